What follows belongs to an exercise in optimizing a design on an open flow for small area; a production flow would make more cautious choices. Only simulation tests tie the RTL to the original design; equivalence was not proved. Runs are listed by start time; runs that overlapped did not see each other's results, and the first one shown may already differ from the original design. The series may have gaps, and a smaller design here may also do less where the tests do not look. In runs 4 to 9 and 11 to 13 the design's own scripts or RTL, not TritonCTS, make the clock network. The clock port is modelled as an ideal driver, which makes a skipped or thinned clock tree look cheaper than it is; a real chip needs a root buffer or a tree. Power and IR drop assume default switching activity.

File: flow/run.sh
#!/bin/bash
# synth_recipe.tcl (not shown) runs the flow's synth.tcl, then flattens the netlist and writes it again
# the make line also repeats each setting of config.mk as NAME=value (left out here)
make -C /OpenROAD-flow-scripts/flow DESIGN_CONFIG=/design/flow/config.mk WORK_HOME=/design/flow/orfs CLKGATE_MAP_FILE= SYNTH_SCRIPT=/design/flow/synth_recipe.tcl finish
File: flow/config.mk
export PLATFORM = sky130hd
export DESIGN_NAME = lab6_top
export DESIGN_NICKNAME = lab6_top
export VERILOG_FILES = /design/flow/design.v
export SDC_FILE = /design/flow/constraint.sdc
export NUM_CORES = 4
export LEC_CHECK = 0
export ABC_AREA = 1
export CAP_MARGIN = 20
export CORE_MARGIN = 2
export CORE_UTILIZATION = 40
export SLEW_MARGIN = 20
File: flow/constraint.sdc
create_clock -name core_clock -period 125.0 [get_ports {clk}]
set_input_delay 25.0000 -clock core_clock [delete_from_list [all_inputs] [get_ports {clk}]]
set_output_delay 25.0000 -clock core_clock [all_outputs]
set_load 0.01 [all_outputs]
File: flow/design.v
module seven_seg_display(input clk, input rst,
 input [3:0] digit,    
 input uscore,         
 output reg [3:0] cnt,
 output a, b, c, d, e, f, g,
 output [3:0] an
 );
always @(posedge clk)
  if (rst) cnt <= 4'd0;
  else cnt <= cnt + 4'd1;
assign an = {~(cnt[3] & cnt[2]), ~(cnt[3] & ~cnt[2]), ~(~cnt[3] & cnt[2]), ~(~cnt[3] & ~cnt[2])};
wire x3 = digit[3], x2 = digit[2], x1 = digit[1], x0 = digit[0];
wire sa = ~x3 & ~x1 & (x2 ^ x0);            
wire sb = x2 & (x1 ^ x0);                   
wire sc = ~x2 & x1 & ~x0;                   
wire sd = (x2 & ~x1 & ~x0) | (~x3 & ~x2 & ~x1 & x0) | (x2 & x1 & x0);  
wire se = x0 | (x2 & ~x1);                  
wire sf = (~x3 & ~x2 & x0) | (~x2 & x1) | (x1 & x0);  
wire sg = (~x3 & ~x2 & ~x1) | (x2 & x1 & x0);         
assign a = sa | uscore;
assign b = sb | uscore;
assign c = sc | uscore;
assign d = sd & ~uscore;
assign e = se | uscore;
assign f = sf | uscore;
assign g = sg | uscore;
endmodule
module tracker(input clk, input rst, input pulse, input one_hz, input half_hz,
               input [1:0] sel,             
               output reg si,
               output reg [7:0] steps_per_sec,
               output reg [3:0] digit,
               output reg uscore);
reg p1, p2, p3, o1, o2, o3, h1, h2, h3;
always @(posedge clk) begin
  p1 <= pulse;   p2 <= p1; p3 <= p2;
  o1 <= one_hz;  o2 <= o1; o3 <= o2;
  h1 <= half_hz; h2 <= h1; h3 <= h2;
end
wire step = p2 & ~p3;
wire sec  = o2 & ~o3;
wire half = h2 & ~h3;
function [3:0] inc10(input [3:0] x);
  inc10 = {x[3] ? ~x[0] : (x[2] & x[1] & x[0]),
           x[2] ^ (x[1] & x[0]),
           (x[1] ^ x[0]) & ~x[3],
           ~x[0]};
endfunction
function nine(input [3:0] x);
  nine = x[3] & x[0];
endfunction
reg [3:0] s0, s1, s2, s3;
wire c0 = nine(s0);
wire c1 = c0 & nine(s1);
wire c2 = c1 & nine(s2);
wire all9 = c2 & nine(s3);
always @(posedge clk) begin
  if (rst) begin
    s0 <= 4'd0; s1 <= 4'd0; s2 <= 4'd0; s3 <= 4'd0; si <= 1'b0;
  end else if (step) begin
    if (all9) si <= 1'b1;
    else begin
      s0 <= inc10(s0);
      if (c0) s1 <= inc10(s1);
      if (c1) s2 <= inc10(s2);
      if (c2) s3 <= inc10(s3);
    end
  end
end
reg started;
reg [10:0] lcount;
reg [3:0] m0, m1;
always @(posedge clk) begin
  if (rst) begin
    started <= 1'b0; lcount <= 11'd0; m0 <= 4'd0; m1 <= 4'd0;
  end else if (step) begin
    started <= 1'b1;
    if (started) begin
      lcount <= lcount + 11'd1;
      if (&lcount) begin
        m0 <= inc10(m0);
        if (nine(m0)) m1 <= inc10(m1);
      end
    end
  end
end
reg [7:0] scount;
reg ge64;   
wire gt32 = ge64 | (scount[5] & (|scount[4:0]));
always @(posedge clk) begin
  if (rst) begin
    scount <= 8'd0; ge64 <= 1'b0; steps_per_sec <= 8'd0;
  end else if (sec) begin
    scount <= 8'd0; ge64 <= 1'b0; steps_per_sec <= scount;
  end else if (step) begin
    scount <= scount + 8'd1;
    if (&scount[5:0]) ge64 <= 1'b1;
  end
end
reg [3:0] nsec, nact;
always @(posedge clk) begin
  if (rst) begin
    nsec <= 4'd0; nact <= 4'd0;
  end else if (sec & ~nine(nsec)) begin
    nsec <= nsec + 4'd1;
    if (gt32) nact <= nact + 4'd1;
  end
end
reg [5:0] run;      
reg [3:0] t0, t1, t2, t3;
wire is59 = (run == 6'd59);
wire is60 = (run == 6'd60);
wire [3:0] t1p6 = t1 + 4'd6;
wire t1c6 = t1[3] | t1[2];    
wire [3:0] t1add6 = t1c6 ? t1 - 4'd4 : t1p6;
wire u0 = nine(t0);
wire u1 = nine(t1);
wire u2 = nine(t2);
always @(posedge clk) begin
  if (rst) begin
    run <= 6'd0; t0 <= 4'd0; t1 <= 4'd0; t2 <= 4'd0; t3 <= 4'd0;
  end else if (sec) begin
    if (!ge64) run <= 6'd0;
    else begin
      if (!is60) run <= run + 6'd1;
      if (is59) begin
        t1 <= t1add6;
        if (t1c6) begin
          t2 <= inc10(t2);
          if (u2) t3 <= inc10(t3);
        end
      end else if (is60) begin
        t0 <= inc10(t0);
        if (u0) begin
          t1 <= inc10(t1);
          if (u1) begin
            t2 <= inc10(t2);
            if (u2) t3 <= inc10(t3);
          end
        end
      end
    end
  end
end
reg [1:0] state;
always @(posedge clk)
  if (rst) state <= 2'd0;
  else if (half) state <= state + 2'd1;
always @(*) begin
  uscore = 1'b0;
  case (state)
    2'd0: case (sel)
            2'd0: digit = s0;
            2'd1: digit = s1;
            2'd2: digit = s2;
            default: digit = s3;
          endcase
    2'd1: case (sel)
            2'd0: digit = {1'b0, lcount[10], 1'b0, lcount[10]};
            2'd1: begin digit = 4'd0; uscore = 1'b1; end
            2'd2: digit = m0;
            default: digit = m1;
          endcase
    2'd2: digit = (sel == 2'd0) ? nact : 4'd0;
    default: case (sel)
            2'd0: digit = t0;
            2'd1: digit = t1;
            2'd2: digit = t2;
            default: digit = t3;
          endcase
  endcase
end
endmodule
module lab6_top(clk, rst, pulse, one_hz, half_hz, si, steps_per_sec, a, b, c, d, e, f, g, an);
input clk, rst;
input pulse, one_hz, half_hz;  
output si, a, b, c, d, e, f, g;
output [3:0] an;
output [7:0] steps_per_sec;
wire [1:0] state;
wire [3:0] digit;
wire uscore;
wire [3:0] cnt;
tracker tracker_inst(.clk(clk), .rst(rst), .pulse(pulse), .one_hz(one_hz), .half_hz(half_hz),
                     .sel(cnt[3:2]), .si(si), .steps_per_sec(steps_per_sec),
                     .digit(digit), .uscore(uscore));
seven_seg_display seven_seg_display_inst(.clk(clk), .rst(rst), .digit(digit), .uscore(uscore),
                     .cnt(cnt), .a(a), .b(b), .c(c), .d(d), .e(e), .f(f), .g(g), .an(an));
endmodule
==> qor.csv, run 1 <==
metric,value,unit
status,finished clean,
max frequency,36.0,MHz
Internal Dissipation,0.0520,mW
top cell family by delay on the critical path,simple AND/OR/NAND/NOR gates,
element type at the critical path start,flip-flop,
vias after detailed routing,4231,
final period utilization,22.2,%
kind of critical path,reg2out,
post-CTS setup-driven buffer insertion count,0,
HPWL Detailed,7660,µm
sequential element share of the synthesized area,40.9,%
count of buffering cells on the critical path with inverters included,3,
syn nets,706,
Clock Latency Late Sink,0.35,ns
"Arr. time, crit path",2.77,ns
area growth from synthesis to layout,14.4,%
vias in the first global route,3914,
number of levels in the clock H-tree,3,
number of endpoints with negative hold slack in the final report,0,
Die Span X,114,µm
antenna-violating nets left,0,
Switch Pwr,0.0151,mW
number of core rows,40,
synthesized netlist cell count,676,
routed length per instance,12.2,µm
sort of element at the end of the critical path,output pin,
stage delay of the slowest cell on the critical path,0.52,ns
post-cts resize count,0,
power density over the cells,12.1,mW/mm²
DIE HEIGHT,114,µm
count of pins on the block boundary,25,
total iterations of the first detailed-routing run,5,
"slowest stage cell, crit path",clkdlybuf4s50_1,
cts hold-fix bufs,0,
GPL Wtd Cong,0.846,
CTS tree,built,
maximum number of pins on one net before global-route repair,35,
Hold/Removal Path Class,reg2reg,
Total Negative Setup Slacks,0,ns
NumNets Final,729,
number of clock sinks seen by CTS,99,
number of diodes,0,
WHS,0.329,ns
clock slew seen by the registers of the worst setup and hold paths,0.07,ns
total leakage power,2.20,nW
fraction of layout cells with a size suffix above 1,6.96,%
area of the mapped netlist,0.00485,mm²
Yosys warning total,2,
most frequent cells in the layout,"129 x nand2_1, 99 x dfxtp_1, 90 x inv_1, 73 x a21oi_1, 58 x o21ai_0",
starting density of the core,40.7,%
RSZ-0062 raised after global routing,false,
global router's overall resource usage,17.0,%
number of antenna violations at the first check in global routing,0,
Maximum Capacitance Violations,0,
die area,0.0130,mm²
cell-by-cell trace of the critical path,nor2_2 > nand2_1 > o21ai_0 > nand3b_1 > nand2_2 > inv_2 > nand3_1 > nand3_1 > nand2_1 > inv_1 > clkdlybuf4s50_1,
"wirelength, routed",10400,µm
Flop pwr share,48.6,%
post-DR vias/cell,4.97,
Switching Fraction,22.5,%
peak ir drop on the vdd network,0.00000775,V
Final Total Pwr,0.0671,mW
Logic pwr share,6.4,%
Area after DPL,0.00522,mm²
global-route wire length before repair,18000,µm
number of failing setup endpoints in the final timing report,0,
number of slew-limit violations in the final report,0,
Worst EP required,100.00,ns
clk root buf,clkbuf_16,
mean instance size in the synthesized netlist,7.17,µm²
post-route DRC violation count,0,
count of different cell masters after synthesis,41,
Max clock buf depth,2,
Core Region,0.0119,mm²
"flops & latches, synth",99,
final critical-path required period,27.77,ns
normalized max-slew margin,61.1,%
final standard cell area without fillers,0.00555,mm²
number of DRC violations after detailed-routing iteration 0,198,
port buffer count,24,
global route overflow,0,
"most common cell after layout, fill and taps aside",nand2_1,
slew at the pin closest to its max-slew limit,0.582,ns
cts bufs inserted,9,
Clock Skew,0.00653,ns
share of power burned in the clock network,45.1,%
worst-path maximum fanout,17,
## logic make-up (layout without fill, tap and decap cells)
group | after synthesis | after routing | share of synthesized area (%)
DFF | 99 | 99 | 40.9
adders and majority gates | 25 | 25 | 6.45
xor gates and xnor gates | 4 | 4 | 0.723
buffers and inverters | 115 | 143 | 9.22
AOI/OAI and AO/OA | 154 | 154 | 17.1
and+or+nand+nor | 279 | 279 | 25.6
## power by group through the flow
stage	registers, mW	logic (mW)	clock network, mW
final	0.0326	0.00428	0.0302
after global routing	0.0326	0.00488	0.0325
after CTS	0.0326	0.00433	0.0312
after detailed placement	0.0333	0.00431	0
after global placement	0.0333	0.00422	0
after floorplan	0.0332	0.00282	0
## registers in the layout, indices dropped and copies added (netlist names), 2 cells and up
name,flops
tracker_inst.m0,4
tracker_inst.nact,4
tracker_inst.lcount,11
tracker_inst.t0,4
tracker_inst.run,6
tracker_inst.s2,4
tracker_inst.t3,4
tracker_inst.t2,4
tracker_inst.s0,4
tracker_inst.nsec,4
tracker_inst.state,2
tracker_inst.m1,4
tracker_inst.t1,4
tracker_inst.s1,4
tracker_inst.s3,4
tracker_inst.steps_per_sec,8
tracker_inst.scount,8
seven_seg_display_inst.cnt,4
## worst paths after layout
kind	from	end	slack [ns]	cells after the start
hold reg to reg	tracker_inst.h1$_DFF_P_	tracker_inst.h2$_DFF_P_	0.33	0
setup reg to reg	tracker_inst.o2$_DFF_P_	tracker_inst.run[5]$_SDFFE_PP0P_	123.16	9
hold / removal	tracker_inst.h1$_DFF_P_	tracker_inst.h2$_DFF_P_	0.33	0
setup / recovery	seven_seg_display_inst.cnt[2]$_SDFF_PP0_	d	97.23	11
## Yosys cell counts, drive strengths merged
master	count	area, µm²
clkinv	2	7.51
a21oi	75	383
nor4	2	12.5
nor3	13	65.1
or2	3	18.8
nor3b	1	7.51
and3	3	18.8
a32oi	1	8.76
o22ai	1	6.26
ha	25	313
nand2	133	509
a2bb2oi	1	8.76
a211oi	3	22.5
inv	99	372
xor2	3	26.3
nand3	43	220
nor2	65	284
a22oi	1	7.51
dfxtp	99	1980
buf	6	37.5
o21ai	62	314
nand4	14	87.6
nand3b	2	15.0
xnor2	1	8.76
a31oi	3	18.8
o211ai	2	20.0
a41oi	1	8.76
clkbuf	8	30.0
o21ba	1	10.0
o21a	3	22.5
## worst register-to-register path, cell delays in order, from the launching register on
cell and delay, ns:
dfxtp_1 0.32, inv_1 0.04, or2_1 0.31, inv_1 0.41
nand2_1 0.14, inv_1 0.13, nand2_1 0.08, nor2_1 0.13
a21oi_1 0.08, o21a_1 0.11
## metal layers
layer | track usage, % | share of wire, % | vias up
li1 | - | - | 2265
met1 | 22.2 | 50 | 1891
met2 | 27.3 | 45 | 62
met3 | 3.92 | 4.2 | 13
met4 | 6.26 | 1.7 | 0
met5 | 0 | 0 | -
## stage by stage
step,setup slack (ns),cells,utilization (%)
global placement,97.69,835,43.8
finish,97.23,851,46.6
floorplan,98.54,676,-
global route,97.02,851,46.6
detailed placement,97.61,835,43.8
CTS,97.25,851,46.6
## layout make-up
class / instances / area, µm²
well taps: 147 / 184
clock buffers: 10 / 239
multi-input cells: 462 / 2420
repair buffers: 26 / 255
flip-flops and latches: 99 / 1980
inverters: 101 / 379
clock inverters: 6 / 88.8
fillers: 1175 / 6370
==> run 2, diff against run 1 <==
==> flow/flow/run.sh (new file) <==
#!/bin/bash
# Own layout flow: the standard flow with an area-oriented ABC script, plain buf_1 port
# buffers and a smaller clock tree. Each tool's output is kept in its own log here.
set -euo pipefail
W=$PWD
export OWN_WORK=$W
export OWN_ABC_SCRIPT=$W/flow/abc.scr
bash standard.sh SYNTH_SCRIPT=$W/flow/synth.tcl \
  "BUFFER_PORTS_ARGS=-buffer_cell sky130_fd_sc_hd__buf_1" \
  "CTS_ARGS=$(cat $W/flow/cts_args)" \
  finish > $W/flow_make.log 2>&1
==> flow/flow/abc.scr (new file) <==
strash
&get -n
&deepsyn -T 60
&dch -f
&nf -R 1000
&put
==> flow/flow/cts_args (new file) <==
-sink_clustering_enable -repair_clock_nets -dont_use_dummy_load -buf_list sky130_fd_sc_hd__clkbuf_8
==> flow/flow/synth.tcl (new file) <==
# The standard flow's synthesis (synth_recipe.tcl, sourced unchanged) with ABC's technology mapping run on a
# stronger area-recovery script; registers are mapped before ABC and are left as they are.
proc abc {args} {
  set i [lsearch -exact $args -script]
  if { $i >= 0 } { lset args [expr { $i + 1 }] $::env(OWN_ABC_SCRIPT) }
  yosys abc {*}$args
}
source $::env(OWN_WORK)/synth_recipe.tcl
==> flow/standard.sh (new file) <==
#!/bin/bash
# synth_recipe.tcl (not shown) runs the flow's synth.tcl, then flattens the netlist and writes it again
# the make line also repeats each setting of config.mk as NAME=value (left out here)
make -C /OpenROAD-flow-scripts/flow DESIGN_CONFIG=/design/flow/config.mk WORK_HOME=/design/flow/orfs CLKGATE_MAP_FILE= SYNTH_SCRIPT=/design/flow/synth_recipe.tcl "${@:-finish}"
removed: flow/run.sh
==> run 2 against run 1 <==
Compared with the run above:
- maximum frequency down 1.7%
- flip-flop and latch count did not move
- die area down 12%
- area after synthesis down 12%
- critical path depth decreased by 2
- register-to-register slack worse by 1.2 ns
- global-route usage up 0.087 points
- synthesized cell count is 30% lower
- critical path type unchanged
==> qor.csv, run 2 <==
metric,value,unit,change
launch instance of the worst min-delay path,tracker_inst.o1$_DFF_P_,,
number of core rows,37,,-7.5%
cts bufs inserted,9,,unchanged
register ranked first by flip-flop count,tracker_inst.lcount,,
mean instance size in the synthesized netlist,9.03,µm²,+26%
cell types with the highest counts after synthesis,"99 x dfxtp_1, 51 x nor2_1, 48 x nor3_1, 38 x a21oi_1, 31 x and3_1",,
Maximum Capacitance Violations,0,,unchanged
"wirelength, routed",9020,µm,-13%
power density over the cells,11.5,mW/mm²,-5.2%
GPL Wtd Cong,0.827,,-2.4%
cts hold-fix bufs,0,,unchanged
area growth from synthesis to layout,9.22,%,
number of levels in the clock H-tree,3,,unchanged
worst-path maximum fanout,10,,-7
Inst Count DP,633,,-24%
vias in the first global route,3391,,-13%
Core Region,0.0103,mm²,-13%
antenna-violating nets left,0,,unchanged
Die Span X,107,µm,-6.0%
slew at the pin closest to its max-slew limit,0.744,ns,+0.162 ns
area share of the leading cell type in the synthesized netlist,46.5,%,+5.6 points
RSZ-0062 raised after global routing,false,,
max frequency,35.4,MHz,-1.7%
total leakage power,1.82,nW,-17%
Max clock buf depth,2,,unchanged
post-cts resize count,0,,unchanged
global-route wire length before repair,15400,µm,-15%
die area,0.0115,mm²,-12%
final period utilization,22.6,%,+0.39 points
Flop pwr share,60.7,%,+12 points
Hold/Removal Path Class,reg2reg,,
maximum number of pins on one net before global-route repair,72,,+110%
"most common cell after layout, fill and taps aside",dfxtp_1,,
number of failing setup endpoints in the final timing report,0,,unchanged
post-CTS setup-driven buffer insertion count,0,,unchanged
sort of element at the end of the critical path,output pin,,
Logic pwr share,8.7,%,+2.3 points
global router's overall resource usage,17.0,%,+0.087 points
Switching Fraction,24.9,%,+2.3 points
post-DR vias/cell,5.57,,+12%
Worst R2R End,tracker_inst.t3[3]$_SDFFE_PP0P_,,
Yosys warning total,2,,unchanged
Filler cells,1020,,-13%
vias after detailed routing,3576,,-15%
peak ir drop on the vdd network,0.00000645,V,-17%
worst r2r src,tracker_inst.o2$_DFF_P_,,
area of the mapped netlist,0.00426,mm²,-12%
number of antenna violations at the first check in global routing,0,,unchanged
number of slew-limit violations in the final report,0,,unchanged
Final Total Pwr,0.0534,mW,-20%
final standard cell area without fillers,0.00465,mm²,-16%
global route overflow,0,,unchanged
r2r setup slk,121.96,ns,-1.20 ns
number of DRC violations after detailed-routing iteration 0,212,,+7.1%
normalized max-slew margin,50.4,%,-11 points
DIE HEIGHT,107,µm,-6.0%
capture endpoint of the worst hold path,tracker_inst.o2$_DFF_P_,,
"flops & latches, synth",99,,unchanged
WHS,0.331,ns,+0.00172 ns
final critical-path required period,28.25,ns,+0.487 ns
fraction of layout cells with a size suffix above 1,2.17,%,-4.8 points
worst reg-to-reg path cell count,11,,+2
number of flip-flops under the largest register name,11,,unchanged
Post-synth EDFFs,0,,unchanged
element type at the critical path start,flip-flop,,
number of diodes,0,,unchanged
post-route DRC violation count,0,,unchanged
dominant register cell in the synthesized netlist,dfxtp_1,,
Worst EP required,100.00,ns,about the same
total iterations of the first detailed-routing run,5,,unchanged
count of different cell masters after synthesis,40,,-2.4%
kind of critical path,reg2out,,
Area after DPL,0.00453,mm²,-13%
Clock Skew,0.0179,ns,+0.0114 ns
clk root buf,clkbuf_8,,
status,finished clean,,
HPWL Detailed,6270,µm,-18%
CTS tree,built,,
"Arr. time, crit path",3.25,ns,+0.48 ns
share of power burned in the clock network,30.5,%,-15 points
NumNets Final,538,,-26%
Internal Dissipation,0.0401,mW,-23%
cell type with the highest aggregate area in the netlist,dfxtp_1,,
syn nets,502,,-29%
number of clock sinks seen by CTS,99,,unchanged
port buffer count,24,,unchanged
ys async rst share,0,%,unchanged
most frequently used cell type in the post-synthesis netlist,dfxtp_1,,
Clock Latency Late Sink,0.38,ns,+0.03 ns
number of endpoints with negative hold slack in the final report,0,,unchanged
sequential element share of the synthesized area,46.5,%,+5.6 points
count of pins on the block boundary,25,,unchanged
most frequent cells in the layout,"99 x dfxtp_1, 51 x nor2_1, 48 x nor3_1, 38 x a21oi_1, 31 x and3_1",,
"count of placed standard cells in the final layout, fillers left out",642,,-25%
synthesized netlist cell count,472,,-30%
starting density of the core,41.3,%,+0.60 points
leading cell types by total area after synthesis,"dfxtp_1 47%, ha_1 7.3%, nor3_1 5.6%",,
Regs by FF count,"tracker_inst.lcount (11), tracker_inst.scount (8), tracker_inst.steps_per_sec (8)",,
Switch Pwr,0.0133,mW,-12%
number of cells on the worst hold path,0,,unchanged
clock slew seen by the registers of the worst setup and hold paths,0.09,ns,+0.02 ns
Total Negative Setup Slacks,0,ns,unchanged
routed length per instance,14.0,µm,+15%
run 2: cell count changes in the layout (fill, tap and decap cells not counted), sizes merged, moves of 28 or more:
cell   change
nor3      +35
and3      +28
o21ai     -50
nand3     -28
a21oi     -37
nand2    -114
inv       -99
run 2: cell families after synthesis:
group | synth area share (%)
xor gates and xnor gates | 0.822
DFF | 46.5
and+or+nand+nor | 24.3
buffers and inverters | 1.59
AOI/OAI and AO/OA | 18.0
adders and majority gates | 7.34
muxes | 1.41
run 2: layout make-up:
class | count | area [µm²] | share of cell area (%)
multi-input cells | 355 | 2210 | 47.5
flip-flops and latches | 99 | 1980 | 42.6
well taps | 136 | 170 | 3.66
clock buffers | 9 | 124 | 2.66
repair buffers | 25 | 98.8 | 2.12
inverters | 18 | 67.6 | 1.45
run 2: routing by layer:
metal  track usage [%]  routed length (µm)
met1              20.9                4340
met2              27.8                4210
met3              5.47                 365
met4              6.59                 108
met5                 0                   0
run 2: worst max-delay path, cell delays in order (launching register included):
cell and delay (ns):
dfxtp_1 0.36, nor2_1 0.48, clkinv_1 0.32, o21ai_0 0.26, nor3_1 0.09, o21ai_0 0.54
nor2_1 0.13, xnor2_1 0.26, a31o_1 0.25, buf_1 0.17
run 2: worst max-delay path by stage:
stage / endpoint / start / cells after the start
after floorplan: d / seven_seg_display_inst.cnt[3]$_SDFF_PP0_ / 8
after detailed placement: c / seven_seg_display_inst.cnt[2]$_SDFF_PP0_ / 9
final: c / seven_seg_display_inst.cnt[2]$_SDFF_PP0_ / 9
after global placement: c / seven_seg_display_inst.cnt[3]$_SDFF_PP0_ / 9
after CTS: c / seven_seg_display_inst.cnt[2]$_SDFF_PP0_ / 9
after global routing: c / seven_seg_display_inst.cnt[3]$_SDFF_PP0_ / 9
run 2: stage by stage:
| stage | worst slack, ns | utilization [%] |
|---|---|---|
| after floorplan | 97.74 | - |
| after global placement | 97.35 | 43.9 |
| after detailed placement | 97.22 | 43.9 |
| after CTS | 96.77 | 45.1 |
| after global routing | 96.45 | 45.1 |
| final | 96.75 | 45.1 |
run 2: power groups by stage:
stage / Clock (mW) / Sequential (mW) / Combinational [mW]
after global placement: 0 / 0.0331 / 0.00453
after CTS: 0.0172 / 0.0324 / 0.00469
final: 0.0163 / 0.0324 / 0.00467
after floorplan: 0 / 0.0331 / 0.00310
after detailed placement: 0 / 0.0332 / 0.00466
after global routing: 0.0184 / 0.0325 / 0.00524
==> run 3, diff against run 2 <==
--- a/flow/design.v
+++ b/flow/design.v
@@ -68,18 +68,24 @@
   end
 end
 reg started;
-reg [10:0] lcount;
+reg [9:0] lq;
+reg half_mile;
 reg [3:0] m0, m1;
+wire lq_low0 = ~|lq[8:0];
+wire lq_last = lq[9] & lq_low0;    
 always @(posedge clk) begin
   if (rst) begin
-    started <= 1'b0; lcount <= 11'd0; m0 <= 4'd0; m1 <= 4'd0;
+    started <= 1'b0; lq <= 10'd0; half_mile <= 1'b0; m0 <= 4'd0; m1 <= 4'd0;
   end else if (step) begin
     started <= 1'b1;
     if (started) begin
-      lcount <= lcount + 11'd1;
-      if (&lcount) begin
-        m0 <= inc10(m0);
-        if (nine(m0)) m1 <= inc10(m1);
+      lq <= {lq[8:0], lq[9] ^ lq[6] ^ lq_low0};
+      if (lq_last) begin
+        half_mile <= ~half_mile;
+        if (half_mile) begin
+          m0 <= inc10(m0);
+          if (nine(m0)) m1 <= inc10(m1);
+        end
       end
     end
   end
@@ -106,10 +112,10 @@
     if (gt32) nact <= nact + 4'd1;
   end
 end
-reg [5:0] run;      
+reg [5:0] run;
 reg [3:0] t0, t1, t2, t3;
-wire is59 = (run == 6'd59);
-wire is60 = (run == 6'd60);
+wire is59 = ~run[5] & run[4] & ~run[3] & ~run[1] & ~run[0];
+wire is60 = run[5] & ~run[4] & ~run[2] & ~run[1] & ~run[0];
 wire [3:0] t1p6 = t1 + 4'd6;
 wire t1c6 = t1[3] | t1[2];    
 wire [3:0] t1add6 = t1c6 ? t1 - 4'd4 : t1p6;
@@ -122,7 +128,7 @@
   end else if (sec) begin
     if (!ge64) run <= 6'd0;
     else begin
-      if (!is60) run <= run + 6'd1;
+      if (!is60) run <= {run[4:0], ~(run[5] ^ run[4])};
       if (is59) begin
         t1 <= t1add6;
         if (t1c6) begin
@@ -156,7 +162,7 @@
             default: digit = s3;
           endcase
     2'd1: case (sel)
-            2'd0: digit = {1'b0, lcount[10], 1'b0, lcount[10]};
+            2'd0: digit = {1'b0, half_mile, 1'b0, half_mile};
             2'd1: begin digit = 4'd0; uscore = 1'b1; end
             2'd2: digit = m0;
             default: digit = m1;
==> flow/flow/run.sh (replaced) <==
#!/bin/bash
# Own layout flow: the standard flow with an area-oriented ABC script, no separate adder mapping, plain buf_1 port
# buffers and a smaller clock tree. Each tool's output is kept in its own log here.
set -euo pipefail
W=$PWD
export OWN_WORK=$W
export OWN_ABC_SCRIPT=$W/flow/abc.scr
bash standard.sh SYNTH_SCRIPT=$W/flow/synth.tcl \
  ADDER_MAP_FILE= "BUFFER_PORTS_ARGS=-buffer_cell sky130_fd_sc_hd__buf_1" \
  "CTS_ARGS=$(cat $W/flow/cts_args)" \
  finish > $W/flow_make.log 2>&1
==> run 3 against run 2 <==
Compared with the run above:
- critical endpoint is now a
- sequential share of layout area is 5.5 points higher
- cell count is 13% lower
- largest cell class is now sequential cells
- hold slack better by 0.0044 ns
- clock skew hardly changed
- count of clock-buffer cells in the layout stayed put
- flip-flop and latch count stayed put
==> qor.csv, run 3 <==
metric,value,unit,change
RSZ-0062 raised after global routing,false,,
launch instance of the worst min-delay path,tracker_inst.p1$_DFF_P_,,
total iterations of the first detailed-routing run,4,,-1
area of the mapped netlist,0.00376,mm²,-12%
top cell family by delay on the critical path,simple AND/OR/NAND/NOR gates,,
Regs by FF count,"tracker_inst.lq (10), tracker_inst.scount (8), tracker_inst.steps_per_sec (8)",,
post-cts resize count,0,,unchanged
post-CTS setup-driven buffer insertion count,0,,unchanged
clk root buf,clkbuf_8,,
number of levels in the clock H-tree,3,,unchanged
routed length per instance,13.9,µm,-0.87%
count of pins on the block boundary,25,,unchanged
"most common cell after layout, fill and taps aside",dfxtp_1,,
dominant register cell in the synthesized netlist,dfxtp_1,,
worst-path maximum fanout,9,,-1
NumNets Final,454,,-16%
normalized max-slew margin,32.9,%,-17 points
starting density of the core,40.9,%,-0.35 points
Inst Count DP,549,,-13%
Clock Skew,0.0183,ns,+0.000391 ns
final critical-path required period,28.04,ns,-0.216 ns
worst reg-to-reg path cell count,13,,+2
"wirelength, routed",7770,µm,-14%
vias after detailed routing,3093,,-14%
worst r2r src,tracker_inst.o3$_DFF_P_,,
number of clock sinks seen by CTS,99,,unchanged
DIE HEIGHT,101,µm,-5.8%
die area,0.0102,mm²,-11%
area growth from synthesis to layout,9.61,%,
capture endpoint of the worst hold path,tracker_inst.p2$_DFF_P_,,
leading cell types by total area after synthesis,"dfxtp_1 53%, nor2_1 6.1%, a22o_1 6.1%",,
Worst EP required,100.00,ns,about the same
r2r setup slk,121.29,ns,-0.67 ns
global route overflow,0,,unchanged
number of diodes,0,,unchanged
synthesized netlist cell count,413,,-13%
Clock Latency Late Sink,0.36,ns,-0.02 ns
"flops & latches, synth",99,,unchanged
Hold/Removal Path Class,reg2reg,,
cell type with the highest aggregate area in the netlist,dfxtp_1,,
mean instance size in the synthesized netlist,9.11,µm²,+0.93%
Post-synth EDFFs,0,,unchanged
Maximum Capacitance Violations,0,,unchanged
sort of element at the end of the critical path,output pin,,
syn nets,418,,-17%
clock slew seen by the registers of the worst setup and hold paths,0.08,ns,about the same
final period utilization,22.4,%,-0.17 points
slew at the pin closest to its max-slew limit,1.00,ns,+0.258 ns
stage delay of the slowest cell on the critical path,0.50,ns,-0.04 ns
HPWL Detailed,5420,µm,-14%
most frequent cells in the layout,"99 x dfxtp_1, 61 x nor2_1, 41 x a21oi_1, 39 x nor3_1, 26 x a22o_1",,
number of failing setup endpoints in the final timing report,0,,unchanged
fraction of layout cells with a size suffix above 1,2.46,%,+0.29 points
GPL Wtd Cong,0.876,,+6.0%
global-route wire length before repair,12900,µm,-16%
number of endpoints with negative hold slack in the final report,0,,unchanged
CTS tree,built,,
number of slew-limit violations in the final report,0,,unchanged
Total Negative Setup Slacks,0,ns,unchanged
peak ir drop on the vdd network,0.00000501,V,-22%
register ranked first by flip-flop count,tracker_inst.lq,,
cts bufs inserted,9,,unchanged
count of different cell masters after synthesis,34,,-15%
maximum number of pins on one net before global-route repair,66,,-8.3%
element type at the critical path start,flip-flop,,
cts hold-fix bufs,0,,unchanged
sequential element share of the synthesized area,52.7,%,+6.2 points
global router's overall resource usage,16.0,%,-1.0 points
count of buffering cells on the critical path with inverters included,2,,unchanged
Max clock buf depth,2,,unchanged
cell types with the highest counts after synthesis,"99 x dfxtp_1, 61 x nor2_1, 41 x a21oi_1, 39 x nor3_1, 26 x a22o_1",,
Worst R2R End,tracker_inst.t3[3]$_SDFFE_PP0P_,,
post-DR vias/cell,5.54,,-0.49%
ys async rst share,0,%,unchanged
cell-by-cell trace of the critical path,nor2b_1 > clkinv_1 > nor2_1 > nor3_1 > nor2_1 > o21ai_0 > a211oi_1 > nor2b_1 > nand2_1 > o21ai_0 > a21o_1 > buf_1,,
port buffer count,24,,unchanged
total leakage power,1.55,nW,-15%
power density over the cells,12.6,mW/mm²,+9.6%
Yosys warning total,2,,unchanged
number of core rows,35,,-5.4%
Die Span X,101,µm,-5.8%
"Arr. time, crit path",3.04,ns,-0.21 ns
"slowest stage cell, crit path",nor2b_1,,
max frequency,35.7,MHz,+0.77%
number of antenna violations at the first check in global routing,0,,unchanged
"count of placed standard cells in the final layout, fillers left out",558,,-13%
number of cells on the worst hold path,0,,unchanged
area share of the leading cell type in the synthesized netlist,52.7,%,+6.2 points
antenna-violating nets left,0,,unchanged
status,finished clean,,
number of DRC violations after detailed-routing iteration 0,144,,-32%
Core Region,0.00920,mm²,-11%
post-route DRC violation count,0,,unchanged
vias in the first global route,2782,,-18%
most frequently used cell type in the post-synthesis netlist,dfxtp_1,,
number of flip-flops under the largest register name,10,,-1
kind of critical path,reg2out,,
==> run 3: cell count changes after synthesis, moves of 9 or more <==
cell,delta
nor2_1,+10
a22o_1,+17
clkinv_1,-11
a31oi_1,-13
nor3_1,-9
ha_1,-25
nand3_1,-10
==> run 3: final cells by class <==
cell class / instances / area, µm²
inverters: 7 / 26.3
clock buffers: 9 / 124
multi-input cells: 307 / 1760
repair buffers: 25 / 98.8
fillers: 906 / 5070
well taps: 111 / 139
flip-flops and latches: 99 / 1980
==> run 3: how the worst max path moves through the flow <==
stage / start / endpoint / slack (ns) / cells past startpoint
3_3_place_gp: seven_seg_display_inst.cnt[3]$_SDFF_PP0_ / a / 97.53 / 12
3_5_place_dp: seven_seg_display_inst.cnt[3]$_SDFF_PP0_ / a / 97.36 / 12
2_1_floorplan: seven_seg_display_inst.cnt[3]$_SDFF_PP0_ / a / 97.65 / 11
5_1_grt: seven_seg_display_inst.cnt[3]$_SDFF_PP0_ / a / 96.47 / 12
4_1_cts: seven_seg_display_inst.cnt[3]$_SDFF_PP0_ / a / 96.96 / 12
6_report: seven_seg_display_inst.cnt[3]$_SDFF_PP0_ / a / 96.96 / 12
==> run 3: cells by family after synthesis <==
family / synth area share [%]
buffers and inverters: 0.698
AND/OR/NAND/NOR: 21.8
flip-flops: 52.7
XOR/XNOR: 0.233
AO/OA/AOI/OAI: 24.4
multiplexers: 0.266
==> run 3: routing by layer <==
metal  up-vias  part of all wire (%)  track usage (%)  routed length (µm)
met4         0                   2.4             7.38                 185
li1       1613                     -                -                   -
met2        53                    45             24.7                3510
met3        18                   4.9             5.06                 383
met5         -                     0                0                   0
met1      1409                    47             20.5                3680
==> run 3: stage by stage <==
stage | power, mW | hold slack (ns) | util (%) | area (µm²) | setup WS, ns
3_3_place_gp | 0.0364 | 0.310 | 43.5 | 4000 | 97.53
6_report | 0.0518 | 0.335 | 44.9 | 4130 | 96.96
3_5_place_dp | 0.0365 | 0.315 | 43.5 | 4000 | 97.36
5_1_grt | 0.0544 | 0.342 | 44.9 | 4130 | 96.47
2_1_floorplan | 0.0353 | 0.310 | - | 3760 | 97.65
4_1_cts | 0.0527 | 0.339 | 44.9 | 4130 | 96.96
==> run 3: power by group <==
group	leakage (nW)	internal (mW)	switching [mW]	total, mW
logic	0.688	0.00123	0.00228	0.00352
clock network	0.0647	0.00648	0.00957	0.0160
registers	0.803	0.0319	0.000353	0.0323
total	1.55	0.0396	0.0122	0.0518
==> run 4, diff against run 3 <==
--- a/flow/design.v
+++ b/flow/design.v
@@ -67,25 +67,21 @@
     end
   end
 end
-reg started;
 reg [9:0] lq;
 reg half_mile;
 reg [3:0] m0, m1;
-wire lq_low0 = ~|lq[8:0];
-wire lq_last = lq[9] & lq_low0;    
+wire lq_last = lq[9] & ~|lq[8:0];
+wire mile_step = lq_last & (s1[0] | s1[1] | s1[2]);
 always @(posedge clk) begin
   if (rst) begin
-    started <= 1'b0; lq <= 10'd0; half_mile <= 1'b0; m0 <= 4'd0; m1 <= 4'd0;
+    lq <= 10'b1000000000; half_mile <= 1'b0; m0 <= 4'd0; m1 <= 4'd0;
   end else if (step) begin
-    started <= 1'b1;
-    if (started) begin
-      lq <= {lq[8:0], lq[9] ^ lq[6] ^ lq_low0};
-      if (lq_last) begin
-        half_mile <= ~half_mile;
-        if (half_mile) begin
-          m0 <= inc10(m0);
-          if (nine(m0)) m1 <= inc10(m1);
-        end
+    lq <= {lq[8:0], lq[9] ^ lq[6] ^ ~|lq[8:0]};
+    if (mile_step) begin
+      half_mile <= ~half_mile;
+      if (half_mile) begin
+        m0 <= inc10(m0);
+        if (nine(m0)) m1 <= inc10(m1);
       end
     end
   end
==> flow/flow/run.sh (replaced) <==
#!/bin/bash
# Own layout flow: the standard flow with an area-oriented ABC script, no separate adder mapping, plain buf_1 port
# buffers and a two-level inverter clock tree in place of the one CTS builds. Each tool's output is kept in its own log here.
set -euo pipefail
W=$PWD
export OWN_WORK=$W
export OWN_ABC_SCRIPT=$W/flow/abc.scr
export POST_CTS_TCL=$W/flow/cts_post.tcl
bash standard.sh SYNTH_SCRIPT=$W/flow/synth.tcl \
  ADDER_MAP_FILE= "BUFFER_PORTS_ARGS=-buffer_cell sky130_fd_sc_hd__buf_1" \
  "CTS_ARGS=$(cat $W/flow/cts_args)" \
  finish > $W/flow_make.log 2>&1
==> flow/flow/cts_post.tcl (new file) <==
# POST_CTS hook: swap the clock tree CTS built for a smaller two-level inverter tree,
# then legalise the new cells.
source $::env(OWN_WORK)/flow/owntree.tcl
own_clock_tree sky130_fd_sc_hd__inv_4 sky130_fd_sc_hd__inv_12 4
detailed_placement
check_placement -verbose
estimate_parasitics -placement
report_clock_skew
==> flow/flow/owntree.tcl (new file) <==
# Replace the clock tree that CTS built with a two-level inverter tree:
# clk port -> one root inverter -> nleaf leaf inverters -> flip-flop clock pins.
# Leaves drive flip-flop groups found by k-means on the flip-flop positions.
proc own_clock_tree {root_master leaf_master nleaf} {
  set db [ord::get_db]
  set block [ord::get_db_block]
  set clknet [[$block findBTerm clk] getNet]
  set sinks {}
  foreach inst [$block getInsts] {
    if {[[$inst getMaster] isSequential]} {
      foreach it [$inst getITerms] {
        if {[[$it getMTerm] getName] == "CLK"} { lappend sinks $it }
      }
    }
  }
  # remove the cells CTS added and their nets
  foreach inst [$block getInsts] {
    set n [$inst getName]
    if {[string match clkbuf_* $n] || [string match clkload* $n]} { odb::dbInst_destroy $inst }
  }
  foreach net [$block getNets] {
    if {[string match clknet_* [$net getName]]} { odb::dbNet_destroy $net }
  }
  # sink positions
  set pts {}
  foreach it $sinks {
    set b [[$it getInst] getBBox]
    lappend pts [list [expr {([$b xMin]+[$b xMax])/2}] [expr {([$b yMin]+[$b yMax])/2}]]
  }
  set n [llength $pts]
  # k-means, seeded with points spread along the sorted order
  set order [lsort -integer -index 0 $pts]
  set cent {}
  for {set k 0} {$k < $nleaf} {incr k} { lappend cent [lindex $order [expr {int(($k+0.5)*$n/$nleaf)}]] }
  set cap [expr {int(ceil(double($n)/$nleaf)) + 2}]
  for {set iter 0} {$iter < 30} {incr iter} {
    # balanced assignment: greedy by distance with a size cap
    set pairs {}
    for {set i 0} {$i < $n} {incr i} {
      set p [lindex $pts $i]
      for {set k 0} {$k < $nleaf} {incr k} {
        set c [lindex $cent $k]
        lappend pairs [list [expr {abs([lindex $p 0]-[lindex $c 0]) + abs([lindex $p 1]-[lindex $c 1])}] $i $k]
      }
    }
    set pairs [lsort -integer -index 0 $pairs]
    set asg [lrepeat $n -1]
    set cnt [lrepeat $nleaf 0]
    foreach pr $pairs {
      lassign $pr d i k
      if {[lindex $asg $i] >= 0 || [lindex $cnt $k] >= $cap} continue
      lset asg $i $k
      lset cnt $k [expr {[lindex $cnt $k] + 1}]
    }
    set sx [lrepeat $nleaf 0]; set sy [lrepeat $nleaf 0]
    for {set i 0} {$i < $n} {incr i} {
      set k [lindex $asg $i]; set p [lindex $pts $i]
      lset sx $k [expr {[lindex $sx $k] + [lindex $p 0]}]
      lset sy $k [expr {[lindex $sy $k] + [lindex $p 1]}]
    }
    set cent {}
    for {set k 0} {$k < $nleaf} {incr k} {
      set c [expr {max(1,[lindex $cnt $k])}]
      lappend cent [list [expr {[lindex $sx $k]/$c}] [expr {[lindex $sy $k]/$c}]]
    }
  }
  # build the tree
  set rootm [$db findMaster $root_master]
  set leafm [$db findMaster $leaf_master]
  set rnet [odb::dbNet_create $block clknet_root]
  $rnet setSigType CLOCK
  set root [odb::dbInst_create $block $rootm clkbuf_root]
  [$root findITerm A] connect $clknet
  [$root findITerm Y] connect $rnet
  set rx 0; set ry 0
  for {set k 0} {$k < $nleaf} {incr k} {
    set net [odb::dbNet_create $block "clknet_leaf_$k"]
    $net setSigType CLOCK
    set inst [odb::dbInst_create $block $leafm "clkbuf_leaf_$k"]
    [$inst findITerm A] connect $rnet
    [$inst findITerm Y] connect $net
    set c [lindex $cent $k]
    $inst setLocation [lindex $c 0] [lindex $c 1]
    $inst setPlacementStatus PLACED
    incr rx [lindex $c 0]; incr ry [lindex $c 1]
  }
  for {set i 0} {$i < $n} {incr i} {
    set it [lindex $sinks $i]
    $it disconnect
    $it connect [$block findNet "clknet_leaf_[lindex $asg $i]"]
  }
  $root setLocation [expr {$rx/$nleaf}] [expr {$ry/$nleaf}]
  $root setPlacementStatus PLACED
}
==> run 4 against run 3 <==
Compared with the run above:
- critical path type unchanged
- clock skew is 0.0032 ns lower
- still clean on timing, DRC and antenna
- highest routed layer unchanged
- flip-flop and latch count is 1 lower
- combinational power hardly changed
==> qor.csv, run 4 <==
metric,value,unit,change
top cell family by delay on the critical path,simple AND/OR/NAND/NOR gates,,
"wirelength, routed",7840,µm,+0.98%
number of cells on the critical path,11,,-1
RSZ-0062 raised after global routing,false,,
die area,0.0102,mm²,-0.13%
post-route DRC violation count,0,,unchanged
"most common cell after layout, fill and taps aside",dfxtp_1,,
Die Span X,101,µm,about the same
starting density of the core,40.9,%,-0.054 points
most frequent cells in the layout,"98 x dfxtp_1, 52 x a21oi_1, 50 x nor2_1, 35 x nor3_1, 23 x buf_1",,
global router's overall resource usage,15.5,%,-0.53 points
final standard cell area without fillers,0.00407,mm²,-1.4%
vias after detailed routing,3104,,+0.36%
sequential element share of the synthesized area,52.2,%,-0.46 points
Hold/Removal Path Class,reg2reg,,
maximum number of pins on one net before global-route repair,65,,-1.5%
max frequency,35.8,MHz,+0.31%
GPL Wtd Cong,0.862,,-1.7%
post-DR vias/cell,5.61,,+1.3%
normalized max-slew margin,33.0,%,+0.10 points
register ranked first by flip-flop count,tracker_inst.lq,,
number of cells on the worst hold path,0,,unchanged
port buffer count,24,,unchanged
global route overflow,0,,unchanged
mean instance size in the synthesized netlist,9.12,µm²,+0.11%
Clock Latency Late Sink,0.26,ns,-0.10 ns
peak ir drop on the vdd network,0.00000585,V,+17%
Core Region,0.00920,mm²,unchanged
number of clock sinks seen by CTS,98,,-1.0%
syn nets,417,,-0.24%
most frequently used cell type in the post-synthesis netlist,dfxtp_1,,
dominant register cell in the synthesized netlist,dfxtp_1,,
power density over the cells,12.0,mW/mm²,-4.9%
Worst EP required,100.00,ns,about the same
Filler cells,929,,+2.5%
number of failing setup endpoints in the final timing report,0,,unchanged
stage delay of the slowest cell on the critical path,0.44,ns,-0.06 ns
number of antenna violations at the first check in global routing,0,,unchanged
leading cell types by total area after synthesis,"dfxtp_1 52%, a21oi_1 6.9%, nor2_1 5.0%",,
number of flip-flops under the largest register name,10,,unchanged
global-route wire length before repair,13200,µm,+2.3%
clock slew seen by the registers of the worst setup and hold paths,0.10,ns,+0.02 ns
"count of placed standard cells in the final layout, fillers left out",553,,-0.90%
total leakage power,1.49,nW,-4.0%
count of buffering cells on the critical path with inverters included,3,,+1
cell type with the highest aggregate area in the netlist,dfxtp_1,,
antenna-violating nets left,0,,unchanged
"flops & latches, synth",98,,-1.0%
final worst slack,97.05,ns,+0.0859 ns
routed length per instance,14.2,µm,+1.9%
Maximum Capacitance Violations,0,,unchanged
status,finished clean,,
NumNets Final,449,,-1.1%
ys async rst share,0,%,unchanged
"slowest stage cell, crit path",nor2b_1,,
HPWL Detailed,5480,µm,+1.1%
Flop pwr share,66.1,%,+3.8 points
worst setup slack before clock tree synthesis,97.37,ns,+0.00960 ns
slew at the pin closest to its max-slew limit,1.00,ns,-0.00157 ns
DIE HEIGHT,101,µm,about the same
number of DRC violations after detailed-routing iteration 0,155,,+7.6%
number of endpoints with negative hold slack in the final report,0,,unchanged
Internal Dissipation,0.0348,mW,-12%
element type at the critical path start,flip-flop,,
share of power burned in the clock network,26.7,%,-4.3 points
number of diodes,0,,unchanged
number of core rows,35,,unchanged
Area after DPL,0.00400,mm²,-0.13%
area of the mapped netlist,0.00376,mm²,-0.13%
final period utilization,22.4,%,-0.069 points
number of slew-limit violations in the final report,0,,unchanged
count of different cell masters after synthesis,41,,+21%
cell-by-cell trace of the critical path,nor2b_1 > clkinv_1 > o22ai_1 > o21bai_1 > a32o_1 > or3_1 > clkinv_1 > nand3_1 > nand2_1 > o2bb2ai_1 > buf_1,,
Regs by FF count,"tracker_inst.lq (10), tracker_inst.scount (8), tracker_inst.steps_per_sec (8)",,
Yosys warning total,2,,unchanged
kind of critical path,reg2out,,
count of pins on the block boundary,25,,unchanged
worst-path maximum fanout,7,,-2
Total Negative Setup Slacks,0,ns,unchanged
worst reg-to-reg path cell count,12,,-1
area growth from synthesis to layout,8.22,%,
area share of the leading cell type in the synthesized netlist,52.2,%,-0.46 points
synthesized netlist cell count,412,,-0.24%
final critical-path required period,27.95,ns,-0.0859 ns
cell repeated most along the worst path,clkinv_1,,
vias in the first global route,2780,,-0.072%
Switch Pwr,0.0139,mW,+14%
Post-synth EDFFs,0,,unchanged
Logic pwr share,7.2,%,+0.4 points
Inst Count DP,548,,-0.18%
cell types with the highest counts after synthesis,"98 x dfxtp_1, 52 x a21oi_1, 50 x nor2_1, 35 x nor3_1",,
"Arr. time, crit path",2.95,ns,-0.09 ns
Switching Fraction,28.5,%,+5.0 points
total iterations of the first detailed-routing run,6,,+2
Clock Skew,0.0151,ns,-0.00320 ns
fraction of layout cells with a size suffix above 1,1.58,%,-0.88 points
sort of element at the end of the critical path,output pin,,
run 4: cell count changes after synthesis, sizes merged, moves of 4 or more:
| cell | previous run | this run |
|---|---|---|
| or3 | 0 | 5 |
| a221oi | 7 | 2 |
| a21oi | 41 | 52 |
| nor3 | 39 | 35 |
| nor2 | 61 | 50 |
| a21o | 7 | 1 |
| a22o | 26 | 20 |
run 4: area by class of cell:
type / instances / area [µm²] / area share [%]
repair buffers: 25 / 98.8 / 2.43
well taps: 111 / 139 / 3.41
multi-input cells: 306 / 1770 / 43.4
inverters: 13 / 101 / 2.49
flip-flops and latches: 98 / 1960 / 48.2
run 4: final timing paths:
path / start / endpoint / slack, ns
setup / recovery: seven_seg_display_inst.cnt[3]$_SDFF_PP0_ / a / 97.05
setup reg to reg: tracker_inst.o2$_DFF_P_ / tracker_inst.t3[3]$_SDFFE_PP0P_ / 121.57
hold / removal: tracker_inst.o1$_DFF_P_ / tracker_inst.o2$_DFF_P_ / 0.34
hold reg to reg: tracker_inst.o1$_DFF_P_ / tracker_inst.o2$_DFF_P_ / 0.34
run 4: through the flow:
| stage | utilization, % | total power, mW | hold slack [ns] |
|---|---|---|---|
| finish | 44.2 | 0.0486 | 0.337 |
| global route | 44.2 | 0.0511 | 0.346 |
| detailed placement | 43.5 | 0.0364 | 0.312 |
| global placement | 43.5 | 0.0363 | 0.313 |
| floorplan | - | 0.0351 | 0.310 |
run 4: kinds of logic after synthesis:
kind of cell,count (synthesis),share of synthesized area [%]
buffers and inverters,8,0.799
flip-flops,98,52.2
XOR/XNOR,1,0.233
AND/OR/NAND/NOR,160,21.4
AO/OA/AOI/OAI,145,25.3
run 4: metal layers:
metal	wire length (µm)	share of wire, %	GRT usage, %	vias to the layer above
met3	208	2.7	2.08	8
met4	123	1.6	3.33	0
met5	0	0	0	-
met2	3430	44	25.0	37
met1	4080	52	22.2	1447
li1	-	-	-	1612
run 4: power by group through the flow:
| stage | registers, mW | clock network, mW | logic (mW) |
|---|---|---|---|
| finish | 0.0322 | 0.0130 | 0.00351 |
| global route | 0.0323 | 0.0148 | 0.00404 |
| detailed placement | 0.0328 | 0 | 0.00353 |
| global placement | 0.0328 | 0 | 0.00344 |
| floorplan | 0.0327 | 0 | 0.00241 |
==> run 5, diff against run 4 <==
==> flow/flow/run.sh (replaced) <==
#!/bin/bash
# Own layout flow: the standard flow with an area-oriented ABC script (best of several seeds), no separate adder mapping, plain buf_1 port
# buffers and a two-level inverter clock tree in place of the one CTS builds. Each tool's output is kept in its own log here.
set -euo pipefail
W=$PWD
export OWN_WORK=$W
export OWN_ABC_SCRIPT=$W/flow/abc.scr
export OWN_ABC_SEEDS="1 2 3 4 5 6"
export POST_CTS_TCL=$W/flow/cts_post.tcl
bash standard.sh SYNTH_SCRIPT=$W/flow/synth.tcl \
  ADDER_MAP_FILE= "BUFFER_PORTS_ARGS=-buffer_cell sky130_fd_sc_hd__buf_1" \
  "CTS_ARGS=$(cat $W/flow/cts_args)" \
  finish > $W/flow_make.log 2>&1
==> flow/flow/abc.scr (replaced) <==
strash
&get -n
&deepsyn -T 30 -S @SEED@
&dch -f
&nf -R 1000 -p
&put
==> flow/flow/synth.tcl (replaced) <==
# The standard flow's synthesis (synth_recipe.tcl, sourced unchanged) with ABC's technology mapping run on a
# stronger area-recovery script: deepsyn with a few random seeds, keeping the smallest result.
# Registers are mapped before ABC and are left as they are.
proc abc {args} {
  set i [lsearch -exact $args -script]
  set lib_args {}
  foreach lib $::env(LIB_FILES) { lappend lib_args -liberty $lib }
  yosys design -save own_pre
  set best_area -1
  foreach seed $::env(OWN_ABC_SEEDS) {
    yosys design -load own_pre
    set scr [file join $::env(OBJECTS_DIR) own_abc_$seed.script]
    set fh [open $::env(OWN_ABC_SCRIPT) r]
    set body [string map [list @SEED@ $seed] [read $fh]]
    close $fh
    set fh [open $scr w]; puts -nonewline $fh $body; close $fh
    if { $i >= 0 } { lset args [expr { $i + 1 }] $scr }
    yosys abc {*}$args
    set rpt [file join $::env(OBJECTS_DIR) own_abc_$seed.stat]
    yosys tee -q -o $rpt stat {*}$lib_args
    set fh [open $rpt r]; set txt [read $fh]; close $fh
    regexp {Chip area for module[^:]*:\s*([0-9.]+)} $txt -> area
    puts "own abc seed $seed: area $area"
    if { $best_area < 0 || $area < $best_area } {
      set best_area $area
      yosys design -save own_best
    }
  }
  yosys design -load own_best
  puts "own abc: kept area $best_area"
}
source $::env(OWN_WORK)/synth_recipe.tcl
--- a/flow/config.mk
+++ b/flow/config.mk
@@ -6,7 +6,7 @@
 export NUM_CORES = 4
 export LEC_CHECK = 0
 export ABC_AREA = 1
-export CAP_MARGIN = 20
+export CAP_MARGIN = 0
 export CORE_MARGIN = 2
 export CORE_UTILIZATION = 40
-export SLEW_MARGIN = 20
+export SLEW_MARGIN = 0
==> run 5 against run 4 <==
Compared with the run above:
- cell count is 1.6% lower
- register-to-register slack better by 0.07 ns
- final area is 0.65% lower
- critical path type unchanged
- sequential power hardly changed
- combinational power hardly changed
- utilization is 0.076 points lower
- largest power group unchanged
- hold slack worse by 0.0018 ns
- setup slack better by 0.016 ns
- area after synthesis is 0.70% lower
==> qor.csv, run 5 <==
metric,value,unit,change
RSZ-0062 raised after global routing,false,,
element type at the critical path start,flip-flop,,
HPWL Detailed,5500,µm,+0.47%
area of the mapped netlist,0.00373,mm²,-0.70%
normalized max-slew margin,34.0,%,+0.96 points
post-route DRC violation count,0,,unchanged
final critical-path required period,27.94,ns,-0.0155 ns
sequential element share of the synthesized area,52.6,%,+0.37 points
count of pins on the block boundary,25,,unchanged
routed length per instance,14.4,µm,+1.7%
"flops & latches, synth",98,,unchanged
launch instance of the worst min-delay path,tracker_inst.h1$_DFF_P_,,
antenna-violating nets left,0,,unchanged
global route overflow,0,,unchanged
GPL Wtd Cong,0.826,,-4.1%
combined flip-flop and latch cell area,0.00196,mm²,unchanged
sort of element at the end of the critical path,output pin,,
number of DRC violations after detailed-routing iteration 0,160,,+3.2%
Area after DPL,0.00397,mm²,-0.66%
DIE HEIGHT,101,µm,-0.34%
die area,0.0101,mm²,-0.67%
most frequent cells in the layout,"98 x dfxtp_1, 48 x a21oi_1, 42 x nor2_1, 33 x nor3_1",,
clock slew seen by the registers of the worst setup and hold paths,0.09,ns,about the same
post-DR vias/cell,5.73,,+2.1%
Regs by FF count,"tracker_inst.lq (10), tracker_inst.scount (8), tracker_inst.steps_per_sec (8)",,
leading cell types by total area after synthesis,"dfxtp_1 53%, a21oi_1 6.4%, a22o_1 4.7%",,
number of clock sinks seen by CTS,98,,unchanged
vias in the first global route,2642,,-5.0%
cell types with the highest counts after synthesis,"98 x dfxtp_1, 48 x a21oi_1, 42 x nor2_1, 33 x nor3_1, 23 x nand2_1",,
count of different cell masters after synthesis,43,,+4.9%
"most common cell after layout, fill and taps aside",dfxtp_1,,
Worst EP required,100.00,ns,about the same
multi-input logic area,0.00174,mm²,-1.3%
Filler cells,905,,-2.6%
synthesized netlist cell count,403,,-2.2%
area growth from synthesis to layout,8.28,%,about the same
"wirelength, routed",7850,µm,about the same
worst r2r src,tracker_inst.o2$_DFF_P_,,
Die Span X,101,µm,-0.34%
most frequently used cell type in the post-synthesis netlist,dfxtp_1,,
maximum number of pins on one net before global-route repair,62,,-4.6%
register ranked first by flip-flop count,tracker_inst.lq,,
number of core rows,35,,unchanged
total leakage power,1.45,nW,-2.5%
slew at the pin closest to its max-slew limit,0.986,ns,-0.0144 ns
mean instance size in the synthesized netlist,9.26,µm²,+1.5%
NumNets Final,440,,-2.0%
starting density of the core,40.8,%,-0.092 points
syn nets,408,,-2.2%
Core Region,0.00915,mm²,-0.48%
Total Negative Setup Slacks,0,ns,unchanged
"Arr. time, crit path",2.94,ns,about the same
area share of the leading cell type in the synthesized netlist,52.6,%,+0.37 points
power density over the cells,12.0,mW/mm²,about the same
kind of critical path,reg2out,,
number of diodes,0,,unchanged
number of flip-flops under the largest register name,10,,unchanged
status,finished clean,,
dominant register cell in the synthesized netlist,dfxtp_1,,
worst-path maximum fanout,8,,+1
cell type with the highest aggregate area in the netlist,dfxtp_1,,
total iterations of the first detailed-routing run,4,,-2
WHS,0.335,ns,-0.00184 ns
number of failing setup endpoints in the final timing report,0,,unchanged
Post-synth EDFFs,0,,unchanged
fraction of layout cells with a size suffix above 1,1.62,%,+0.033 points
final period utilization,22.3,%,about the same
max frequency,35.8,MHz,about the same
ys async rst share,0,%,unchanged
Clock Skew,0.0122,ns,-0.00291 ns
Yosys warning total,2,,unchanged
vias after detailed routing,3118,,+0.45%
global router's overall resource usage,15.3,%,-0.17 points
final standard cell area without fillers,0.00404,mm²,-0.65%
number of endpoints with negative hold slack in the final report,0,,unchanged
peak ir drop on the vdd network,0.00000583,V,-0.29%
Hold/Removal Path Class,reg2reg,,
Maximum Capacitance Violations,0,,unchanged
Clock Latency Late Sink,0.26,ns,about the same
port buffer count,24,,unchanged
number of slew-limit violations in the final report,0,,unchanged
origin of the worst setup path,seven_seg_display_inst.cnt[3]$_SDFF_PP0_,,
number of antenna violations at the first check in global routing,0,,unchanged
global-route wire length before repair,12900,µm,-2.7%
run 5: cell count changes after synthesis, moves of 3 or more:
cell,before,now
nand2_1,14,23
nor2_1,50,42
o21ai_0,20,15
a21oi_1,52,48
or3_1,5,1
and3_1,20,17
nand3_1,3,6
o221ai_1,0,3
run 5: kinds of logic (layout without fill, tap and decap cells):
kind of cell / after synthesis / count (layout) / share of synthesized area (%)
and+or+nand+nor: 156 / 156 / 20.9
AOI/OAI and AO/OA: 138 / 138 / 24.9
DFF: 98 / 98 / 52.6
buffers and inverters: 7 / 37 / 0.704
xor gates and xnor gates: 4 / 4 / 0.939
run 5: worst paths after layout:
kind / slack [ns] / depth (start not counted) / to
worst max register to register: 121.64 / 12 / tracker_inst.t3[3]$_SDFFE_PP0P_
worst max-delay path: 97.06 / 9 / f
worst min-delay path: 0.33 / 0 / tracker_inst.h2$_DFF_P_
worst min register to register: 0.33 / 0 / tracker_inst.h2$_DFF_P_
run 5: power breakdown:
group | internal, mW | switching, mW | leakage (nW)
sequential | 0.0316 | 0.000359 | 0.795
combinational | 0.00119 | 0.00229 | 0.626
clock | 0.00178 | 0.0111 | 0.0336
run 5: routing by layer:
| metal | up-vias | global-route usage (%) | wire length, µm |
|---|---|---|---|
| li1 | 1590 | - | - |
| met4 | 0 | 5.06 | 187 |
| met5 | - | 0 | 0 |
| met2 | 60 | 24.1 | 3490 |
| met1 | 1453 | 21.7 | 3900 |
| met3 | 15 | 2.15 | 263 |
run 5: area by class of cell:
class / count / share of cell area [%]
repair buffers: 25 / 2.45
inverters: 12 / 2.41
multi-input cells: 298 / 43.2
well taps: 111 / 3.44
flip-flops and latches: 98 / 48.5
run 5: per-stage QoR:
stage                     std cells  worst slack, ns  util [%]  power, mW
final                           544            97.06      44.2     0.0483
after global routing            544            96.67      44.2     0.0505
after detailed placement        539            97.41      43.4     0.0362
after global placement          539            97.59      43.4     0.0360
after floorplan                 403            97.69         -     0.0349
run 5: critical path, cell delays in order, from the launching register on:
cell      delay [ns]
dfxtp_1         0.39
nor2b_1         0.48
clkinv_1        0.31
o221ai_1        0.29
nor2_1          0.09
o31ai_1         0.46
nand2_1         0.08
o21ai_0         0.25
nand3b_1        0.17
buf_1           0.16
==> run 6, diff against run 5 <==
--- a/flow/design.v
+++ b/flow/design.v
@@ -112,9 +112,11 @@
 reg [3:0] t0, t1, t2, t3;
 wire is59 = ~run[5] & run[4] & ~run[3] & ~run[1] & ~run[0];
 wire is60 = run[5] & ~run[4] & ~run[2] & ~run[1] & ~run[0];
-wire [3:0] t1p6 = t1 + 4'd6;
 wire t1c6 = t1[3] | t1[2];    
-wire [3:0] t1add6 = t1c6 ? t1 - 4'd4 : t1p6;
+wire [3:0] t1add6 = {~t1[2] & t1[1],
+                     ~t1[2] & ~t1[1],
+                     (~t1[3] & ~t1[2] & ~t1[1]) | (t1[2] & t1[1]),
+                     t1[0]};    
 wire u0 = nine(t0);
 wire u1 = nine(t1);
 wire u2 = nine(t2);
--- a/flow/flow/run.sh
+++ b/flow/flow/run.sh
@@ -5,7 +5,7 @@
 W=$PWD
 export OWN_WORK=$W
 export OWN_ABC_SCRIPT=$W/flow/abc.scr
-export OWN_ABC_SEEDS="1 2 3 4 5 6"
+export OWN_ABC_SEEDS="1 2 3 4 5 6 7 8"
 export POST_CTS_TCL=$W/flow/cts_post.tcl
 bash standard.sh SYNTH_SCRIPT=$W/flow/synth.tcl \
   ADDER_MAP_FILE= "BUFFER_PORTS_ARGS=-buffer_cell sky130_fd_sc_hd__buf_1" \
==> flow/flow/abc.scr (replaced) <==
strash
&get -n
&deepsyn -T 30 -S @SEED@
&dch -f
&nf -R 1000 -p -F 8 -A 8
&put
strash
&get -n
&dch -f
&nf -R 1000 -p -F 8 -A 8
&put
strash
&get -n
&dch -f
&nf -R 1000 -p -F 8 -A 8
&put
==> flow/flow/cts_post.tcl (replaced) <==
# POST_CTS hook: swap the clock tree CTS built for a smaller two-level inverter tree,
# then legalise the new cells.
source $::env(OWN_WORK)/flow/owntree.tcl
own_clock_tree sky130_fd_sc_hd__inv_4 sky130_fd_sc_hd__inv_8 5
detailed_placement
check_placement -verbose
estimate_parasitics -placement
report_clock_skew
==> run 6 against run 5 <==
Compared with the run above:
- hold slack better by 0.0045 ns
- final area unchanged
- maximum frequency up 0.38%
- utilization unchanged
- setup slack better by 0.11 ns
- global-route usage up 0.71 points
- critical path depth up 5
- register-to-register slack better by 0.13 ns
==> qor.csv, run 6 <==
metric,value,unit,change
status,finished clean,,
Core Region,0.00915,mm²,unchanged
Post-synth EDFFs,0,,unchanged
post-DR vias/cell,5.59,,-2.4%
port buffer count,24,,unchanged
number of flip-flops under the largest register name,10,,unchanged
sequential element share of the synthesized area,52.4,%,-0.12 points
total leakage power,1.49,nW,+2.4%
Regs by FF count,"tracker_inst.lq (10), tracker_inst.scount (8), tracker_inst.steps_per_sec (8)",,
number of core rows,35,,unchanged
Flop pwr share,67.3,%,+1.1 points
mean instance size in the synthesized netlist,9.04,µm²,-2.4%
Hold/Removal Path Class,reg2reg,,
starting density of the core,40.9,%,+0.096 points
routing usage on met1,22.2,%,+0.46 points
power density over the cells,11.8,mW/mm²,-1.6%
area share of the leading cell type in the synthesized netlist,52.4,%,-0.12 points
r2r setup slk,121.77,ns,+0.13 ns
Logic pwr share,6.9,%,-0.3 points
met2 Usage GRT,26.1,%,+2.0 points
register ranked first by flip-flop count,tracker_inst.lq,,
syn nets,419,,+2.7%
number of failing setup endpoints in the final timing report,0,,unchanged
antenna-violating nets left,0,,unchanged
number of clock sinks seen by CTS,98,,unchanged
Internal Dissipation,0.0343,mW,-0.96%
Maximum Capacitance Violations,0,,unchanged
peak ir drop on the vdd network,0.00000519,V,-11%
DIE HEIGHT,101,µm,+0.11%
GR met3 Demand/Resource,2.64,%,+0.49 points
Filler cells,927,,+2.4%
share of power burned in the clock network,25.8,%,-0.8 points
worst r2r src,tracker_inst.o2$_DFF_P_,,
cell types with the highest counts after synthesis,"98 x dfxtp_1, 55 x a21oi_1, 41 x nor2_1, 29 x nand2_1, 28 x nor3_1",,
"flops & latches, synth",98,,unchanged
WHS,0.339,ns,+0.00450 ns
final critical-path required period,27.83,ns,-0.106 ns
launch instance of the worst min-delay path,tracker_inst.p1$_DFF_P_,,
routed length per instance,14.1,µm,-2.6%
number of slew-limit violations in the final report,0,,unchanged
clock slew seen by the registers of the worst setup and hold paths,0.11,ns,+0.02 ns
slew at the pin closest to its max-slew limit,1.21,ns,+0.227 ns
worst reg-to-reg path cell count,11,,-1
leading cell types by total area after synthesis,"dfxtp_1 52%, a21oi_1 7.4%, a22o_1 4.2%",,
Worst R2R End,tracker_inst.t3[2]$_SDFFE_PP0P_,,
cell type with the highest aggregate area in the netlist,dfxtp_1,,
Clock Skew,0.0208,ns,+0.00863 ns
number of diodes,0,,unchanged
final period utilization,22.3,%,-0.085 points
Worst EP required,100.00,ns,about the same
timing endpoint of the critical path,a,,
most frequent cells in the layout,"98 x dfxtp_1, 55 x a21oi_1, 41 x nor2_1, 29 x nand2_1, 28 x nor3_1",,
"wirelength, routed",7820,µm,-0.41%
Total Negative Setup Slacks,0,ns,unchanged
sort of element at the end of the critical path,output pin,,
number of endpoints with negative hold slack in the final report,0,,unchanged
count of pins on the block boundary,25,,unchanged
global router's overall resource usage,16.0,%,+0.71 points
origin of the worst setup path,seven_seg_display_inst.cnt[3]$_SDFF_PP0_,,
number of DRC violations after detailed-routing iteration 0,172,,+7.5%
global route overflow,0,,unchanged
post-route DRC violation count,0,,unchanged
vias after detailed routing,3110,,-0.26%
Yosys warning total,2,,unchanged
RSZ-0062 raised after global routing,false,,
ys async rst share,0,%,unchanged
count of different cell masters after synthesis,38,,-12%
fraction of layout cells with a size suffix above 1,1.80,%,+0.18 points
area growth from synthesis to layout,8.03,%,
Switching Fraction,27.9,%,-0.48 points
worst-path maximum fanout,9,,+1
HPWL Detailed,5480,µm,-0.44%
layer carrying the most global-route usage,met2,,
"Arr. time, crit path",2.83,ns,-0.11 ns
Clock Latency Late Sink,0.25,ns,about the same
GPL Wtd Cong,0.898,,+8.7%
NumNets Final,452,,+2.7%
element type at the critical path start,flip-flop,,
number of antenna violations at the first check in global routing,0,,unchanged
kind of critical path,reg2out,,
max frequency,35.9,MHz,+0.38%
most frequently used cell type in the post-synthesis netlist,dfxtp_1,,
maximum number of pins on one net before global-route repair,68,,+9.7%
total iterations of the first detailed-routing run,4,,unchanged
Die Span X,101,µm,+0.11%
Switch Pwr,0.0133,mW,-3.3%
global-route wire length before repair,13600,µm,+5.9%
vias in the first global route,2869,,+8.6%
dominant register cell in the synthesized netlist,dfxtp_1,,
normalized max-slew margin,18.8,%,-15 points
"most common cell after layout, fill and taps aside",dfxtp_1,,
die area,0.0101,mm²,+0.23%
synthesized netlist cell count,414,,+2.7%
area of the mapped netlist,0.00374,mm²,+0.23%
## run 6: cell types whose count changed after synthesis, moves of 3 or more
| cell | delta |
|---|---|
| nand2b_1 | -4 |
| and3_1 | +5 |
| o21ai_0 | +5 |
| nand2_1 | +6 |
| a21oi_1 | +7 |
| a22oi_1 | +3 |
| nor4_1 | +6 |
| nor3_1 | -5 |
## run 6: metrics by stage
step | utilization, % | power [mW] | cells | setup slack (ns) | area [µm²]
finish | 44.2 | 0.0476 | 556 | 97.17 | 4040
global route | 44.2 | 0.0501 | 556 | 96.77 | 4040
detailed placement | 43.5 | 0.0360 | 550 | 97.45 | 3980
global placement | 43.5 | 0.0359 | 550 | 97.61 | 3980
floorplan | - | 0.0348 | 414 | 97.86 | 3740
## run 6: cell families after synthesis
kind of cell | after synthesis | share of synthesized area [%]
and+or+nand+nor | 164 | 21.8
AOI/OAI and AO/OA | 141 | 24.2
xor gates and xnor gates | 3 | 0.702
DFF | 98 | 52.4
buffers and inverters | 8 | 0.803
## run 6: cell type report
class | instances | area [µm²] | area share (%)
Sequential cell | 98 | 1960 | 48.5
Multi-Input combinational cell | 308 | 1750 | 43.3
Tap cell | 111 | 139 | 3.44
Timing Repair Buffer | 25 | 98.8 | 2.45
Inverter | 14 | 92.6 | 2.29
## run 6: metal layers
metal | up-vias | routed length (µm)
met2 | 31 | 3590
met4 | 0 | 140
met1 | 1452 | 3840
li1 | 1618 | -
met5 | - | 0
met3 | 9 | 253
## run 6: worst min path at each step
stage / endpoint / slack (ns) / depth (start not counted)
2_1_floorplan: tracker_inst.h2$_DFF_P_ / 0.31 / 0
3_3_place_gp: tracker_inst.o2$_DFF_P_ / 0.31 / 0
3_5_place_dp: tracker_inst.p2$_DFF_P_ / 0.32 / 0
5_1_grt: tracker_inst.p2$_DFF_P_ / 0.35 / 0
6_report: tracker_inst.p2$_DFF_P_ / 0.34 / 0
## run 6: power by group through the flow
stage	sequential (mW)	clock [mW]	combinational, mW
finish	0.0320	0.0122	0.00330
global route	0.0321	0.0143	0.00375
detailed placement	0.0327	0	0.00330
global placement	0.0327	0	0.00323
floorplan	0.0326	0	0.00216
## run 6: worst max-delay path, cell delays in order (launching register included)
cell and delay, ns:
dfxtp_1 0.39, nor2b_1 0.51, clkinv_1 0.29, o22ai_1 0.23, nor4_1 0.06, nor2_1 0.12
a21oi_1 0.05, a31oi_1 0.15, a21oi_1 0.06, nor2_1 0.18, nand3_1 0.14, nand2_1 0.13
nand2_1 0.06, nand2_1 0.07, buf_1 0.15
==> run 7, diff against run 6 <==
--- a/flow/design.v
+++ b/flow/design.v
@@ -15,7 +15,7 @@
 wire sc = ~x2 & x1 & ~x0;                   
 wire sd = (x2 & ~x1 & ~x0) | (~x3 & ~x2 & ~x1 & x0) | (x2 & x1 & x0);  
 wire se = x0 | (x2 & ~x1);                  
-wire sf = (~x3 & ~x2 & x0) | (~x2 & x1) | (x1 & x0);  
+wire sf = ~x3 & ((~x2 & x0) | (~x2 & x1) | (x1 & x0));  
 wire sg = (~x3 & ~x2 & ~x1) | (x2 & x1 & x0);         
 assign a = sa | uscore;
 assign b = sb | uscore;
@@ -27,7 +27,7 @@
 endmodule
 module tracker(input clk, input rst, input pulse, input one_hz, input half_hz,
                input [1:0] sel,             
-               output reg si,
+               output si,
                output reg [7:0] steps_per_sec,
                output reg [3:0] digit,
                output reg uscore);
@@ -50,15 +50,16 @@
   nine = x[3] & x[0];
 endfunction
 reg [3:0] s0, s1, s2, s3;
+assign si = s0[3] & s0[1];
 wire c0 = nine(s0);
 wire c1 = c0 & nine(s1);
 wire c2 = c1 & nine(s2);
-wire all9 = c2 & nine(s3);
+wire all9 = c2 & nine(s3);    
 always @(posedge clk) begin
   if (rst) begin
-    s0 <= 4'd0; s1 <= 4'd0; s2 <= 4'd0; s3 <= 4'd0; si <= 1'b0;
+    s0 <= 4'd0; s1 <= 4'd0; s2 <= 4'd0; s3 <= 4'd0;
   end else if (step) begin
-    if (all9) si <= 1'b1;
+    if (all9) s0 <= 4'b1011;
     else begin
       s0 <= inc10(s0);
       if (c0) s1 <= inc10(s1);
--- a/flow/flow/run.sh
+++ b/flow/flow/run.sh
@@ -5,7 +5,7 @@
 W=$PWD
 export OWN_WORK=$W
 export OWN_ABC_SCRIPT=$W/flow/abc.scr
-export OWN_ABC_SEEDS="1 2 3 4 5 6 7 8"
+export OWN_ABC_SEEDS="1 2 3 4 5 6 7 8 9 10 11 12"
 export POST_CTS_TCL=$W/flow/cts_post.tcl
 bash standard.sh SYNTH_SCRIPT=$W/flow/synth.tcl \
   ADDER_MAP_FILE= "BUFFER_PORTS_ARGS=-buffer_cell sky130_fd_sc_hd__buf_1" \
--- a/flow/flow/abc.scr
+++ b/flow/flow/abc.scr
@@ -1,6 +1,6 @@
 strash
 &get -n
-&deepsyn -T 30 -S @SEED@
+&deepsyn -T 20 -S @SEED@
 &dch -f
 &nf -R 1000 -p -F 8 -A 8
 &put
==> run 7 against run 6 <==
Compared with the run above:
- synthesized cell count up 0.72%
- sequential power about the same
- clock skew down 0.0056 ns
- cell count up 0.54%
- largest cell class unchanged
- first-iteration DRC count down 40%
- combinational power down 4%
- clock power about the same
==> qor.csv, run 7 <==
metric,value,unit,change
"wirelength, routed",7910,µm,+1.1%
status,finished clean,,
normalized max-slew margin,38.6,%,+20 points
number of flip-flops under the largest register name,10,,unchanged
"count of placed standard cells in the final layout, fillers left out",559,,+0.54%
count of pins on the block boundary,25,,unchanged
Regs by FF count,"tracker_inst.lq (10), tracker_inst.scount (8), tracker_inst.steps_per_sec (8)",,
count of different cell masters after synthesis,33,,-13%
synthesized netlist cell count,417,,+0.72%
Worst R2R End,tracker_inst.t3[1]$_SDFFE_PP0P_,,
ys async rst share,0,%,unchanged
leading cell types by total area after synthesis,"dfxtp_1 52%, a21oi_1 7.3%, a22o_1 5.7%",,
clock slew seen by the registers of the worst setup and hold paths,0.11,ns,about the same
Yosys warning total,2,,unchanged
number of endpoints with negative hold slack in the final report,0,,unchanged
multi-input logic area,0.00174,mm²,-0.43%
r2r setup slk,121.40,ns,-0.37 ns
final critical-path required period,27.84,ns,+0.00600 ns
Inst Count DP,553,,+0.55%
fraction of layout cells with a size suffix above 1,1.56,%,-0.24 points
power density over the cells,11.8,mW/mm²,about the same
worst r2r src,tracker_inst.o2$_DFF_P_,,
dominant register cell in the synthesized netlist,dfxtp_1,,
global router's overall resource usage,15.5,%,-0.56 points
Final Total Pwr,0.0472,mW,-0.79%
register ranked first by flip-flop count,tracker_inst.lq,,
max frequency,35.9,MHz,about the same
Worst EP required,100.00,ns,about the same
Hold/Removal Path Class,reg2reg,,
post-route DRC violation count,0,,unchanged
GPL Wtd Cong,0.789,,-12%
Filler cells,910,,-1.8%
starting density of the core,40.8,%,-0.11 points
area of the mapped netlist,0.00371,mm²,-0.74%
maximum number of pins on one net before global-route repair,41,,-40%
number of diodes,0,,unchanged
number of failing setup endpoints in the final timing report,0,,unchanged
die area,0.0101,mm²,-0.70%
combined flip-flop and latch cell area,0.00194,mm²,-1.0%
number of core rows,35,,unchanged
"most common cell after layout, fill and taps aside",dfxtp_1,,
Clock Latency Late Sink,0.25,ns,about the same
vias in the first global route,2803,,-2.3%
vias after detailed routing,3144,,+1.1%
area share of the leading cell type in the synthesized netlist,52.3,%,-0.15 points
number of cells on the worst hold path,0,,unchanged
mean instance size in the synthesized netlist,8.91,µm²,-1.4%
sort of element at the end of the critical path,output pin,,
antenna-violating nets left,0,,unchanged
HPWL Detailed,5420,µm,-1.0%
area growth from synthesis to layout,8.05,%,about the same
port buffer count,24,,unchanged
peak ir drop on the vdd network,0.00000631,V,+21%
post-DR vias/cell,5.62,,+0.55%
most frequently used cell type in the post-synthesis netlist,dfxtp_1,,
syn nets,422,,+0.72%
number of antenna violations at the first check in global routing,0,,unchanged
number of DRC violations after detailed-routing iteration 0,104,,-40%
Post-synth EDFFs,0,,unchanged
Die Span X,100,µm,-0.35%
element type at the critical path start,flip-flop,,
worst-path maximum fanout,9,,unchanged
total leakage power,1.48,nW,-0.53%
routed length per instance,14.1,µm,+0.58%
sequential element share of the synthesized area,52.3,%,-0.15 points
cell type with the highest aggregate area in the netlist,dfxtp_1,,
number of slew-limit violations in the final report,0,,unchanged
kind of critical path,reg2out,,
number of clock sinks seen by CTS,97,,-1.0%
Core Region,0.00911,mm²,-0.48%
cell types with the highest counts after synthesis,"97 x dfxtp_1, 54 x a21oi_1, 44 x nor2_1, 41 x o21ai_0, 29 x nor3_1",,
capture endpoint of the worst hold path,tracker_inst.o2$_DFF_P_,,
DIE HEIGHT,100,µm,-0.35%
Clock Skew,0.0152,ns,-0.00561 ns
Total Negative Setup Slacks,0,ns,unchanged
global-route wire length before repair,13100,µm,-4.3%
slew at the pin closest to its max-slew limit,0.913,ns,-0.300 ns
most frequent cells in the layout,"97 x dfxtp_1, 54 x a21oi_1, 44 x nor2_1, 41 x o21ai_0, 29 x nor3_1",,
total iterations of the first detailed-routing run,4,,unchanged
RSZ-0062 raised after global routing,false,,
final period utilization,22.3,%,about the same
NumNets Final,455,,+0.66%
Maximum Capacitance Violations,0,,unchanged
"flops & latches, synth",97,,-1.0%
worst reg-to-reg path cell count,12,,+1
global route overflow,0,,unchanged
launch instance of the worst min-delay path,tracker_inst.o1$_DFF_P_,,
"Arr. time, crit path",2.84,ns,about the same
-- run 7: final cells by class --
class,count,area share [%]
sequential,97,48.4
inverter,14,2.31
tap,111,3.46
multi-input combinational,312,43.4
timing repair buffer,25,2.43
-- run 7: logic make-up after synthesis --
logic type	count (synthesis)	share of synthesized area (%)
AO/OA/AOI/OAI	157	26.3
buffers and inverters	8	0.809
flip-flops	97	52.3
AND/OR/NAND/NOR	155	20.6
-- run 7: metal layers --
layer	track usage [%]	part of all wire (%)
met1	22.1	51
met2	24.8	45
met3	2.65	2.9
met4	3.06	1.2
met5	0	0
-- run 7: power by group --
part | switching [mW] | internal (mW)
logic | 0.00214 | 0.00104
registers | 0.000355 | 0.0313
clock network | 0.0108 | 0.00154
-- run 7: how the worst max path moves through the flow --
| stage | from | to | slack, ns | depth (start not counted) |
|---|---|---|---|---|
| floorplan | seven_seg_display_inst.cnt[3]$_SDFF_PP0_ | a | 97.82 | 12 |
| global placement | seven_seg_display_inst.cnt[3]$_SDFF_PP0_ | a | 97.67 | 12 |
| detailed placement | seven_seg_display_inst.cnt[3]$_SDFF_PP0_ | a | 97.49 | 12 |
| global route | seven_seg_display_inst.cnt[3]$_SDFF_PP0_ | a | 96.82 | 12 |
| finish | seven_seg_display_inst.cnt[3]$_SDFF_PP0_ | a | 97.16 | 12 |
-- run 7: stage by stage --
stage | hold WS (ns) | util, % | setup slack (ns) | instance area [µm²]
floorplan | 0.310 | - | 97.82 | 3710
global placement | 0.311 | 43.4 | 97.67 | 3950
detailed placement | 0.315 | 43.4 | 97.49 | 3950
global route | 0.344 | 44.1 | 96.82 | 4010
finish | 0.335 | 44.1 | 97.16 | 4010
-- run 7: critical path, cell delays in order (launching register included) --
cell and delay (ns):
dfxtp_1 0.40, nor2b_1 0.55, clkinv_1 0.30, o22ai_1 0.22
nor2_1 0.06, o21ai_0 0.15, nand2_1 0.14, nor2_1 0.20
and2_0 0.19, a21o_1 0.11, nand2_1 0.06, nand2_1 0.06
buf_1 0.15
==> run 8, diff against run 7 <==
==> flow/flow/adapt.tcl (new file) <==
# Try clock trees from the smallest up; keep the first whose estimated worst flip-flop
# clock-pin slew is below the target.
proc own_max_clk_slew {} {
  set ms 0
  foreach p [get_pins -hierarchical */CLK] {
    set s [get_property $p slew_max]
    if { $s > $ms } { set ms $s }
  }
  return $ms
}
proc own_adaptive_tree {target candidates} {
  foreach c $candidates {
    lassign $c rm lm n
    own_clock_tree $rm $lm $n
    estimate_parasitics -placement
    set s [own_max_clk_slew]
    puts "own clock tree $rm + $n x $lm: estimated worst clock-pin slew [format %.4f $s] ns"
    if { $s < $target } { return $c }
  }
  error "no clock tree candidate met the slew target"
}
==> flow/flow/cts_post.tcl (replaced) <==
source $::env(OWN_WORK)/flow/owntree.tcl
source $::env(OWN_WORK)/flow/adapt.tcl
set_propagated_clock [all_clocks]
set own_tree [own_adaptive_tree 0.118 {
  {sky130_fd_sc_hd__inv_2 sky130_fd_sc_hd__inv_8 4}
  {sky130_fd_sc_hd__inv_4 sky130_fd_sc_hd__inv_8 4}
  {sky130_fd_sc_hd__inv_4 sky130_fd_sc_hd__inv_12 3}
  {sky130_fd_sc_hd__inv_4 sky130_fd_sc_hd__inv_8 5}
  {sky130_fd_sc_hd__inv_6 sky130_fd_sc_hd__inv_8 5}
  {sky130_fd_sc_hd__inv_4 sky130_fd_sc_hd__inv_12 4}
  {sky130_fd_sc_hd__inv_6 sky130_fd_sc_hd__inv_12 4}
  {sky130_fd_sc_hd__inv_6 sky130_fd_sc_hd__inv_16 4}
}]
puts "own clock tree chosen: $own_tree"
detailed_placement
check_placement -verbose
estimate_parasitics -placement
report_clock_skew
--- a/flow/config.mk
+++ b/flow/config.mk
@@ -8,5 +8,6 @@
 export ABC_AREA = 1
 export CAP_MARGIN = 0
 export CORE_MARGIN = 2
-export CORE_UTILIZATION = 40
+export CORE_UTILIZATION = 60
+export PLACE_DENSITY = 0.8
 export SLEW_MARGIN = 0
==> run 8 against run 7 <==
Compared with the run above:
- routed wire length decreased by 2.7%
- critical endpoint unchanged
- synthesized cell count did not move
- flip-flop and latch count unchanged
- die area shrank 32%
- largest power group unchanged
- combinational power barely moved
- utilization grew 23 points
- hold slack worse by 0.0089 ns
==> qor.csv, run 8 <==
metric,value,unit,change
Worst EP required,100.00,ns,about the same
"wirelength, routed",7690,µm,-2.7%
Hold/Removal Path Class,reg2reg,,
clock slew seen by the registers of the worst setup and hold paths,0.10,ns,about the same
post-route DRC violation count,0,,unchanged
slew at the pin closest to its max-slew limit,0.902,ns,-0.0117 ns
mean instance size in the synthesized netlist,8.91,µm²,unchanged
Regs by FF count,"tracker_inst.lq (10), tracker_inst.scount (8), tracker_inst.steps_per_sec (8)",,
number of endpoints with negative hold slack in the final report,0,,unchanged
Maximum Capacitance Violations,0,,unchanged
status,finished clean,,
Clock Latency Late Sink,0.24,ns,about the same
vias in the first global route,2831,,+1.0%
routed length per instance,14.7,µm,+4.0%
total iterations of the first detailed-routing run,4,,unchanged
Yosys warning total,2,,unchanged
max frequency,36.0,MHz,+0.17%
Total Negative Setup Slacks,0,ns,unchanged
number of slew-limit violations in the final report,0,,unchanged
area growth from synthesis to layout,6.84,%,
element type at the critical path start,flip-flop,,
number of antenna violations at the first check in global routing,0,,unchanged
sort of element at the end of the critical path,output pin,,
antenna-violating nets left,0,,unchanged
vias after detailed routing,3176,,+1.0%
Final Total Pwr,0.0466,mW,-1.2%
cell types with the highest counts after synthesis,"97 x dfxtp_1, 54 x a21oi_1, 44 x nor2_1, 41 x o21ai_0, 29 x nor3_1",,
maximum number of pins on one net before global-route repair,41,,unchanged
count of different cell masters after synthesis,33,,unchanged
ys async rst share,0,%,unchanged
worst reg-to-reg path cell count,11,,-1
port buffer count,24,,unchanged
power density over the cells,11.8,mW/mm²,about the same
HPWL Detailed,5360,µm,-1.2%
WHS,0.326,ns,-0.00893 ns
starting density of the core,62.4,%,+22 points
RSZ-0062 raised after global routing,false,,
syn nets,422,,unchanged
dominant register cell in the synthesized netlist,dfxtp_1,,
post-synthesis mux area share,0,%,unchanged
"flops & latches, synth",97,,unchanged
capture endpoint of the worst hold path,tracker_inst.o2$_DFF_P_,,
main combinational cell family by area after synthesis,compound AO/OA/AOI/OAI gates,,
normalized max-slew margin,39.7,%,+1.0 points
"Arr. time, crit path",2.79,ns,-0.05 ns
area share of the leading cell type in the synthesized netlist,52.3,%,unchanged
Core Region,0.00596,mm²,-35%
most frequent cells in the layout,"97 x dfxtp_1, 54 x a21oi_1, 44 x nor2_1, 41 x o21ai_0, 29 x nor3_1",,
launch instance of the worst min-delay path,tracker_inst.o1$_DFF_P_,,
leading cell types by total area after synthesis,"dfxtp_1 52%, a21oi_1 7.3%, a22o_1 5.7%",,
Post-synth EDFFs,0,,unchanged
die area,0.00683,mm²,-32%
Worst R2R End,tracker_inst.t3[3]$_SDFFE_PP0P_,,
Clock Skew,0.0224,ns,+0.00719 ns
worst r2r src,tracker_inst.o2$_DFF_P_,,
area of the mapped netlist,0.00371,mm²,unchanged
adder-cell area share of the yosys netlist,0,%,unchanged
register ranked first by flip-flop count,tracker_inst.lq,,
kind of critical path,reg2out,,
global router's overall resource usage,23.3,%,+7.8 points
number of failing setup endpoints in the final timing report,0,,unchanged
number of core rows,28,,-20%
global route overflow,0,,unchanged
synthesized netlist cell count,417,,unchanged
post-synthesis compound-gate area fraction,26.3,%,unchanged
sequential element share of the synthesized area,52.3,%,unchanged
r2r setup slk,121.32,ns,-0.08 ns
count of pins on the block boundary,25,,unchanged
XOR/XNOR Fraction of Synth Area,0,%,unchanged
number of clock sinks seen by CTS,97,,unchanged
final period utilization,22.2,%,-0.038 points
number of flip-flops under the largest register name,10,,unchanged
cell type with the highest aggregate area in the netlist,dfxtp_1,,
most frequently used cell type in the post-synthesis netlist,dfxtp_1,,
DIE HEIGHT,82.7,µm,-18%
simple logic cell fraction of the synthesized area,20.6,%,unchanged
number of DRC violations after detailed-routing iteration 0,170,,+63%
post-DR vias/cell,6.07,,+8.0%
NumNets Final,455,,unchanged
number of cells on the worst hold path,0,,unchanged
"most common cell after layout, fill and taps aside",dfxtp_1,,
total leakage power,1.48,nW,unchanged
peak ir drop on the vdd network,0.00000900,V,+43%
Die Span X,82.7,µm,-18%
global-route wire length before repair,12800,µm,-2.2%
fraction of layout cells with a size suffix above 1,1.56,%,unchanged
worst-path maximum fanout,9,,unchanged
GPL Wtd Cong,0.848,,+7.6%
final critical-path required period,27.79,ns,-0.0470 ns
number of diodes,0,,unchanged
[run 8: cell counts in the layout (fill, tap and decap cells not counted)]
No cell type changed its count.
[run 8: kinds of logic (layout without fill, tap and decap cells)]
logic type	after synthesis	after routing
AND/OR/NAND/NOR	155	155
AO/OA/AOI/OAI	157	157
flip-flops	97	97
buffers and inverters	8	39
[run 8: where the power goes]
group	switching, mW	internal, mW
sequential	0.000350	0.0313
clock	0.0103	0.00153
combinational	0.00212	0.00104
total	0.0127	0.0339
[run 8: cell type report]
class / instances / area [µm²]
Inverter: 14 / 92.6
Multi-Input combinational cell: 312 / 1740
Timing Repair Buffer: 25 / 97.6
Sequential cell: 97 / 1940
Tap cell: 75 / 93.8
Fill cell: 521 / 1990
[run 8: how the worst max path moves through the flow]
stage,startpoint,to,slack [ns]
floorplan,seven_seg_display_inst.cnt[3]$_SDFF_PP0_,a,97.82
global placement,seven_seg_display_inst.cnt[3]$_SDFF_PP0_,a,97.71
detailed placement,seven_seg_display_inst.cnt[3]$_SDFF_PP0_,a,97.50
global route,seven_seg_display_inst.cnt[3]$_SDFF_PP0_,a,96.91
finish,seven_seg_display_inst.cnt[3]$_SDFF_PP0_,a,97.21
[run 8: worst max-delay path, cell delays in order, from the launching register on]
cell and delay (ns):
dfxtp_1 0.38, nor2b_1 0.55, clkinv_1 0.30, o22ai_1 0.23, nor2_1 0.06, o21ai_0 0.16
nand2_1 0.14, nor2_1 0.20, and2_0 0.18, a21o_1 0.11, nand2_1 0.06, nand2_1 0.06
buf_1 0.15
[run 8: stage by stage]
step	cells	worst slack, ns	cell area [µm²]	utilization, %
after detailed placement	517	97.50	3910	65.6
final	523	97.21	3970	66.6
after global placement	517	97.71	3910	65.6
after global routing	523	96.91	3970	66.6
after floorplan	417	97.82	3710	-
[run 8: per-layer routing]
layer  vias to the layer above  GRT usage, %  wire [µm]
met4                         0          3.44         93
met5                         -             0          0
met1                      1493          32.1       3770
li1                       1629             -          -
met2                        46          39.8       3550
met3                         8          3.37        280
==> run 9, diff against run 8 <==
--- a/flow/config.mk
+++ b/flow/config.mk
@@ -8,6 +8,6 @@
 export ABC_AREA = 1
 export CAP_MARGIN = 0
 export CORE_MARGIN = 2
-export CORE_UTILIZATION = 60
-export PLACE_DENSITY = 0.8
+export CORE_UTILIZATION = 75
+export PLACE_DENSITY = 0.9
 export SLEW_MARGIN = 0
==> run 9 against run 8 <==
Compared with the run above:
- still clean on timing, DRC and antenna
- routed wire length rose by 5.4%
- hold slack improved by 0.012 ns
- clock skew fell by 0.013 ns
- largest cell class unchanged
==> qor.csv, run 9 <==
metric,value,unit,change
ys async rst share,0,%,unchanged
global route overflow,0,,unchanged
DIE HEIGHT,74.4,µm,-10%
number of clock sinks seen by CTS,97,,unchanged
count of pins on the block boundary,25,,unchanged
most frequent cells in the layout,"97 x dfxtp_1, 54 x a21oi_1, 44 x nor2_1, 41 x o21ai_0, 29 x nor3_1",,
Worst EP required,100.00,ns,about the same
max frequency,36.0,MHz,about the same
routed length per instance,15.8,µm,+7.4%
mean instance size in the synthesized netlist,8.91,µm²,unchanged
register ranked first by flip-flop count,tracker_inst.lq,,
most frequently used cell type in the post-synthesis netlist,dfxtp_1,,
number of endpoints with negative hold slack in the final report,0,,unchanged
slew at the pin closest to its max-slew limit,0.911,ns,+0.00957 ns
die area,0.00553,mm²,-19%
origin of the worst setup path,seven_seg_display_inst.cnt[3]$_SDFF_PP0_,,
Total Negative Setup Slacks,0,ns,unchanged
vias after detailed routing,3299,,+3.9%
maximum number of pins on one net before global-route repair,41,,unchanged
fraction of layout cells with a size suffix above 1,1.12,%,-0.44 points
Post-synth EDFFs,0,,unchanged
post-route DRC violation count,0,,unchanged
Filler cells,312,,-40%
r2r setup slk,121.26,ns,-0.06 ns
top cell family by delay on the critical path,simple AND/OR/NAND/NOR gates,,
leading cell types by total area after synthesis,"dfxtp_1 52%, a21oi_1 7.3%, a22o_1 5.7%",,
cell repeated most along the worst path,nand2_1,,
multi-input logic area,0.00174,mm²,unchanged
normalized max-slew margin,38.8,%,-0.88 points
"slowest stage cell, crit path",nor2b_1,,
area growth from synthesis to layout,6.37,%,
combined flip-flop and latch cell area,0.00194,mm²,unchanged
Yosys warning total,2,,unchanged
number of core rows,25,,-11%
cell type with the highest aggregate area in the netlist,dfxtp_1,,
RSZ-0062 raised after global routing,false,,
sequential element share of the synthesized area,52.3,%,unchanged
Inst Count DP,509,,-1.5%
count of different cell masters after synthesis,33,,unchanged
Hold/Removal Path Class,reg2reg,,
kind of critical path,reg2out,,
peak ir drop on the vdd network,0.0000148,V,+65%
number of flip-flops under the largest register name,10,,unchanged
count of buffering cells on the critical path with inverters included,2,,unchanged
global router's overall resource usage,29.6,%,+6.4 points
status,finished clean,,
Die Span X,74.4,µm,-10%
port buffer count,24,,unchanged
final critical-path required period,27.81,ns,+0.0153 ns
"most common cell after layout, fill and taps aside",dfxtp_1,,
area share of the leading cell type in the synthesized netlist,52.3,%,unchanged
element type at the critical path start,flip-flop,,
"wirelength, routed",8110,µm,+5.4%
synthesized netlist cell count,417,,unchanged
worst-path maximum fanout,9,,unchanged
capture endpoint of the worst hold path,tracker_inst.o2$_DFF_P_,,
global-route wire length before repair,13100,µm,+2.6%
GPL Wtd Cong,0.916,,+8.0%
"Arr. time, crit path",2.81,ns,+0.02 ns
"flops & latches, synth",97,,unchanged
stage delay of the slowest cell on the critical path,0.53,ns,-0.02 ns
power density over the cells,11.7,mW/mm²,-0.66%
number of DRC violations after detailed-routing iteration 0,376,,+120%
number of slew-limit violations in the final report,0,,unchanged
antenna-violating nets left,0,,unchanged
Final Core Density,83.1,%,+16 points
worst r2r src,tracker_inst.o2$_DFF_P_,,
Worst R2R End,tracker_inst.t3[3]$_SDFFE_PP0P_,,
number of diodes,0,,unchanged
post-DR vias/cell,6.43,,+5.9%
HPWL Detailed,5580,µm,+4.3%
Clock Latency Late Sink,0.23,ns,about the same
NumNets Final,453,,-0.44%
"count of placed standard cells in the final layout, fillers left out",513,,-1.9%
clock slew seen by the registers of the worst setup and hold paths,0.11,ns,about the same
dominant register cell in the synthesized netlist,dfxtp_1,,
total leakage power,1.47,nW,-0.56%
final period utilization,22.2,%,about the same
vias in the first global route,2891,,+2.1%
Core Region,0.00475,mm²,-20%
Regs by FF count,"tracker_inst.lq (10), tracker_inst.scount (8), tracker_inst.steps_per_sec (8)",,
number of cells on the worst hold path,0,,unchanged
number of failing setup endpoints in the final timing report,0,,unchanged
Clock Skew,0.00974,ns,-0.0127 ns
starting density of the core,78.1,%,+16 points
syn nets,422,,unchanged
sort of element at the end of the critical path,output pin,,
area of the mapped netlist,0.00371,mm²,unchanged
cell-by-cell trace of the critical path,nor2b_1 > clkinv_1 > o22ai_1 > nor2_1 > o21ai_0 > nand2_1 > nor2_1 > and2_0 > a21o_1 > nand2_1 > nand2_1 > buf_1,,
cell types with the highest counts after synthesis,"97 x dfxtp_1, 54 x a21oi_1, 44 x nor2_1, 41 x o21ai_0, 29 x nor3_1",,
Maximum Capacitance Violations,0,,unchanged
total iterations of the first detailed-routing run,5,,+1
launch instance of the worst min-delay path,tracker_inst.o1$_DFF_P_,,
worst reg-to-reg path cell count,11,,unchanged
number of antenna violations at the first check in global routing,0,,unchanged
[run 9: cell count changes in the layout (fill, tap and decap cells not counted), sizes merged]
cell  previous run  this run
inv              6         4
[run 9: metrics by stage]
step	hold WS, ns	area [µm²]	setup WS [ns]	total power, mW
2_1_floorplan	0.310	3710	97.82	0.0344
3_3_place_gp	0.311	3890	97.70	0.0353
3_5_place_dp	0.313	3890	97.56	0.0355
5_1_grt	0.345	3950	96.98	0.0476
6_report	0.338	3950	97.19	0.0461
[run 9: per-layer routing]
metal / global-route usage, % / part of all wire (%) / wire (µm) / vias up
li1: - / - / - / 1619
met1: 39.5 / 44 / 3580 / 1555
met2: 51.5 / 49 / 3970 / 113
met3: 3.66 / 5.5 / 445 / 12
met4: 7.14 / 1.4 / 114 / 0
met5: 0 / 0 / 0 / -
[run 9: area by class of cell]
| cell class | count | area share, % |
|---|---|---|
| Inverter | 12 | 2.15 |
| Tap cell | 67 | 2.12 |
| Sequential cell | 97 | 49.2 |
| Timing Repair Buffer | 25 | 2.47 |
| Multi-Input combinational cell | 312 | 44.1 |
[run 9: worst max-delay path by stage]
| stage | endpoint | slack [ns] | depth (start not counted) |
|---|---|---|---|
| after floorplan | a | 97.82 | 12 |
| after global placement | a | 97.70 | 12 |
| after detailed placement | a | 97.56 | 12 |
| after global routing | a | 96.98 | 13 |
| final | a | 97.19 | 12 |
[run 9: where the power goes]
group / total (mW) / internal, mW / switching, mW / leakage [nW]
combinational: 0.00318 / 0.00104 / 0.00213 / 0.660
clock: 0.0113 / 0.00140 / 0.00985 / 0.0263
sequential: 0.0317 / 0.0313 / 0.000369 / 0.786
total: 0.0461 / 0.0338 / 0.0123 / 1.47
[run 9: cells by family (layout without fill, tap and decap cells)]
| family | count (synthesis) | count (layout) | synth area share, % |
|---|---|---|---|
| AOI/OAI and AO/OA | 157 | 157 | 26.3 |
| buffers and inverters | 8 | 37 | 0.809 |
| DFF | 97 | 97 | 52.3 |
| and+or+nand+nor | 155 | 155 | 20.6 |
==> run 10, diff against run 9 <==
--- a/flow/config.mk
+++ b/flow/config.mk
@@ -8,6 +8,6 @@
 export ABC_AREA = 1
 export CAP_MARGIN = 0
 export CORE_MARGIN = 2
-export CORE_UTILIZATION = 75
-export PLACE_DENSITY = 0.9
+export CORE_UTILIZATION = 85
+export PLACE_DENSITY = 0.95
 export SLEW_MARGIN = 0
==> run 10 against run 9 <==
Compared with the run above:
- the flow now stops in 3_3_place_gp
- area after synthesis up 0.20%
- synthesized cell count down 0.48%
==> qor.csv, run 10 <==
metric,value,unit,change
status,did not finish,,
terminating stage of the flow,3_3_place_gp,,
Stop Error,[ERROR GPL-0301] Utilization 101.875 % exceeds 100%.,,
dominant register cell in the synthesized netlist,dfxtp_1,,
most frequently used cell type in the post-synthesis netlist,dfxtp_1,,
number of core rows,24,,-4.0%
port buffer count,24,,unchanged
ys async rst share,0,%,unchanged
Post-synth EDFFs,0,,unchanged
count of different cell masters after synthesis,38,,+15%
sequential element share of the synthesized area,52.2,%,-0.11 points
syn nets,420,,-0.47%
Die Span X,70.2,µm,-5.6%
count of pins on the block boundary,25,,unchanged
adder-cell area share of the yosys netlist,0,%,unchanged
Yosys warning total,2,,unchanged
DIE HEIGHT,70.2,µm,-5.6%
post-synthesis compound-gate area fraction,23.9,%,-2.4 points
"flops & latches, synth",97,,unchanged
cell type with the highest aggregate area in the netlist,dfxtp_1,,
post-synthesis mux area share,0,%,unchanged
XOR/XNOR Fraction of Synth Area,0.471,%,+0.47 points
leading cell types by total area after synthesis,"dfxtp_1 52%, a21oi_1 7.4%, nor2_1 5.3%",,
area share of the leading cell type in the synthesized netlist,52.2,%,-0.11 points
simple logic cell fraction of the synthesized area,22.7,%,+2.2 points
cell types with the highest counts after synthesis,"97 x dfxtp_1, 55 x a21oi_1, 53 x nor2_1, 37 x nor3_1",,
area of the mapped netlist,0.00372,mm²,+0.20%
synthesized netlist cell count,415,,-0.48%
starting density of the core,86.7,%,+8.5 points
main combinational cell family by area after synthesis,compound AO/OA/AOI/OAI gates,,
mean instance size in the synthesized netlist,8.97,µm²,+0.69%
[run 10: cell count changes after synthesis, sizes merged, moves of 2 or more]
| cell | previous run | this run |
|---|---|---|
| o22ai | 8 | 6 |
| o21a | 3 | 11 |
| nand2 | 23 | 17 |
| or3 | 4 | 2 |
| o21ai | 41 | 20 |
| nor3 | 29 | 37 |
| nor4 | 2 | 4 |
| xnor2 | 0 | 2 |
| a22o | 24 | 20 |
| o21bai | 0 | 2 |
| nor2 | 44 | 53 |
[run 10: cells by family after synthesis]
family	after synthesis
AND/OR/NAND/NOR	170
buffers and inverters	7
AO/OA/AOI/OAI	139
flip-flops	97
XOR/XNOR	2
==> run 11, diff against run 10 <==
--- a/flow/flow/run.sh
+++ b/flow/flow/run.sh
@@ -5,7 +5,7 @@
 W=$PWD
 export OWN_WORK=$W
 export OWN_ABC_SCRIPT=$W/flow/abc.scr
-export OWN_ABC_SEEDS="1 2 3 4 5 6 7 8 9 10 11 12"
+export OWN_ABC_SEEDS="1 2 3 4 5 6 7 8 9 10 11 12 13 14 15 16 17 18 19 20 21 22 23 24"
 export POST_CTS_TCL=$W/flow/cts_post.tcl
 bash standard.sh SYNTH_SCRIPT=$W/flow/synth.tcl \
   ADDER_MAP_FILE= "BUFFER_PORTS_ARGS=-buffer_cell sky130_fd_sc_hd__buf_1" \
--- a/flow/config.mk
+++ b/flow/config.mk
@@ -8,6 +8,6 @@
 export ABC_AREA = 1
 export CAP_MARGIN = 0
 export CORE_MARGIN = 2
-export CORE_UTILIZATION = 85
-export PLACE_DENSITY = 0.95
+export CORE_UTILIZATION = 75
+export PLACE_DENSITY = 0.9
 export SLEW_MARGIN = 0
==> run 11 against run 10 <==
Compared with the run above:
- now clean on timing, DRC and antenna
- synthesized cell count grew 0.48%
- area after synthesis shrank 0.20%
==> qor.csv, run 11 <==
metric,value,unit,change
status,finished clean,,
Total Negative Setup Slacks,0,ns,
number of core rows,25,,+4.2%
post-DR vias/cell,6.43,,
Area after DPL,0.00389,mm²,
sort of element at the end of the critical path,output pin,,
ys async rst share,0,%,unchanged
Hold/Removal Path Class,reg2reg,,
area share of the leading cell type in the synthesized netlist,52.3,%,+0.11 points
Clock Latency Late Sink,0.23,ns,
worst-path maximum fanout,9,,
sequential element share of the synthesized area,52.3,%,+0.11 points
antenna-violating nets left,0,,
"flops & latches, synth",97,,unchanged
HPWL Detailed,5580,µm,
total leakage power,1.47,nW,
slew at the pin closest to its max-slew limit,0.911,ns,
met2 Usage GRT,51.5,%,
count of different cell masters after synthesis,33,,-13%
most frequently used cell type in the post-synthesis netlist,dfxtp_1,,
Inst Count DP,509,,
area of the mapped netlist,0.00371,mm²,-0.20%
element type at the critical path start,flip-flop,,
number of failing setup endpoints in the final timing report,0,,
Die Span X,74.4,µm,+6.0%
post-route DRC violation count,0,,
most frequent cells in the layout,"97 x dfxtp_1, 54 x a21oi_1, 44 x nor2_1, 41 x o21ai_0, 29 x nor3_1",,
number of DRC violations after detailed-routing iteration 0,376,,
global router's overall resource usage,29.6,%,
NumNets Final,453,,
"wirelength, routed",8110,µm,
Maximum Capacitance Violations,0,,
Regs by FF count,"tracker_inst.lq (10), tracker_inst.scount (8), tracker_inst.steps_per_sec (8)",,
DIE HEIGHT,74.4,µm,+6.0%
number of antenna violations at the first check in global routing,0,,
Post-synth EDFFs,0,,unchanged
syn nets,422,,+0.48%
number of diodes,0,,
"Arr. time, crit path",2.81,ns,
"most common cell after layout, fill and taps aside",dfxtp_1,,
Final Total Pwr,0.0461,mW,
leading cell types by total area after synthesis,"dfxtp_1 52%, a21oi_1 7.3%, a22o_1 5.7%",,
starting density of the core,78.1,%,-8.5 points
Core Region,0.00475,mm²,
total iterations of the first detailed-routing run,5,,
count of pins on the block boundary,25,,unchanged
cell type with the highest aggregate area in the netlist,dfxtp_1,,
area growth from synthesis to layout,6.37,%,
kind of critical path,reg2out,,
r2r setup slk,121.26,ns,
peak ir drop on the vdd network,0.0000148,V,
cell types with the highest counts after synthesis,"97 x dfxtp_1, 54 x a21oi_1, 44 x nor2_1, 41 x o21ai_0, 29 x nor3_1",,
number of clock sinks seen by CTS,97,,
mean instance size in the synthesized netlist,8.91,µm²,-0.68%
global route overflow,0,,
Filler cells,312,,
synthesized netlist cell count,417,,+0.48%
maximum number of pins on one net before global-route repair,41,,
register ranked first by flip-flop count,tracker_inst.lq,,
global-route wire length before repair,13100,µm,
GPL Wtd Cong,0.916,,
GR met3 Demand/Resource,3.66,%,
max frequency,36.0,MHz,
Worst EP required,100.00,ns,
number of endpoints with negative hold slack in the final report,0,,
vias after detailed routing,3299,,
number of slew-limit violations in the final report,0,,
RSZ-0062 raised after global routing,false,,
port buffer count,24,,unchanged
routed length per instance,15.8,µm,
"count of placed standard cells in the final layout, fillers left out",513,,
Yosys warning total,2,,unchanged
vias in the first global route,2891,,
routing usage on met1,39.5,%,
worst setup slack before clock tree synthesis,97.56,ns,
number of flip-flops under the largest register name,10,,
final standard cell area without fillers,0.00395,mm²,
normalized max-slew margin,38.8,%,
power density over the cells,11.7,mW/mm²,
layer carrying the most global-route usage,met2,,
die area,0.00553,mm²,
final period utilization,22.2,%,
Clock Skew,0.00974,ns,
clock slew seen by the registers of the worst setup and hold paths,0.11,ns,
dominant register cell in the synthesized netlist,dfxtp_1,,
fraction of layout cells with a size suffix above 1,1.12,%,
final worst slack,97.19,ns,
final critical-path required period,27.81,ns,
[run 11: changes by cell type after synthesis, sizes merged, moves of 2 or more]
cell,before,now
o21a,11,3
nor4,4,2
nand2,17,23
o21ai,20,41
xnor2,2,0
o22ai,6,8
nor2,53,44
o21bai,2,0
a22o,20,24
or3,2,4
nor3,37,29
[run 11: where the power goes]
| group | switching, mW | internal (mW) |
|---|---|---|
| logic | 0.00213 | 0.00104 |
| registers | 0.000369 | 0.0313 |
| clock network | 0.00985 | 0.00140 |
[run 11: per-layer routing]
layer	vias to the layer above	part of all wire, %
li1	1619	-
met1	1555	44
met2	113	49
met3	12	5.5
met4	0	1.4
met5	-	0
[run 11: final cells by class]
| class | instances | area (µm²) | area share [%] |
|---|---|---|---|
| Sequential cell | 97 | 1940 | 49.2 |
| Tap cell | 67 | 83.8 | 2.12 |
| Multi-Input combinational cell | 312 | 1740 | 44.1 |
| Timing Repair Buffer | 25 | 97.6 | 2.47 |
| Inverter | 12 | 85.1 | 2.15 |
[run 11: cell families after synthesis]
logic type | after synthesis | share of synthesized area (%)
compound gates | 157 | 26.3
buf+inv | 8 | 0.809
flops | 97 | 52.3
simple gates | 155 | 20.6
[run 11: final timing paths]
check	to	startpoint	cells after the start
worst min-delay path	tracker_inst.o2$_DFF_P_	tracker_inst.o1$_DFF_P_	0
worst max-delay path	a	seven_seg_display_inst.cnt[3]$_SDFF_PP0_	12
worst min register to register	tracker_inst.o2$_DFF_P_	tracker_inst.o1$_DFF_P_	0
worst max register to register	tracker_inst.t3[3]$_SDFFE_PP0P_	tracker_inst.o2$_DFF_P_	11
[run 11: critical path, cell delays in order (launching register included)]
cell      delay [ns]
dfxtp_1         0.41
nor2b_1         0.53
clkinv_1        0.30
o22ai_1         0.21
nor2_1          0.06
o21ai_0         0.14
nand2_1         0.14
nor2_1          0.21
and2_0          0.18
a21o_1          0.12
nand2_1         0.06
nand2_1         0.07
buf_1           0.15
[run 11: metrics by stage]
step                      utilization, %  hold WS [ns]
final                               83.1         0.338
after global placement              81.9         0.311
after floorplan                        -         0.310
after detailed placement            81.9         0.313
after global routing                83.1         0.345
==> run 12, diff against run 11 <==
--- a/flow/design.v
+++ b/flow/design.v
@@ -104,8 +104,8 @@
 always @(posedge clk) begin
   if (rst) begin
     nsec <= 4'd0; nact <= 4'd0;
-  end else if (sec & ~nine(nsec)) begin
-    nsec <= nsec + 4'd1;
+  end else if (sec & ~(nsec[3] & nsec[2])) begin
+    nsec <= {nsec[2:0], ~(nsec[3] ^ nsec[0])};
     if (gt32) nact <= nact + 4'd1;
   end
 end
--- a/flow/flow/run.sh
+++ b/flow/flow/run.sh
@@ -5,7 +5,7 @@
 W=$PWD
 export OWN_WORK=$W
 export OWN_ABC_SCRIPT=$W/flow/abc.scr
-export OWN_ABC_SEEDS="1 2 3 4 5 6 7 8 9 10 11 12 13 14 15 16 17 18 19 20 21 22 23 24"
+export OWN_ABC_SEEDS="1 2 3 4 5 6 7 8 9 10 11 12"
 export POST_CTS_TCL=$W/flow/cts_post.tcl
 bash standard.sh SYNTH_SCRIPT=$W/flow/synth.tcl \
   ADDER_MAP_FILE= "BUFFER_PORTS_ARGS=-buffer_cell sky130_fd_sc_hd__buf_1" \
==> run 12 against run 11 <==
Compared with the run above:
- final area grew 0.79%
- area after synthesis is 0.81% higher
- utilization up 0.66 points
- maximum frequency is 0.64% lower
- flip-flop and latch count is the same
- synthesized cell count decreased by 0.24%
- cell count shrank 0.19%
- die area up 0.77%
- global-route usage rose by 1.7 points
- clock power about the same
==> qor.csv, run 12 <==
metric,value,unit,change
sequential element share of the synthesized area,51.9,%,-0.42 points
number of flip-flops under the largest register name,10,,unchanged
adder-cell area share of the yosys netlist,0,%,unchanged
Worst EP required,100.00,ns,about the same
origin of the worst setup path,seven_seg_display_inst.cnt[3]$_SDFF_PP0_,,
Clock Latency Late Sink,0.23,ns,about the same
worst-path maximum fanout,8,,-1
cell type with the highest aggregate area in the netlist,dfxtp_1,,
area growth from synthesis to layout,6.35,%,about the same
final period utilization,22.4,%,+0.14 points
Worst R2R End,tracker_inst.t3[3]$_SDFFE_PP0P_,,
number of DRC violations after detailed-routing iteration 0,265,,-30%
"wirelength, routed",8480,µm,+4.6%
main combinational cell family by area after synthesis,compound AO/OA/AOI/OAI gates,,
"flops & latches, synth",97,,unchanged
post-DR vias/cell,6.48,,+0.77%
mean instance size in the synthesized netlist,9.00,µm²,+1.1%
count of different cell masters after synthesis,39,,+18%
total iterations of the first detailed-routing run,5,,unchanged
most frequent cells in the layout,"97 x dfxtp_1, 52 x nor2_1, 50 x a21oi_1, 35 x nor3_1",,
port buffer count,24,,unchanged
normalized max-slew margin,30.3,%,-8.5 points
share of power burned in the clock network,24.3,%,about the same
RSZ-0062 raised after global routing,false,,
area share of the leading cell type in the synthesized netlist,51.9,%,-0.42 points
power density over the cells,11.7,mW/mm²,-0.10%
global-route wire length before repair,13700,µm,+4.6%
GPL Wtd Cong,0.896,,-2.3%
post-route DRC violation count,0,,unchanged
number of antenna violations at the first check in global routing,0,,unchanged
routed length per instance,16.6,µm,+4.8%
number of endpoints with negative hold slack in the final report,0,,unchanged
timing endpoint of the critical path,a,,
Die Span X,74.7,µm,+0.38%
"most common cell after layout, fill and taps aside",dfxtp_1,,
slew at the pin closest to its max-slew limit,1.04,ns,+0.130 ns
XOR/XNOR Fraction of Synth Area,0.702,%,+0.70 points
global route overflow,0,,unchanged
post-synthesis mux area share,0.568,%,+0.57 points
Core Region,0.00475,mm²,unchanged
Flop pwr share,68.3,%,-0.4 points
starting density of the core,78.7,%,+0.63 points
HPWL Detailed,5830,µm,+4.3%
peak ir drop on the vdd network,0.00000891,V,-40%
post-synthesis compound-gate area fraction,24.3,%,-2.0 points
NumNets Final,452,,-0.22%
number of core rows,25,,unchanged
worst reg-to-reg path cell count,12,,+1
max frequency,35.7,MHz,-0.64%
antenna-violating nets left,0,,unchanged
Switching Fraction,27.0,%,+0.17 points
clock slew seen by the registers of the worst setup and hold paths,0.11,ns,about the same
Hold/Removal Path Class,reg2reg,,
ys async rst share,0,%,unchanged
r2r setup slk,121.46,ns,+0.20 ns
global router's overall resource usage,31.4,%,+1.7 points
synthesized netlist cell count,416,,-0.24%
number of failing setup endpoints in the final timing report,0,,unchanged
vias in the first global route,2988,,+3.4%
kind of critical path,reg2out,,
simple logic cell fraction of the synthesized area,21.8,%,+1.3 points
number of diodes,0,,unchanged
Inst Count DP,508,,-0.20%
Clock Skew,0.0134,ns,+0.00362 ns
cell types with the highest counts after synthesis,"97 x dfxtp_1, 52 x nor2_1, 50 x a21oi_1, 35 x nor3_1",,
Internal Dissipation,0.0339,mW,+0.45%
"Arr. time, crit path",2.98,ns,+0.17 ns
leading cell types by total area after synthesis,"dfxtp_1 52%, a21oi_1 6.7%, a22o_1 5.4%",,
Maximum Capacitance Violations,0,,unchanged
WHS,0.355,ns,+0.0168 ns
total leakage power,1.51,nW,+2.2%
most frequently used cell type in the post-synthesis netlist,dfxtp_1,,
syn nets,421,,-0.24%
Post-synth EDFFs,0,,unchanged
Switch Pwr,0.0125,mW,+1.3%
maximum number of pins on one net before global-route repair,62,,+51%
register ranked first by flip-flop count,tracker_inst.lq,,
Yosys warning total,2,,unchanged
"count of placed standard cells in the final layout, fillers left out",512,,-0.19%
die area,0.00557,mm²,+0.77%
count of pins on the block boundary,25,,unchanged
final critical-path required period,27.98,ns,+0.179 ns
sort of element at the end of the critical path,output pin,,
dominant register cell in the synthesized netlist,dfxtp_1,,
Regs by FF count,"tracker_inst.lq (10), tracker_inst.scount (8), tracker_inst.steps_per_sec (8)",,
fraction of layout cells with a size suffix above 1,1.35,%,+0.23 points
number of slew-limit violations in the final report,0,,unchanged
number of clock sinks seen by CTS,97,,unchanged
element type at the critical path start,flip-flop,,
Logic pwr share,7.4,%,+0.5 points
vias after detailed routing,3318,,+0.58%
worst r2r src,tracker_inst.run[4]$_SDFFE_PP0P_,,
DIE HEIGHT,74.7,µm,+0.38%
status,finished clean,,
Total Negative Setup Slacks,0,ns,unchanged
area of the mapped netlist,0.00374,mm²,+0.81%
==> run 12: through the flow <==
stage               utilization (%)  area [µm²]  setup slack (ns)  power [mW]
global route                   83.7        3980             96.62      0.0480
detailed placement             82.6        3930             97.35      0.0357
global placement               82.6        3930             97.54      0.0356
finish                         83.7        3980             97.02      0.0464
floorplan                         -        3740             97.68      0.0345
==> run 12: worst min path at each step <==
stage / from / to / depth (start not counted)
2_1_floorplan: tracker_inst.h1$_DFF_P_ / tracker_inst.h2$_DFF_P_ / 0
3_3_place_gp: tracker_inst.p1$_DFF_P_ / tracker_inst.p2$_DFF_P_ / 0
3_5_place_dp: tracker_inst.h1$_DFF_P_ / tracker_inst.h2$_DFF_P_ / 0
5_1_grt: tracker_inst.h1$_DFF_P_ / tracker_inst.h2$_DFF_P_ / 0
6_report: tracker_inst.h1$_DFF_P_ / tracker_inst.h2$_DFF_P_ / 0
==> run 12: power by group through the flow <==
stage               clock [mW]  combinational [mW]  sequential, mW
floorplan                    0             0.00226          0.0323
global placement             0             0.00326          0.0323
detailed placement           0             0.00336          0.0324
global route            0.0123             0.00386          0.0318
finish                  0.0113             0.00343          0.0317
==> run 12: kinds of logic after synthesis <==
group | count (synthesis)
mux | 2
simple gates | 167
flops | 97
buf+inv | 7
xor+xnor | 3
compound gates | 140
==> run 12: worst max-delay path, cell delays in order (launching register included) <==
cell and delay, ns:
dfxtp_1 0.39, nor2b_1 0.55, clkinv_1 0.31, nor2_1 0.16
nor3_1 0.06, o21ai_0 0.07, o21ai_0 0.10, a211o_1 0.34
o21ai_0 0.24, o21ai_0 0.17, o31ai_1 0.21, buf_1 0.17
==> run 12: area by class of cell <==
| cell class | instances | area, µm² |
|---|---|---|
| Sequential cell | 97 | 1940 |
| Fill cell | 288 | 773 |
| Tap cell | 67 | 83.8 |
| Multi-Input combinational cell | 312 | 1780 |
| Inverter | 11 | 81.3 |
| Timing Repair Buffer | 25 | 98.8 |
==> run 12: per-layer routing <==
metal | wire [µm] | vias up | GRT usage, %
met5 | 0 | - | 0
met4 | 190 | 0 | 8.73
li1 | - | 1608 | -
met1 | 3570 | 1573 | 40.7
met2 | 4220 | 116 | 55.2
met3 | 500 | 21 | 4.42
==> run 13, diff against run 12 <==
--- a/flow/design.v
+++ b/flow/design.v
@@ -88,24 +88,25 @@
   end
 end
 reg [7:0] scount;
-reg ge64;   
+reg over128;
+wire ge64 = over128 | scount[7] | scount[6];
 wire gt32 = ge64 | (scount[5] & (|scount[4:0]));
 always @(posedge clk) begin
   if (rst) begin
-    scount <= 8'd0; ge64 <= 1'b0; steps_per_sec <= 8'd0;
+    scount <= 8'd0; over128 <= 1'b0; steps_per_sec <= 8'd0;
   end else if (sec) begin
-    scount <= 8'd0; ge64 <= 1'b0; steps_per_sec <= scount;
-  end else if (step) begin
-    scount <= scount + 8'd1;
-    if (&scount[5:0]) ge64 <= 1'b1;
+    scount <= 8'd0; over128 <= 1'b0; steps_per_sec <= scount;
+  end else begin
+    if (step) scount <= scount + 8'd1;
+    if (scount[7]) over128 <= 1'b1;
   end
 end
 reg [3:0] nsec, nact;
 always @(posedge clk) begin
   if (rst) begin
     nsec <= 4'd0; nact <= 4'd0;
-  end else if (sec & ~(nsec[3] & nsec[2])) begin
-    nsec <= {nsec[2:0], ~(nsec[3] ^ nsec[0])};
+  end else if (sec & ~nine(nsec)) begin
+    nsec <= nsec + 4'd1;
     if (gt32) nact <= nact + 4'd1;
   end
 end
==> run 13 against run 12 <==
Compared with the run above:
- still clean on timing, DRC and antenna
- area after synthesis shrank 0.80%
- critical endpoint is now f
- via count shrank 1.9%
- first-iteration DRC count rose by 26%
==> qor.csv, run 13 <==
metric,value,unit,change
element type at the critical path start,flip-flop,,
final critical-path required period,28.18,ns,+0.200 ns
total iterations of the first detailed-routing run,5,,unchanged
NumNets Final,443,,-2.0%
GR met3 Demand/Resource,4.34,%,-0.082 points
port buffer count,24,,unchanged
"slowest stage cell, crit path",nor2b_1,,
sequential element share of the synthesized area,52.3,%,+0.42 points
Switch Pwr,0.0124,mW,-0.97%
number of core rows,25,,unchanged
power density over the cells,11.7,mW/mm²,+0.31%
RSZ-0062 raised after global routing,false,,
total leakage power,1.43,nW,-4.9%
"flops & latches, synth",97,,unchanged
HPWL Detailed,5550,µm,-4.6%
"wirelength, routed",7930,µm,-6.5%
number of antenna violations at the first check in global routing,0,,unchanged
"count of placed standard cells in the final layout, fillers left out",503,,-1.8%
number of DRC violations after detailed-routing iteration 0,334,,+26%
post-DR vias/cell,6.47,,-0.11%
cell-by-cell trace of the critical path,nor2b_1 > clkinv_1 > o221ai_1 > o21ai_0 > a32oi_1 > o21ai_0 > or2_0 > a21oi_1 > nor3_1 > buf_1,,
GPL Wtd Cong,0.852,,-4.8%
leading cell types by total area after synthesis,"dfxtp_1 52%, a21oi_1 6.2%, a22o_1 5.4%",,
sort of element at the end of the critical path,output pin,,
number of flip-flops under the largest register name,10,,unchanged
max frequency,35.5,MHz,-0.71%
die area,0.00553,mm²,-0.76%
dominant register cell in the synthesized netlist,dfxtp_1,,
starting density of the core,78.1,%,-0.63 points
Final Total Pwr,0.0462,mW,-0.45%
synthesized netlist cell count,407,,-2.2%
Core Region,0.00475,mm²,unchanged
ys async rst share,0,%,unchanged
most frequently used cell type in the post-synthesis netlist,dfxtp_1,,
Hold/Removal Path Class,reg2reg,,
Switching Fraction,26.8,%,-0.14 points
number of diodes,0,,unchanged
Post-synth EDFFs,0,,unchanged
"Arr. time, crit path",3.18,ns,+0.20 ns
count of pins on the block boundary,25,,unchanged
vias in the first global route,2856,,-4.4%
Die Span X,74.4,µm,-0.38%
cell types with the highest counts after synthesis,"97 x dfxtp_1, 52 x nor2_1, 46 x a21oi_1, 38 x nor3_1, 23 x a22o_1",,
fraction of layout cells with a size suffix above 1,1.38,%,+0.028 points
worst-path maximum fanout,9,,+1
layer carrying the most global-route usage,met2,,
area growth from synthesis to layout,6.40,%,about the same
global router's overall resource usage,29.3,%,-2.1 points
Final Core Density,83.1,%,-0.63 points
most frequent cells in the layout,"97 x dfxtp_1, 52 x nor2_1, 46 x a21oi_1, 38 x nor3_1",,
normalized max-slew margin,33.2,%,+2.9 points
area of the mapped netlist,0.00371,mm²,-0.80%
met2 Usage GRT,51.4,%,-3.7 points
Inst Count DP,499,,-1.8%
maximum number of pins on one net before global-route repair,64,,+3.2%
Filler cells,313,,+8.7%
share of power burned in the clock network,24.1,%,-0.2 points
cell repeated most along the worst path,o21ai_0,,
clock slew seen by the registers of the worst setup and hold paths,0.11,ns,about the same
post-route DRC violation count,0,,unchanged
cell type with the highest aggregate area in the netlist,dfxtp_1,,
mean instance size in the synthesized netlist,9.12,µm²,+1.4%
Worst EP required,100.00,ns,about the same
Regs by FF count,"tracker_inst.lq (10), tracker_inst.scount (8), tracker_inst.steps_per_sec (8)",,
antenna-violating nets left,0,,unchanged
slew at the pin closest to its max-slew limit,0.998,ns,-0.0436 ns
Clock Skew,0.0110,ns,-0.00241 ns
register ranked first by flip-flop count,tracker_inst.lq,,
routed length per instance,15.8,µm,-4.8%
number of failing setup endpoints in the final timing report,0,,unchanged
DIE HEIGHT,74.4,µm,-0.38%
area share of the leading cell type in the synthesized netlist,52.3,%,+0.42 points
number of endpoints with negative hold slack in the final report,0,,unchanged
Area after DPL,0.00390,mm²,-0.76%
Yosys warning total,2,,unchanged
Maximum Capacitance Violations,0,,unchanged
top cell family by delay on the critical path,compound AO/OA/AOI/OAI gates,,
global route overflow,0,,unchanged
global-route wire length before repair,12800,µm,-6.6%
Clock Latency Late Sink,0.23,ns,about the same
Total Negative Setup Slacks,0,ns,unchanged
number of slew-limit violations in the final report,0,,unchanged
Internal Dissipation,0.0338,mW,-0.26%
Logic pwr share,7.3,%,about the same
kind of critical path,reg2out,,
Flop pwr share,68.6,%,+0.3 points
peak ir drop on the vdd network,0.0000119,V,+33%
count of buffering cells on the critical path with inverters included,2,,unchanged
count of different cell masters after synthesis,39,,unchanged
final period utilization,22.5,%,+0.16 points
syn nets,412,,-2.1%
"most common cell after layout, fill and taps aside",dfxtp_1,,
vias after detailed routing,3256,,-1.9%
routing usage on met1,37.8,%,-2.8 points
number of clock sinks seen by CTS,97,,unchanged
stage delay of the slowest cell on the critical path,0.57,ns,+0.02 ns
status,finished clean,,
final standard cell area without fillers,0.00395,mm²,-0.75%
[run 13: changes by cell type after synthesis, moves of 3 or more]
cell      previous run  this run
xnor2_1              3         0
xor2_1               0         3
nor3_1              35        38
o21bai_1             6         3
nand3_1              5         2
and2_0               9        13
nand2_1             23        19
a21oi_1             50        46
[run 13: kinds of logic (layout without fill, tap and decap cells)]
group / after synthesis / count (layout) / synth area share (%)
AND/OR/NAND/NOR: 165 / 165 / 22.0
buffers and inverters: 6 / 35 / 0.606
AO/OA/AOI/OAI: 136 / 136 / 24.4
flip-flops: 97 / 97 / 52.3
XOR/XNOR: 3 / 3 / 0.708
[run 13: worst register-to-register path, stage by stage (launching register included)]
cell      delay, ns
dfxtp_1        0.42
nor3_1         0.10
or4_1          0.53
nor3_1         0.71
and3_1         0.34
and2_0         0.25
nor2_1         0.09
nor2_1         0.24
and3_1         0.32
and3_1         0.26
a21oi_1        0.09
a311oi_1       0.23
[run 13: path summary, 6_finish.rpt]
path	from	end	slack (ns)	depth (start not counted)
min reg2reg	tracker_inst.o1$_DFF_P_	tracker_inst.o2$_DFF_P_	0.34	0
max	seven_seg_display_inst.cnt[3]$_SDFF_PP0_	f	96.82	10
min	tracker_inst.o1$_DFF_P_	tracker_inst.o2$_DFF_P_	0.34	0
max reg2reg	tracker_inst.scount[7]$_SDFFE_PP0P_	tracker_inst.t3[3]$_SDFFE_PP0P_	121.34	11
[run 13: area by class of cell]
cell class	count	area, µm²	share of cell area, %
Timing Repair Buffer	25	98.8	2.50
Tap cell	67	83.8	2.12
Inverter	10	77.6	1.96
Multi-Input combinational cell	304	1750	44.3
Sequential cell	97	1940	49.1
[run 13: through the flow]
step	hold slack [ns]	setup WS, ns
2_1_floorplan	0.310	97.57
6_report	0.339	96.82
3_3_place_gp	0.311	97.42
3_5_place_dp	0.318	97.22
5_1_grt	0.351	96.52
[run 13: power by group through the flow]
stage | logic [mW] | clock network [mW] | registers [mW]
3_3_place_gp | 0.00314 | 0 | 0.0324
2_1_floorplan | 0.00217 | 0 | 0.0323
6_report | 0.00339 | 0.0111 | 0.0317
5_1_grt | 0.00374 | 0.0123 | 0.0318
3_5_place_dp | 0.00329 | 0 | 0.0324
[run 13: metal layers]
| layer | vias to the layer above | part of all wire (%) |
|---|---|---|
| met1 | 1522 | 43 |
| met4 | 0 | 2.6 |
| li1 | 1591 | - |
| met2 | 115 | 49 |
| met3 | 28 | 5.1 |
| met5 | - | 0 |

## re-timing with driven ports
In the flow no input, the clock included, has a driving cell. The finished layouts below were timed again as built, in two steps.
Step 1 assumes that a clkbuf_16 drives the clock port and a buf_2 every other input.
Step 2 times the ports against the registers' clock, not the clock port: input delays grow and output delays shrink by t, the midpoint of the rising clock arrivals with the driver on.
Three values: no drivers, after step 1, after step 2; two values: the first two.
run	t (ns)	slack for setup (ns)	worst setup path after step 2	worst data-port slew with drivers (ns)
run 1	0.380	97.232 / 97.196 / 97.576	register to output	0.03
run 2	0.403	96.745 / 96.712 / 97.115	register to output	0.03
run 3	0.383	96.962 / 96.929 / 97.312	register to output	0.03
run 4	0.292	97.047 / 97.012 / 97.305	register to output	0.03
run 5	0.293	97.063 / 97.025 / 97.319	register to output	0.03
run 6	0.283	97.169 / 97.130 / 97.413	register to output	0.03
run 7	0.283	97.163 / 97.125 / 97.408	register to output	0.03
run 8	0.261	97.210 / 97.177 / 97.438	register to output	0.03
run 9	0.263	97.195 / 97.155 / 97.417	register to output	0.03
run 11	0.263	97.195 / 97.155 / 97.417	register to output	0.03
run 12	0.256	97.016 / 96.980 / 97.236	register to output	0.03
run 13	0.259	96.816 / 96.781 / 97.040	register to output	0.03
After both steps every run listed still meets setup and hold.
